Background: an optimization exercise with open tools, aiming at small area. Do not read the settings as production practice.
Function was checked by simulation only, so behaviour that the tests miss may differ from the original.
Order is by start time. A run may have started before the one above it ended, and the first run may already hold edits.
Not every run is shown, and edits may drop behaviour that the tests do not exercise.
In runs 5 to 10 the design's own scripts or RTL, not TritonCTS, make the clock network.
The clock input has no modelled driver; a real chip could not lean on it and would need a root buffer or a full tree.
Power is estimated from default activity; no workload was simulated.

--- flow/run.sh ---
#!/bin/bash
# synth_recipe.tcl (not shown) runs the flow's synth.tcl, then flattens the netlist and writes it again
# the make line also repeats each setting of config.mk as NAME=value (left out here)
make -C /OpenROAD-flow-scripts/flow DESIGN_CONFIG=/design/flow/config.mk WORK_HOME=/design/flow/orfs CLKGATE_MAP_FILE= SYNTH_SCRIPT=/design/flow/synth_recipe.tcl finish
--- flow/config.mk ---
export PLATFORM = sky130hd
export DESIGN_NAME = space_invaders_vga
export DESIGN_NICKNAME = space_invaders_vga
export VERILOG_FILES = /design/flow/design.v
export SDC_FILE = /design/flow/constraint.sdc
export NUM_CORES = 4
export LEC_CHECK = 0
export CAP_MARGIN = 20
export CORE_MARGIN = 2
export CORE_UTILIZATION = 40
export PLACE_DENSITY = 0.6
export SLEW_MARGIN = 20
--- flow/constraint.sdc ---
create_clock -name core_clock -period 20.0 [get_ports {clk}]
set_input_delay 4.0000 -clock core_clock [delete_from_list [all_inputs] [get_ports {clk}]]
set_output_delay 4.0000 -clock core_clock [all_outputs]
set_load 0.01 [all_outputs]
--- flow/design.v ---
module debounce_switches(
input clk,
input rst,
input [17:0]SW, 
output [17:0]SW_db
);
debounce db0(clk, rst, SW[0], SW_db[0]);
debounce db1(clk, rst, SW[1], SW_db[1]);
debounce db2(clk, rst, SW[2], SW_db[2]);
debounce db3(clk, rst, SW[3], SW_db[3]);
debounce db4(clk, rst, SW[4], SW_db[4]);
debounce db5(clk, rst, SW[5], SW_db[5]);
debounce db6(clk, rst, SW[6], SW_db[6]);
debounce db7(clk, rst, SW[7], SW_db[7]);
debounce db10(clk, rst, SW[8], SW_db[8]);
debounce db11(clk, rst, SW[9], SW_db[9]);
debounce db12(clk, rst, SW[10], SW_db[10]);
debounce db13(clk, rst, SW[11], SW_db[11]);
debounce db14(clk, rst, SW[12], SW_db[12]);
debounce db15(clk, rst, SW[13], SW_db[13]);
debounce db16(clk, rst, SW[14], SW_db[14]);
debounce db17(clk, rst, SW[15], SW_db[15]);
debounce db18(clk, rst, SW[16], SW_db[16]);
debounce db19(clk, rst, SW[17], SW_db[17]);
endmodule
module debounce (
input clk,
input rst,
input SW, 
output reg SW_db
);
reg [7:0]count;
parameter CALMING_WINDOW = 8'd100;
reg [2:0]S;
reg [2:0]NS;
parameter
	START = 3'd0,
	ONE = 3'd1,
	MAYBE_ONE = 3'd2,
	ZERO = 3'd3,
	MAYBE_ZERO = 3'd4,
	ERROR = 3'hF;
always @(posedge clk or negedge rst)
begin
	if (rst == 1'b0)
		S <= START;
	else
		S <= NS;
end
always @(*)
begin
	case (S)
		START: NS = ZERO;  
		ONE: 
			if (SW == 1'b0)
				NS = MAYBE_ZERO;
			else
				NS = ONE;
		MAYBE_ONE:
			if (SW == 1'b1 && count > 8'd100)
				NS = ONE;
			else if (SW == 1'b1)
				NS = MAYBE_ONE;
			else
				NS = ZERO;
		ZERO:
			if (SW == 1'b1)
				NS = MAYBE_ONE;
			else
				NS = ZERO;
		MAYBE_ZERO:
			if (SW == 1'b0 && count > 8'd100)
				NS = ZERO;
			else if (SW == 1'b0)
				NS = MAYBE_ZERO;
			else
				NS = ONE;
		default: NS = ERROR;
	endcase
end
always @(posedge clk or negedge rst)
begin
	if (rst == 1'b0)
	begin
		count <= 8'd0;
		SW_db <= 1'b0;
	end
	else
		case (S)
			START:
			begin
				count <= 8'd0;
			end
			ONE: 
			begin
				count <= 8'd0;
				SW_db <= 1'b1;
			end
			MAYBE_ONE:
			begin
				count <= count + 1'b1;
				SW_db <= 1'b0;
			end
			ZERO:
			begin
				count <= 8'd0;				
				SW_db <= 1'b0;
			end
			MAYBE_ZERO:
			begin
				count <= count + 1'b1;
				SW_db <= 1'b1;
			end
		endcase
end
endmodule
module vga_driver(
input clk,
input rst,
output reg vga_clk,
output reg hsync,  
output reg vsync,  
output reg active_pixels,  
output reg frame_done,  
output reg [9:0]xPixel,  
output reg [9:0]yPixel,  
output reg VGA_BLANK_N,	 
output reg VGA_SYNC_N		 
);
parameter HA_END = 10'd639;            
parameter HS_STA = HA_END + 16;    
parameter HS_END = HS_STA + 96;    
parameter WIDTH   = 10'd799;            
parameter VA_END = 10'd479;            
parameter VS_STA = VA_END + 10;    
parameter VS_END = VS_STA + 2;     
parameter HEIGHT = 10'd524;            
always @(*)
begin 
	hsync = ~((xPixel >= HS_STA) && (xPixel < HS_END));
	vsync = ~((yPixel >= VS_STA) && (yPixel < VS_END));
	active_pixels = (xPixel <= HA_END && yPixel <= VA_END);
	frame_done = (yPixel >= VA_END);
	VGA_BLANK_N = active_pixels;
	VGA_SYNC_N = 1'b1;
end
always @(posedge clk or negedge rst)
begin
	if (rst == 1'b0)
	begin
		vga_clk <= 1'b0;
		xPixel <= 10'd0;
		yPixel <= 10'd0;
	end
	else
	begin
		vga_clk = ~vga_clk;  
		if (vga_clk == 1'b1)
			if(xPixel == WIDTH)
			begin
				xPixel <= 10'd0;
				if(yPixel == HEIGHT)
				begin
					yPixel<=10'd0;
				end
				else
				begin
					yPixel <= yPixel+1'b1;
				end
			end
			else
			begin
				xPixel <= xPixel+1'b1;
			end
		end
end
endmodule
module space_invader(
    input clk,
    input rst,
	 input start,
	 input left,
	 input right,
	 output reg [9:0]player_x_pos,
	 output reg done
	 );
reg [6:0]S;
reg [6:0]NS;
parameter START = 7'd0,
			 START_GAME = 7'd1,
			 PLAYER_WIN = 7'd2,
			 ENEMY_WIN = 7'd3,
			 WIN = 7'd4,
			 GAME_OVER = 7'd5,
			 ERROR = 7'd6;
parameter width = 15,
			 height = 15,
			 i = 0;
wire all_enemy_die = 1'b0;
reg player_die;
reg [9:0] px;  
reg [7:0] score;
reg [9:0] enemy1_x_pos;
reg [9:0] enemy1_y_pos;
reg [9:0] p_bullet_x_pos;
reg [9:0] p_bullet_y_pos;
always @(*)
begin
	case (S)
		START:
		begin
			if (start == 1'b1)
				NS = START_GAME;
			else
				NS = START;
		end
		START_GAME:
		begin
			if (all_enemy_die)
				NS = WIN;
			else if (player_die)
				NS = GAME_OVER;
			else
				NS = START_GAME;
		end
		PLAYER_WIN: 
		if(done == 1'b1)
			NS = WIN;
		else
			NS = PLAYER_WIN;
		ENEMY_WIN: 
		if(done == 1'b1)
			NS = GAME_OVER;
		else
			NS = ENEMY_WIN;
		WIN:
		begin 
			if(start == 1'b1)
				NS = START;
			else
				NS = WIN;
		end
		GAME_OVER: 
		begin
				if(start == 1'b1)
				NS = START;
			else
				NS = WIN;
		end
		default NS = ERROR;
	endcase
end
always @(posedge clk or negedge rst)
begin
	if (rst == 1'b0)
	begin
		done = 1'b0;
		player_die = 1'b0;
		player_x_pos <= 320; 
		enemy1_x_pos = 320; 
		enemy1_y_pos = 240;
		score = 0;
		p_bullet_x_pos = 320;
		p_bullet_y_pos = 15;	
	end
	else
		case (S)
			START_GAME: 
			begin
				if (~done) begin
					px = player_x_pos;
					if ((left == 1) && (px >= 15))
						px = px - 6;
					if ((right == 1) && (px <= 625))
						px = px + 6;
					else if (px >=625)
						px = 625;
					else if (px <=14)
						px = 15;
					player_x_pos <= px;
				end
				if (~done) begin
					enemy1_x_pos = enemy1_x_pos - 1;
					if (enemy1_x_pos <= 14) 
					begin
						enemy1_x_pos = enemy1_x_pos + 1;
						if (enemy1_x_pos >=625)
						begin
							enemy1_y_pos = enemy1_y_pos - 1;
							score = score + 1;
							if (enemy1_y_pos <= 15)
							begin
								player_die = 1'b1;
							end
						end
					end
				end
			end
			PLAYER_WIN: done = 1'b1;
			ENEMY_WIN: done = 1'b1;
		endcase
end
always @(posedge clk or negedge rst)
begin
	if (rst == 1'b0)
	begin
		S <= START;
	end
	else
	begin
		S <= NS;
	end
end
endmodule
module space_invaders_vga (
  input         clk,           
  input         rst_n,         
  input  [3:1]  key,           
  input  [17:0] sw,            
  output        vga_clk,
  output        vga_hs,
  output        vga_vs,
  output        vga_blank_n,
  output        vga_sync_n,
  output reg [7:0] vga_r,
  output reg [7:0] vga_g,
  output reg [7:0] vga_b,
  output        led_done,
  output reg [14:0] fb0_addr,
  output reg [23:0] fb0_wdata,
  output reg        fb0_wren,
  input      [23:0] fb0_rdata,
  output reg [14:0] fb1_addr,
  output reg [23:0] fb1_wdata,
  output reg        fb1_wren,
  input      [23:0] fb1_rdata
);
wire rst;
assign rst = rst_n;
wire left;
wire shoot;
wire right;
assign left = key[3];
assign shoot = key[2];
assign right = key[1];
wire [17:0]SW_db;
debounce_switches db(
.clk(clk),
.rst(rst),
.SW(sw),
.SW_db(SW_db)
);
wire active_pixels;  
wire frame_done;
wire [9:0]posi_x;
wire [9:0]x;  
wire [9:0]y;  
space_invader game(clk ,rst, shoot, left, right, posi_x, led_done);
vga_driver the_vga(
.clk(clk),
.rst(rst),
.vga_clk(vga_clk),
.hsync(vga_hs),
.vsync(vga_vs),
.active_pixels(active_pixels),
.frame_done(frame_done),
.xPixel(x),
.yPixel(y),
.VGA_BLANK_N(vga_blank_n),
.VGA_SYNC_N(vga_sync_n)
);
reg [15:0]i;
reg [7:0]S;
reg [7:0]NS;
parameter
	START 			= 8'd0,
	W2M_INIT 		= 8'd1,
	W2M_COND 		= 8'd2,
	W2M_INC 		= 8'd3,
	W2M_DONE 		= 8'd4,
	RFM_INIT_START 	= 8'd5,
	RFM_INIT_WAIT 	= 8'd6,
	RFM_DRAWING 	= 8'd7,
	ERROR 			= 8'hFF;
parameter MEMORY_SIZE = 16'd19200;  
parameter PIXEL_VIRTUAL_SIZE = 16'd4;  
parameter VGA_WIDTH = 16'd640;
parameter VGA_HEIGHT = 16'd480;
parameter VIRTUAL_PIXEL_WIDTH = VGA_WIDTH/PIXEL_VIRTUAL_SIZE;  
parameter VIRTUAL_PIXEL_HEIGHT = VGA_HEIGHT/PIXEL_VIRTUAL_SIZE;  
reg [1:0]wr_id;
reg [14:0] write_buf_mem_address;
reg [23:0] write_buf_mem_data;
reg write_buf_mem_wren;
reg [23:0]read_buf_mem_q;
reg [14:0] read_buf_mem_address;
parameter MEM_INIT_WRITE = 2'd0,
		  MEM_M0_READ_M1_WRITE = 2'd1,
		  MEM_M0_WRITE_M1_READ = 2'd2,
		  MEM_ERROR = 2'd3;
always @(*)
begin
	if (S == RFM_INIT_WAIT || S == RFM_INIT_START || S == RFM_DRAWING)
	begin
		{vga_r, vga_g, vga_b} = read_buf_mem_q;
	end
	else  
		{vga_r, vga_g, vga_b} = 24'hFFFFFF;
end
always @(*)
	case (S)
		START:
			if (key[1] == 1'b0)  
				NS = W2M_INIT;
			else
				NS = W2M_DONE;
		W2M_INIT: NS = W2M_COND;
		W2M_COND:
			if (i < MEMORY_SIZE)
				NS = W2M_INC;
			else
				NS = W2M_DONE;
		W2M_INC: NS = W2M_COND;
		W2M_DONE:
			if (frame_done == 1'b1)
				NS = RFM_INIT_START;
			else
				NS = W2M_DONE;
		RFM_INIT_START: NS = RFM_INIT_WAIT;
		RFM_INIT_WAIT:
			if (frame_done == 1'b0)
				NS = RFM_DRAWING;
			else
				NS = RFM_INIT_WAIT;
		RFM_DRAWING:
			if (frame_done == 1'b1)
				NS = RFM_INIT_START;
			else
				NS = RFM_DRAWING;
		default:	NS = ERROR;
	endcase
always @(posedge clk or negedge rst)
begin
	if (rst == 1'b0)
	begin
			S <= START;
	end
	else
	begin
			S <= NS;
	end
end
always @(posedge clk or negedge rst)
begin
	if (rst == 1'b0)
	begin
		write_buf_mem_address <= 14'd0;
		write_buf_mem_data <= 24'd0;
		write_buf_mem_wren <= 1'd0;
		i <= 16'd0;
		wr_id <= MEM_INIT_WRITE;
		read_buf_mem_address <= 15'd0;
	end
	else
	begin
		case (S)
			START:
			begin
				write_buf_mem_address <= 14'd0;
				write_buf_mem_data <= 24'd0;
				write_buf_mem_wren <= 1'd0;
				i <= 16'd0;
				wr_id <= MEM_INIT_WRITE;
			end
			W2M_INIT:
			begin
				write_buf_mem_address <= 14'd0;
				write_buf_mem_data <= 24'd0;
				write_buf_mem_wren <= 1'd1;
				i <= 16'd0;
			end
			W2M_COND:
			begin
			end
			W2M_INC:
			begin
				i <= i + 1'b1;
				write_buf_mem_address <= write_buf_mem_address + 1'b1;
				write_buf_mem_data <= 24'hFFFFFF;  
			end
			W2M_DONE: write_buf_mem_wren <= 1'd0;  
			RFM_INIT_START:
			begin
				write_buf_mem_wren <= 1'd0;  
				if (wr_id == MEM_INIT_WRITE)
					wr_id <= MEM_M0_READ_M1_WRITE;
				else if (wr_id == MEM_M0_READ_M1_WRITE)
					wr_id <= MEM_M0_WRITE_M1_READ;
				else
					wr_id <= MEM_M0_READ_M1_WRITE;
				if (y < VGA_HEIGHT-1 && x < VGA_WIDTH-1)  
					read_buf_mem_address <= (x/PIXEL_VIRTUAL_SIZE) * VIRTUAL_PIXEL_HEIGHT + (y/PIXEL_VIRTUAL_SIZE) ;
			end
			RFM_INIT_WAIT:
			begin
				if (y < VGA_HEIGHT-1 && x < VGA_WIDTH-1)  
					read_buf_mem_address <= (x/PIXEL_VIRTUAL_SIZE) * VIRTUAL_PIXEL_HEIGHT + (y/PIXEL_VIRTUAL_SIZE) ;
			end
			RFM_DRAWING:
			begin
				if (y < VGA_HEIGHT-1 && x < VGA_WIDTH-1)
					read_buf_mem_address <= (x/PIXEL_VIRTUAL_SIZE) * VIRTUAL_PIXEL_HEIGHT + (y/PIXEL_VIRTUAL_SIZE) ;
				if (SW_db[17] == 1'b1)  
				begin
					write_buf_mem_address <= posi_x * VIRTUAL_PIXEL_HEIGHT + (SW_db[6:0]);
					write_buf_mem_data <= {SW_db[16]*8'hFF, SW_db[15]*8'hFF, SW_db[14]*8'hFF};
					write_buf_mem_wren <= 1'b1;
				end
				else
					write_buf_mem_wren <= 1'b0;
			end
		endcase
	end
end
always @(*)
begin
	if (wr_id == MEM_INIT_WRITE)  
	begin
		fb0_addr = write_buf_mem_address;
		fb0_wdata = write_buf_mem_data;
		fb0_wren = write_buf_mem_wren;
		fb1_addr = write_buf_mem_address;
		fb1_wdata = write_buf_mem_data;
		fb1_wren = write_buf_mem_wren;
		read_buf_mem_q = fb1_rdata;  
	end
	else if (wr_id == MEM_M0_WRITE_M1_READ)  
	begin
		fb0_addr = write_buf_mem_address;
		fb0_wdata = write_buf_mem_data;
		fb0_wren = write_buf_mem_wren;
		fb1_addr = read_buf_mem_address;
		fb1_wdata = 24'd0;
		fb1_wren = 1'b0;
		read_buf_mem_q = fb1_rdata;
	end
	else  
	begin
		fb0_addr = read_buf_mem_address;
		fb0_wdata = 24'd0;
		fb0_wren = 1'b0;
		read_buf_mem_q = fb0_rdata;
		fb1_addr = write_buf_mem_address;
		fb1_wdata = write_buf_mem_data;
		fb1_wren = write_buf_mem_wren;
	end
end
endmodule
==> flow_metrics.py, run 1 <==
metrics = {
    "status": {
        "outcome": "no timing/DRC/antenna violations",
    },
    "yosys": {
        "synthTopCellsByArea": "sky130_fd_sc_hd__dfrtp_1 35%, sky130_fd_sc_hd__ha_1 7.2%, sky130_fd_sc_hd__o21ai_0 6.4%, sky130_fd_sc_hd__nor2_1 5.0%, sky130_fd_sc_hd__nand2_1 4.9%",
        "synth_flop_cell": "sky130_fd_sc_hd__dfrtp_1",
        "synthesis.instances": 1842,
        "postSynthAreaPerCell_um2": 8.549,
        "synth_largest_type_area_fraction_pct": 35.28,
        "yosys_register_bits": 224,
        "netlist_cell_types": 77,
        "seq_area_frac_synth_pct": 35.61,
        "syn_area_mm2": 0.01575,
        "synth-async-reset-ratio_pct": 100.0,
        "synth_edf_count": 0,
        "synth_largest_area_cell": "sky130_fd_sc_hd__dfrtp_1",
        "yosys_warnings": 5,
    },
    "clock_network": {
        "worst_setup_hold_path_clk_slew_ns": 0.06,
        "cts-resized-gates": 0,
        "holdBufCountCts": 0,
        "post_cts.repair.setup_buffers": 0,
        "cts_tree": "built",
        "insertion_delay_ns": 0.53,
        "cts_sinks": 224,
        "cts-buffers-inserted": 27,
        "ctsHtreeMaxLevel": 1,
        "cts_root_buffer": "sky130_fd_sc_hd__clkbuf_16",
        "max-clock-path-buffers": 3,
    },
    "sta": {
        "hold_viol_final": 0,
        "worst_pin_slew_ns": 1.118,
        "fmax_ghz": 0.1081,
        "finalSetupViolCount": 0,
        "final.period_utilization_pct": 46.23,
        "totalNegativeSetupSlack_ns": 0,
        "final.setup_skew_ns": 0.01268,
        "slew_violations": 0,
        "layout_setup_ws_ns": 10.75,
        "min_period_ns": 9.247,
        "max_slew_margin_pct": 25.37,
        "grt_setup_unrepaired": "no",
    },
    "setup_path": {
        "cp_num_buf_inv": 2,
        "worst_ep_arrival_time_ns": 5.25,
        "cp_top_family": "buffers and inverters",
        "crit_path_top_delay_cell": "sky130_fd_sc_hd__clkdlybuf4s50_1",
        "worst_setup_path_start_kind": "input pin",
        "timing.critical_path.mode_cell": "sky130_fd_sc_hd__clkdlybuf4s50_1",
        "cp_cell_sequence": "clkdlybuf4s50_1 -> mux2i_1 -> nand2_1 -> clkdlybuf4s50_1",
        "crit_path_largest_cell_delay_ns": 0.53,
        "cp_max_fo": 1,
        "endpoint_kind": "output port",
        "critPathRequiredTime_ns": 16.00,
        "worstSetupPathType": "in2out",
        "reg2reg_setup_slack_ns": 15.70,
    },
    "routing": {
        "first_pass_drt_iterations": 5,
        "detail_route.wirelength_um": 35830,
        "drt_drc_violations_left": 0,
        "drt_first_iter_violations": 563,
        "routed-via-count": 12835,
        "avg_vias_per_cell": 5.184,
        "average_wire_length_per_cell_after_detail_routing_um": 14.47,
        "final_antenna_violating_net_count": 0,
    },
    "grt": {
        "first_pass_grt_wire_length_um": 61830,
        "globalRouteTotalUtil_pct": 17.76,
        "initial_antenna_violation_count": 0,
        "pin_count_of_the_biggest_net_entering_global_routing": 95,
        "vias_in_the_first_global_route": 12392,
        "grt_overflow_total": 0,
    },
    "final_layout": {
        "final.fill_count": 3781,
        "antenna_cells": 0,
        "area_growth_syn_to_layout_pct": 17.72,
        "fin_nets": 2133,
        "layout-drive-gt1-share_pct": 6.129,
    },
    "placed_design": {
        "gp_congestion": 0.8052,
        "place_worst_setup_slack_ns": 10.76,
        "place_hpwl_um": 25940,
        "placement.io_buffers": 172,
    },
    "die": {
        "num_rows": 72,
        "starting_density_of_the_core_pct": 40.65,
        "dieHeight_um": 202.4,
        "design.die.area_mm2": 0.04097,
        "core_mm2": 0.03874,
        "top_level_ports": 181,
        "die_width_um": 202.4,
    },
    "pwr": {
        "clock_power_share_pct": 26.0,
        "vdd.ir_drop.worst_uv": 132.8,
        "share_seq_of_total_power_pct": 25.4,
        "sw_share_pct": 39.15,
        "internal-power_w": 0.001203,
        "combinationalPowerShare_pct": 48.7,
        "switchingPower_w": 0.0007739,
        "power_per_cell_area_mw_per_mm2": 106.6,
        "power_leakage_nw": 7.973,
    },
    "min_path": {
        "min_path_type": "reg2reg",
    },
    "flow_run": {
        "max-cap-violations": 0,
    },
}
[kinds of logic (layout without fill, tap and decap cells)]
kind of cell | Yosys count | in the layout | synth area share (%)
XOR/XNOR | 93 | 93 | 5.387
adder cells (fa/ha/maj) | 123 | 123 | 11.30
AND/OR/NAND/NOR | 648 | 648 | 18.98
flip-flops | 224 | 224 | 35.61
multiplexers | 66 | 66 | 4.497
AO/OA/AOI/OAI | 454 | 454 | 17.55
buffers and inverters | 233 | 349 | 6.650
other | 1 | 1 | 0.02381
[flip-flops by register name (all words and copies together) (netlist names), 4 cells and up]
name                   cells
i                         16
read_buf_mem_address      15
write_buf_mem_address     15
game.player_x_pos         10
the_vga.xPixel            10
the_vga.yPixel            10
db.db0.count               8
db.db1.count               8
db.db16.count              8
db.db17.count              8
db.db18.count              8
db.db19.count              8
db.db2.count               8
db.db3.count               8
db.db4.count               8
db.db5.count               8
db.db6.count               8
S                          4
[synthesized netlist by cell type, drive strengths merged, types with 8 or more instances]
master	instances
nor2b	37
xor2	41
clkbuf	66
xnor2	52
inv	122
o31ai	18
nand4	17
nor3	33
o21a	12
a22o	8
nor3b	8
nand3	51
o22ai	8
mux2i	28
a21oi	88
dfrtp	222
a21o	11
ha	91
nand2	204
or3	8
a31oi	35
a41oi	9
o21ai	211
and3	24
nor2	210
fa	32
buf	45
and2	9
nand2b	22
mux2	38
[cells in the final DEF (no fill, tap or decap), types with 49 or more instances in the layout]
| cell type | Yosys | layout |
|---|---|---|
| sky130_fd_sc_hd__nor2_1 | 209 | 208 |
| sky130_fd_sc_hd__nand3_1 | 51 | 51 |
| sky130_fd_sc_hd__dfrtp_1 | 222 | 221 |
| sky130_fd_sc_hd__a21oi_1 | 88 | 87 |
| sky130_fd_sc_hd__nand2_1 | 204 | 204 |
| sky130_fd_sc_hd__inv_1 | 122 | 122 |
| sky130_fd_sc_hd__ha_1 | 91 | 91 |
| sky130_fd_sc_hd__clkdlybuf4s50_1 | 0 | 171 |
| sky130_fd_sc_hd__o21ai_0 | 201 | 201 |
| sky130_fd_sc_hd__xnor2_1 | 49 | 49 |
[worst paths after layout]
check / startpoint / endpoint / cells after the start
min in group asynchronous: rst_n / the_vga.xPixel[5] / 1
min reg2reg: game.player_die / game.player_die / 0
min: game.player_die / game.player_die / 0
max: fb0_rdata[16] / vga_r[0] / 4
max in group asynchronous: rst_n / game.S[1] / 2
max reg2reg: game.player_x_pos[1] / write_buf_mem_address[14] / 13
[power groups by stage]
stage               logic [W]  registers, W  clock network [W]
floorplan            0.000782      0.000498                  0
CTS                  0.000974      0.000501           0.000530
detailed placement   0.000958      0.000509                  0
global placement     0.000953      0.000509                  0
finish               0.000962      0.000501           0.000513
global route          0.00109      0.000505           0.000550
[metal layers]
metal  routed length [µm]  vias up  track usage, %
li1                     -     6478               -
met3                 1058       35           2.290
met4                  474        0           2.946
met5                    0        -               0
met1                17780     6179           25.72
met2                16520      143           28.82
[stage by stage]
step                hold slack, ns  util (%)  area, µm²  instances  power [W]
finish                      0.3799     47.86      18540       2476   0.001977
CTS                         0.3857     47.84      18530       2476   0.002005
floorplan                   0.4293         -      15750       1842   0.001280
global placement            0.3701     45.42      17590       2428   0.001461
global route                0.4080     47.86      18540       2476   0.002149
detailed placement          0.3722     45.44      17600       2428   0.001467
[final cells by class]
cell class	instances	area, µm²	share of cell area (%)
repair buffers	179	1779	9.598
well taps	518	648.1	3.496
clock inverters	12	171.4	0.9247
inverters	122	457.9	2.470
flip-flops and latches	224	5609	30.26
clock buffers	36	759.5	4.097
multi-input cells	1385	9112	49.16
==> run 2, diff against run 1 <==
==> flow/design.v (replaced) <==
module space_invaders_vga (
  input         clk,
  input         rst_n,
  input  [3:1]  key,
  input  [17:0] sw,
  output        vga_clk,
  output        vga_hs,
  output        vga_vs,
  output        vga_blank_n,
  output        vga_sync_n,
  output [7:0]  vga_r,
  output [7:0]  vga_g,
  output [7:0]  vga_b,
  output        led_done,
  output [14:0] fb0_addr,
  output [23:0] fb0_wdata,
  output        fb0_wren,
  input  [23:0] fb0_rdata,
  output [14:0] fb1_addr,
  output [23:0] fb1_wdata,
  output        fb1_wren,
  input  [23:0] fb1_rdata
);
reg       vclk;
reg [9:0] x;    
reg [9:0] y;    
wire x_end = x[9] & x[8] & (&x[4:0]);    
wire y_end = y[9] & y[3] & y[2];          
always @(posedge clk or negedge rst_n)
	if (!rst_n) begin
		vclk <= 1'b0;
		x <= 10'd0;
		y <= 10'd0;
	end else begin
		vclk <= ~vclk;
		if (!vclk) begin
			if (x_end) begin
				x <= 10'd0;
				y <= y_end ? 10'd0 : y + 1'b1;
			end else
				x <= x + 1'b1;
		end
	end
wire x_act = ~(x[9] & (x[8] | x[7]));                 
wire y_act = ~(y[9] | (y[8] & y[7] & y[6] & y[5]));   
assign vga_clk     = vclk;
assign vga_hs      = ~((x >= 10'd655) && (x < 10'd751));
assign vga_vs      = ~(~y[9] & (y[8:4] == 5'b11110) & y[3] & ~y[2] & (y[1] ^ y[0]));  
assign vga_blank_n = x_act & y_act;
assign vga_sync_n  = 1'b1;
assign led_done    = 1'b0;
wire fd = y[9] | (y[8] & y[7] & y[6] & (y[5] | (&y[4:0])));
wire y479 = ~y[9] & (y[8:5] == 4'b1110) & (&y[4:0]);
wire x0 = (x == 10'd0);
wire istart = y479 & x0 & ~vclk;    
reg first;    
wire [10:0] sw_in = {sw[17:14], sw[6:0]};
wire [10:0] db;
genvar gi;
generate for (gi = 0; gi < 11; gi = gi + 1) begin : dbs
	reg       lvl;
	reg       out;
	reg [6:0] c;     
	wire eq = sw_in[gi] ^ lvl;
	wire term = c[6] & c[5] & c[2] & c[1];    
	always @(posedge clk or negedge rst_n)
		if (!rst_n) begin
			lvl <= 1'b0;
			out <= 1'b0;
			c <= 7'd0;
		end else begin
			out <= lvl;
			if (first | ~eq | term)
				c <= 7'd0;
			else
				c <= c + 1'b1;
			if (eq & term)
				lvl <= ~lvl;
		end
	assign db[gi] = out;
end endgenerate
wire        db17 = db[10];
wire [2:0]  dbc  = db[9:7];
wire [6:0]  dby  = db[6:0];
reg       started;
reg [9:0] px;
reg [9:0] p1, p2;
always @(*) begin
	p1 = px;
	if (key[3] && (p1 >= 10'd15))
		p1 = p1 - 10'd6;
	if (key[1] && (p1 <= 10'd625))
		p2 = p1 + 10'd6;
	else if (p1 >= 10'd625)
		p2 = 10'd625;
	else if (p1 <= 10'd14)
		p2 = 10'd15;
	else
		p2 = p1;
end
always @(posedge clk or negedge rst_n)
	if (!rst_n) begin
		started <= 1'b0;
		px <= 10'd320;
	end else begin
		if (!started)
			started <= key[2];
		else
			px <= p2;
	end
reg        w2m_init;
reg        rfm;       
reg        sel;       
reg        fd_d;
reg        wren;
reg [2:0]  wd;
reg [14:0] waddr;
reg [14:0] raddr;
wire rfm_s   = rfm | istart;
wire drawing = rfm & ~fd_d;
wire cnt_end = raddr[14] & raddr[11] & raddr[9] & raddr[8];   
wire inc     = wren & vclk & ~cnt_end;
wire [14:0] pa = px * 15'd120 + dby;
wire [14:0] radd = raddr + (rfm ? 15'd120 : 15'd1);
always @(posedge clk or negedge rst_n)
	if (!rst_n) begin
		first <= 1'b1;
		w2m_init <= 1'b0;
		rfm <= 1'b0;
		sel <= 1'b0;
		fd_d <= 1'b0;
		wren <= 1'b0;
		wd <= 3'd0;
		waddr <= 15'd0;
		raddr <= 15'd0;
	end else begin
		first <= 1'b0;
		w2m_init <= first & ~key[1];
		fd_d <= fd;
		rfm <= rfm_s;
		if (istart & rfm)
			sel <= ~sel;
		if (drawing & db17)
			waddr <= pa;
		else if (istart & ~rfm)
			waddr <= raddr;
		if (rfm_s) begin
			wren <= drawing & db17;
			wd <= dbc;
			if (istart & ~rfm)
				raddr <= 15'd0;
			else if (~fd & x_act) begin
				if (x0)
					raddr <= {8'd0, y[8:2]};
				else if (x[1:0] == 2'b00 && vclk)
					raddr <= radd;
			end
		end else begin
			wren <= w2m_init | (wren & ~(vclk & cnt_end));
			if (inc) begin
				raddr <= radd;
				wd <= 3'b111;
			end
		end
	end
wire rd0 = rfm & ~sel;    
wire rd1 = rfm & sel;     
assign fb0_addr  = rd1 ? waddr : raddr;
assign fb1_addr  = rd0 ? waddr : raddr;
assign fb0_wdata = {{8{wd[2]}}, {8{wd[1]}}, {8{wd[0]}}};
assign fb1_wdata = fb0_wdata;
assign fb0_wren  = wren & ~rd0;
assign fb1_wren  = wren & ~rd1;
wire [23:0] q = rd0 ? fb0_rdata : fb1_rdata;
assign {vga_r, vga_g, vga_b} = rfm_s ? q : 24'hFFFFFF;
endmodule
==> run 2 against run 1 <==
Effect of this change:
- clock-buffer cell count is 18 lower
- sequential cell count is 54 lower
- final cell count decreased by 34%
- non-clock buffer count fell by 4
- largest cell class unchanged
- clock power fell by 35%
==> flow_metrics.py, run 2 <==
metrics = {
    "status": {
        "outcome": "no timing/DRC/antenna violations",
    },
    "grt": {
        "globalRouteTotalUtil_pct": 19.33,
        "first_pass_grt_wire_length_um": 43350,
        "grt_overflow_total": 0,
        "initial_antenna_violation_count": 0,
        "pin_count_of_the_biggest_net_entering_global_routing": 102,
        "vias_in_the_first_global_route": 8220,
    },
    "yosys": {
        "syn_area_mm2": 0.01075,
        "synth-async-reset-ratio_pct": 100.0,
        "synth_edf_count": 0,
        "synthTopCellsByArea": "sky130_fd_sc_hd__dfrtp_1 39%, sky130_fd_sc_hd__nor2_1 6.2%, sky130_fd_sc_hd__ha_1 5.8%, sky130_fd_sc_hd__xnor2_1 5.3%, sky130_fd_sc_hd__mux2_2 4.3%",
        "netlist_cell_types": 74,
        "synthesis.instances": 1175,
        "synth_largest_area_cell": "sky130_fd_sc_hd__dfrtp_1",
        "yosys_register_bits": 170,
        "postSynthAreaPerCell_um2": 9.150,
        "seq_area_frac_synth_pct": 39.60,
        "synth_largest_type_area_fraction_pct": 38.87,
        "yosys_warnings": 1,
        "synth_flop_cell": "sky130_fd_sc_hd__dfrtp_1",
        "ys_top_cells_by_count": "178 x sky130_fd_sc_hd__nor2_1, 167 x sky130_fd_sc_hd__dfrtp_1, 117 x sky130_fd_sc_hd__nand2_1",
        "post-synth-top-count-cell": "sky130_fd_sc_hd__nor2_1",
    },
    "sta": {
        "finalSetupViolCount": 0,
        "grt_setup_unrepaired": "no",
        "hold_ws_ns": 0.4113,
        "max_slew_margin_pct": 36.37,
        "final.period_utilization_pct": 48.72,
        "totalNegativeSetupSlack_ns": 0,
        "hold_viol_final": 0,
        "final.setup_skew_ns": 0.01289,
        "worst_pin_slew_ns": 0.9545,
        "slew_violations": 0,
        "fmax_ghz": 0.1026,
        "min_period_ns": 9.743,
    },
    "placed_design": {
        "placement.io_buffers": 171,
        "place_hpwl_um": 19950,
        "placedCellCount": 1597,
        "gp_congestion": 0.8378,
    },
    "pwr": {
        "sw_share_pct": 39.53,
        "overall_power_of_the_completed_layout_w": 0.001443,
        "internal-power_w": 0.0008723,
        "power_leakage_nw": 5.702,
        "switchingPower_w": 0.0005702,
        "share_seq_of_total_power_pct": 27.3,
        "clock_power_share_pct": 23.3,
        "vdd.ir_drop.worst_uv": 67.92,
        "power_per_cell_area_mw_per_mm2": 111.3,
        "combinationalPowerShare_pct": 49.4,
    },
    "final_layout": {
        "largest-register": "dbs.c",
        "largest_registers": "dbs.c: 77 flops, raddr: 15 flops, waddr: 15 flops",
        "layout-drive-gt1-share_pct": 8.463,
        "largest_register_ffs": 77,
        "final_cell_count_no_fill": 1629,
        "layout.cells.most_common": "sky130_fd_sc_hd__nor2_1",
        "mostFrequentLayoutCells": "177 x sky130_fd_sc_hd__nor2_1, 170 x sky130_fd_sc_hd__clkdlybuf4s50_1, 167 x sky130_fd_sc_hd__dfrtp_1",
        "fin_nets": 1414,
        "area_growth_syn_to_layout_pct": 20.53,
        "antenna_cells": 0,
    },
    "setup_path": {
        "timing.critical_path.mode_cell": "sky130_fd_sc_hd__clkdlybuf4s50_1",
        "cp_max_fo": 1,
        "worst-r2r-cell-count": 13,
        "regToRegEndpoint": "waddr[14]",
        "crit_path_top_delay_cell": "sky130_fd_sc_hd__clkdlybuf4s50_1",
        "cp_top_family": "buffers and inverters",
        "worst_ep_arrival_time_ns": 5.74,
        "worstSetupPathType": "in2out",
        "crit_path_largest_cell_delay_ns": 0.67,
        "cp_num_buf_inv": 2,
        "worst_setup_path_start_kind": "input pin",
        "endpoint_kind": "output port",
        "cp_cell_sequence": "clkdlybuf4s50_1 -> nor2_1 -> o21ai_0 -> clkdlybuf4s50_1",
        "worstReg2RegStart": "px[3]",
        "critical_path_cell_count": 4,
        "reg2reg_setup_slack_ns": 15.77,
        "critPathRequiredTime_ns": 16.00,
    },
    "clock_network": {
        "cts-buffers-inserted": 17,
        "holdBufCountCts": 0,
        "cts_sinks": 170,
        "insertion_delay_ns": 0.43,
        "cts-resized-gates": 0,
        "cts_root_buffer": "sky130_fd_sc_hd__clkbuf_16",
        "cts_tree": "built",
        "post_cts.repair.setup_buffers": 0,
        "ctsHtreeMaxLevel": 4,
        "max-clock-path-buffers": 2,
        "worst_setup_hold_path_clk_slew_ns": 0.06,
    },
    "min_path": {
        "holdPathStages": 0,
        "min_path_type": "reg2reg",
        "worst_hold_startpoint": "dbs[4].lvl",
        "worst_hold_path.endpoint": "dbs[4].out",
    },
    "routing": {
        "first_pass_drt_iterations": 4,
        "avg_vias_per_cell": 5.184,
        "final_antenna_violating_net_count": 0,
        "average_wire_length_per_cell_after_detail_routing_um": 16.45,
        "drt_first_iter_violations": 537,
        "detail_route.wirelength_um": 26790,
        "drt_drc_violations_left": 0,
        "routed-via-count": 8444,
    },
    "die": {
        "num_rows": 60,
        "top_level_ports": 181,
        "design.die.area_mm2": 0.02821,
        "dieHeight_um": 167.9,
        "starting_density_of_the_core_pct": 40.34,
        "die_width_um": 167.9,
        "core_mm2": 0.02665,
    },
    "flow_run": {
        "max-cap-violations": 0,
    },
}
## run 2: cell count changes after synthesis, sizes merged, moves of 41 or more
cell   change
inv       -69
a21oi     -64
o21ai    -141
nand2     -87
ha        -41
dfrtp     -55
## run 2: logic make-up after synthesis
family	synth area share [%]
simple gates	19.81
compound gates	11.23
xor+xnor	8.460
buf+inv	7.273
fa+ha+maj	9.170
flops	39.60
other cells	0.06985
mux	4.387
## run 2: area by class of cell
class / instances / area (µm²)
multi-input cells: 857 / 5729
fillers: 2496 / 13690
clock inverters: 14 / 160.2
inverters: 54 / 202.7
clock buffers: 18 / 439.2
repair buffers: 175 / 1743
well taps: 341 / 426.7
flip-flops and latches: 170 / 4258
## run 2: worst max-delay path by stage
stage / startpoint / endpoint / slack (ns)
final: fb1_rdata[6] / vga_b[6] / 10.26
after global routing: fb1_rdata[6] / vga_b[6] / 10.22
after CTS: fb1_rdata[6] / vga_b[6] / 10.19
after detailed placement: fb1_rdata[6] / vga_b[6] / 10.20
after global placement: fb1_rdata[6] / vga_b[6] / 10.20
after floorplan: fb1_rdata[0] / vga_b[0] / 11.69
## run 2: power groups by stage
stage | clock [W] | sequential [W] | combinational [W]
2_1_floorplan | 0 | 0.000384 | 0.000573
3_3_place_gp | 0 | 0.000399 | 0.000705
3_5_place_dp | 0 | 0.000400 | 0.000716
4_1_cts | 0.000346 | 0.000394 | 0.000718
5_1_grt | 0.000362 | 0.000397 | 0.000818
6_report | 0.000336 | 0.000394 | 0.000713
## run 2: layer usage
| metal | vias to the layer above | track usage (%) | routed length, µm |
|---|---|---|---|
| li1 | 4166 | - | - |
| met1 | 4046 | 24.14 | 11450 |
| met2 | 204 | 33.49 | 13220 |
| met3 | 28 | 3.197 | 1298 |
| met4 | 0 | 7.637 | 822 |
| met5 | - | 0 | 0 |
## run 2: through the flow
step	utilization, %	area (µm²)	worst slack [ns]
after floorplan	-	10760	11.69
after global placement	46.38	12360	10.20
after detailed placement	46.38	12360	10.20
after CTS	48.62	12960	10.19
after global routing	48.62	12960	10.22
final	48.62	12960	10.26
==> run 3, diff against run 2 <==
--- a/flow/design.v
+++ b/flow/design.v
@@ -60,23 +60,17 @@
 generate for (gi = 0; gi < 11; gi = gi + 1) begin : dbs
 	reg       lvl;
-	reg       out;
-	reg [6:0] c;     
-	wire eq = sw_in[gi] ^ lvl;
-	wire term = c[6] & c[5] & c[2] & c[1];    
+	reg [6:0] c;
+	wire eq   = sw_in[gi] ^ lvl;
+	wire term = ~(c[6] | c[4] | c[2] | c[1] | c[0]);    
+	wire jt   = ~(c[6] | c[3] | c[2] | c[1] | c[0]);    
+	wire gate = eq & ~first;
+	always @(posedge clk)
+		c <= gate ? {c[5:2], c[1], c[0] | jt, c[6] ^ c[5]} : 7'd17;
 	always @(posedge clk or negedge rst_n)
-		if (!rst_n) begin
+		if (!rst_n)
 			lvl <= 1'b0;
-			out <= 1'b0;
-			c <= 7'd0;
-		end else begin
-			out <= lvl;
-			if (first | ~eq | term)
-				c <= 7'd0;
-			else
-				c <= c + 1'b1;
-			if (eq & term)
-				lvl <= ~lvl;
-		end
-	assign db[gi] = out;
+		else if (gate & term)
+			lvl <= ~lvl;
+	assign db[gi] = lvl ^ jt;
 end endgenerate
 wire        db17 = db[10];
@@ -85,17 +79,18 @@
 reg       started;
 reg [9:0] px;
-reg [9:0] p1, p2;
+wire hi = px[9] & px[6] & px[5] & px[4] & (px[1] | px[2]);
+wire lo = ~|px[9:5] & (~px[4] | (~px[3] & ~(px[2] & px[0])));
+wire kl = key[3], kr = key[1];
+wire [9:0] psum = px + (kr ? 10'd6 : 10'h3FA);
+reg  [9:0] pn;
 always @(*) begin
-	p1 = px;
-	if (key[3] && (p1 >= 10'd15))
-		p1 = p1 - 10'd6;
-	if (key[1] && (p1 <= 10'd625))
-		p2 = p1 + 10'd6;
-	else if (p1 >= 10'd625)
-		p2 = 10'd625;
-	else if (p1 <= 10'd14)
-		p2 = 10'd15;
+	if (kl & ~kr & lo)
+		pn = 10'd15;
+	else if (~kl & hi)
+		pn = 10'd625;
+	else if (kl ^ kr)
+		pn = psum;
 	else
-		p2 = p1;
+		pn = px;
 end
 always @(posedge clk or negedge rst_n)
@@ -107,5 +102,5 @@
 			started <= key[2];
 		else
-			px <= p2;
+			px <= pn;
 	end
 reg        w2m_init;
@@ -121,6 +116,10 @@
 wire cnt_end = raddr[14] & raddr[11] & raddr[9] & raddr[8];   
 wire inc     = wren & vclk & ~cnt_end;
-wire [14:0] pa = px * 15'd120 + dby;
+wire [11:0] px15 = {px[7:0], 4'b0} - {2'b0, px};
+wire [14:0] pa = {px15 + {8'd0, dby[6:3]}, dby[2:0]};
 wire [14:0] radd = raddr + (rfm ? 15'd120 : 15'd1);
+wire zero = first | (istart & ~rfm);
+wire ld   = rfm & ~fd & x0;
+wire step = rfm ? (~fd & x_act & (x[1:0] == 2'b00) & vclk) : inc;
 always @(posedge clk or negedge rst_n)
 	if (!rst_n) begin
@@ -129,39 +128,34 @@
 		rfm <= 1'b0;
 		sel <= 1'b0;
-		fd_d <= 1'b0;
 		wren <= 1'b0;
 		wd <= 3'd0;
-		waddr <= 15'd0;
-		raddr <= 15'd0;
 	end else begin
 		first <= 1'b0;
 		w2m_init <= first & ~key[1];
-		fd_d <= fd;
 		rfm <= rfm_s;
 		if (istart & rfm)
 			sel <= ~sel;
-		if (drawing & db17)
-			waddr <= pa;
-		else if (istart & ~rfm)
-			waddr <= raddr;
 		if (rfm_s) begin
 			wren <= drawing & db17;
 			wd <= dbc;
-			if (istart & ~rfm)
-				raddr <= 15'd0;
-			else if (~fd & x_act) begin
-				if (x0)
-					raddr <= {8'd0, y[8:2]};
-				else if (x[1:0] == 2'b00 && vclk)
-					raddr <= radd;
-			end
 		end else begin
 			wren <= w2m_init | (wren & ~(vclk & cnt_end));
-			if (inc) begin
-				raddr <= radd;
+			if (inc)
 				wd <= 3'b111;
-			end
 		end
 	end
+always @(posedge clk) begin
+	fd_d <= fd;
+	if (drawing & db17)
+		waddr <= pa;
+	else if (istart & ~rfm)
+		waddr <= raddr;
+	if (zero)
+		raddr <= 15'd0;
+	else if (ld)
+		raddr <= {8'd0, y[8:2]};
+	else if (step)
+		raddr <= radd;
+end
 wire rd0 = rfm & ~sel;    
 wire rd1 = rfm & sel;     
==> run 3 against run 2 <==
Effect of this change:
- sequential cell count down 11
- first-iteration DRC count decreased by 52%
- global-route usage down 2.0 points
- utilization is 2.9 points higher
- non-clock buffer count fell by 1
- cell area is 19% lower
- maximum frequency grew 3.6%
- sequential power increased by 9.1%
- largest power group is now registers
- register-to-register slack gained 0.93 ns
- combinational power down 55%
==> flow_metrics.py, run 3 <==
metrics = {
    "sta": {
        "slew_violations": 0,
        "totalNegativeSetupSlack_ns": 0,
        "min_period_ns": 9.404,
        "finalSetupViolCount": 0,
        "fmax_ghz": 0.1063,
        "hold_viol_final": 0,
        "hold_ws_ns": 0.4468,
        "worst_pin_slew_ns": 0.7771,
        "max_slew_margin_pct": 48.07,
        "final.period_utilization_pct": 47.02,
        "final.setup_skew_ns": 0.007833,
        "grt_setup_unrepaired": "no",
    },
    "grt": {
        "vias_in_the_first_global_route": 6061,
        "globalRouteTotalUtil_pct": 17.37,
        "first_pass_grt_wire_length_um": 30460,
        "grt_overflow_total": 0,
        "pin_count_of_the_biggest_net_entering_global_routing": 52,
        "initial_antenna_violation_count": 0,
    },
    "yosys": {
        "ys_top_cells_by_count": "93 x sky130_fd_sc_hd__dfxtp_1, 93 x sky130_fd_sc_hd__nand2_1, 78 x sky130_fd_sc_hd__o21ai_0",
        "syn_area_mm2": 0.008347,
        "netlist_cell_types": 65,
        "postSynthAreaPerCell_um2": 9.274,
        "yosys_warnings": 1,
        "synthTopCellsByArea": "sky130_fd_sc_hd__dfxtp_1 22%, sky130_fd_sc_hd__dfrtp_1 14%, sky130_fd_sc_hd__mux2_2 5.7%, sky130_fd_sc_hd__edfxtp_1 5.4%, sky130_fd_sc_hd__o21ai_0 4.7%",
        "seq_area_frac_synth_pct": 43.04,
        "synth-async-reset-ratio_pct": 32.08,
        "yosys_register_bits": 159,
        "synth_flop_cell": "sky130_fd_sc_hd__dfxtp_1",
        "synthesis.instances": 900,
        "synth_largest_area_cell": "sky130_fd_sc_hd__dfxtp_1",
        "synth_largest_type_area_fraction_pct": 22.31,
        "synth_edf_count": 15,
    },
    "final_layout": {
        "antenna_cells": 0,
        "post-route-util_pct": 51.55,
        "mostFrequentLayoutCells": "170 x sky130_fd_sc_hd__clkdlybuf4s50_1, 93 x sky130_fd_sc_hd__nand2_1, 93 x sky130_fd_sc_hd__dfxtp_1",
        "layout-drive-gt1-share_pct": 9.293,
        "area_growth_syn_to_layout_pct": 25.77,
        "final_cell_count_no_fill": 1303,
        "largest_register_ffs": 77,
        "largest_registers": "dbs.c: 77 flops, raddr: 15 flops, waddr: 15 flops",
        "layout.cells.most_common": "sky130_fd_sc_hd__clkdlybuf4s50_1",
        "largest-register": "dbs.c",
        "final_area_mm2": 0.01050,
        "fin_nets": 1122,
    },
    "pwr": {
        "combinationalPowerShare_pct": 30.5,
        "sw_share_pct": 33.14,
        "share_seq_of_total_power_pct": 40.6,
        "power_leakage_nw": 4.266,
        "vdd.ir_drop.worst_uv": 65.31,
        "internal-power_w": 0.0007088,
        "switchingPower_w": 0.0003514,
        "clock_power_share_pct": 29.0,
        "power_per_cell_area_mw_per_mm2": 101.0,
    },
    "routing": {
        "avg_vias_per_cell": 5.024,
        "final_antenna_violating_net_count": 0,
        "detail_route.wirelength_um": 18860,
        "drt_first_iter_violations": 260,
        "first_pass_drt_iterations": 5,
        "average_wire_length_per_cell_after_detail_routing_um": 14.47,
        "drt_drc_violations_left": 0,
        "routed-via-count": 6546,
    },
    "clock_network": {
        "post_cts.repair.setup_buffers": 0,
        "cts_tree": "built",
        "cts_sinks": 159,
        "cts-resized-gates": 0,
        "max-clock-path-buffers": 2,
        "worst_setup_hold_path_clk_slew_ns": 0.07,
        "ctsHtreeMaxLevel": 4,
        "holdBufCountCts": 0,
        "insertion_delay_ns": 0.43,
        "cts-buffers-inserted": 17,
        "cts_root_buffer": "sky130_fd_sc_hd__clkbuf_16",
    },
    "die": {
        "core_mm2": 0.02036,
        "num_rows": 52,
        "design.die.area_mm2": 0.02204,
        "top_level_ports": 181,
        "starting_density_of_the_core_pct": 40.99,
        "die_width_um": 148.5,
        "dieHeight_um": 148.5,
    },
    "status": {
        "outcome": "no timing/DRC/antenna violations",
    },
    "placed_design": {
        "gp_congestion": 0.8350,
        "detailed_place.area_mm2": 0.009941,
        "placement.io_buffers": 171,
        "placedCellCount": 1271,
        "place_hpwl_um": 13870,
    },
    "setup_path": {
        "cp_max_fo": 1,
        "endpoint_kind": "output port",
        "critPathRequiredTime_ns": 16.00,
        "worst_ep_arrival_time_ns": 5.40,
        "worst_setup_path_start_kind": "input pin",
        "worstSetupPathType": "in2out",
    },
    "min_path": {
        "min_path_type": "reg2reg",
    },
    "flow_run": {
        "max-cap-violations": 0,
    },
}
-- run 3: cell count changes in the layout (fill, tap and decap cells not counted), moves of 16 or more --
| cell | delta |
|---|---|
| sky130_fd_sc_hd__nand2_1 | -24 |
| sky130_fd_sc_hd__nand3_1 | -27 |
| sky130_fd_sc_hd__and2_1 | +41 |
| sky130_fd_sc_hd__dfxtp_1 | +93 |
| sky130_fd_sc_hd__ha_1 | -21 |
| sky130_fd_sc_hd__inv_1 | -31 |
| sky130_fd_sc_hd__xor2_1 | -16 |
| sky130_fd_sc_hd__xnor2_1 | -21 |
| sky130_fd_sc_hd__fa_1 | -16 |
| sky130_fd_sc_hd__nor2_1 | -106 |
| sky130_fd_sc_hd__dfrtp_1 | -119 |
-- run 3: cell type report --
class	instances	area, µm²
sequential	159	3592
tap	270	337.8
fill	1899	9867
timing repair buffer	174	1729
clock inverter	14	117.6
inverter	24	90.09
multi-input combinational	644	4192
clock buffer	18	439.2
-- run 3: worst max-delay path, cell delays in order --
cell	delay (ns)
sky130_fd_sc_hd__clkdlybuf4s50_1	0.45
sky130_fd_sc_hd__nor2_1	0.04
sky130_fd_sc_hd__o21ai_0	0.31
sky130_fd_sc_hd__clkdlybuf4s50_1	0.61
-- run 3: worst paths after layout --
check | startpoint | to | slack, ns | depth (start not counted)
worst max-delay path | fb1_rdata[22] | vga_r[6] | 10.60 | 4
worst min-delay path | dbs[8].c[1] | dbs[8].c[2] | 0.45 | 1
worst max register to register | dbs[4].c[6] | waddr[12] | 16.70 | 10
worst min register to register | dbs[8].c[1] | dbs[8].c[2] | 0.45 | 1
max in group asynchronous | rst_n | dbs[6].lvl | 15.81 | 2
min in group asynchronous | rst_n | x[2] | 3.71 | 2
-- run 3: layer usage --
metal	global-route usage, %	vias up	part of all wire, %
li1	-	3329	-
met5	0	-	0
met3	4.356	17	5.7
met2	29.84	156	48
met1	21.67	3044	46
met4	5.000	0	1.1
-- run 3: stage by stage --
stage / total power [W] / setup WS (ns)
2_1_floorplan: 0.0006790 / 11.69
3_3_place_gp: 0.0007535 / 10.57
3_5_place_dp: 0.0007604 / 10.57
4_1_cts: 0.001071 / 10.57
5_1_grt: 0.001136 / 10.57
6_report: 0.001060 / 10.60
-- run 3: cell families after synthesis --
| family | count (synthesis) | synth area share [%] |
|---|---|---|
| AOI/OAI and AO/OA | 164 | 12.04 |
| buffers and inverters | 98 | 6.881 |
| adders and majority gates | 31 | 4.827 |
| xor gates and xnor gates | 65 | 6.821 |
| DFF | 159 | 43.04 |
| other | 2 | 0.08998 |
| muxes | 46 | 6.161 |
| and+or+nand+nor | 335 | 20.15 |
-- run 3: power by group through the flow --
stage               Clock, W  Combinational, W  Sequential, W
floorplan                  0          0.000260       0.000419
finish              0.000307          0.000323       0.000430
global route        0.000329          0.000367       0.000439
detailed placement         0          0.000324       0.000436
global placement           0          0.000318       0.000435
CTS                 0.000314          0.000326       0.000431
==> run 4, diff against run 3 <==
==> flow/flow/run.sh (new file) <==
#!/bin/bash
# Layout flow: the standard ORFS flow, with
#  - synthesis mapped by an area-oriented ABC script, without Yosys's
#    full-adder extraction (the registers are those of the standard synthesis);
#  - the smallest buffer (buf_1) on every input and output port;
#  - clock tree synthesis with clkbuf_8 only and without dummy loads.
# Each step's full output goes to a log file in the work folder.
set -euo pipefail
W=$(pwd)
S=$W/scripts
rm -rf "$S"
cp -r "$FLOW_HOME/scripts" "$S"
cp "$W/flow/abc_area.script" "$S/abc_area.script"
export BUFFER_PORTS_ARGS="-buffer_cell sky130_fd_sc_hd__buf_1"
export CTS_ARGS="${CTS_ARGS_OVERRIDE:--sink_clustering_enable -repair_clock_nets -dont_use_dummy_load -buf_list sky130_fd_sc_hd__clkbuf_8}"
V=(SCRIPTS_DIR=$S ABC_AREA=1 ADDER_MAP_FILE=)
bash standard.sh synth "${V[@]}" > "$W/log_1_synth.txt" 2>&1
bash standard.sh floorplan "${V[@]}" > "$W/log_2_floorplan.txt" 2>&1
bash standard.sh place "${V[@]}" > "$W/log_3_place.txt" 2>&1
bash standard.sh cts "${V[@]}" > "$W/log_4_cts.txt" 2>&1
bash standard.sh route "${V[@]}" > "$W/log_5_route.txt" 2>&1
bash standard.sh finish "${V[@]}" > "$W/log_6_finish.txt" 2>&1
==> flow/flow/abc_area.script (new file) <==
strash
&get -n
&st
&dch
&nf -a -R 1000
&put
==> flow/standard.sh (new file) <==
#!/bin/bash
# synth_recipe.tcl (not shown) runs the flow's synth.tcl, then flattens the netlist and writes it again
# the make line also repeats each setting of config.mk as NAME=value (left out here)
make -C /OpenROAD-flow-scripts/flow DESIGN_CONFIG=/design/flow/config.mk WORK_HOME=/design/flow/orfs CLKGATE_MAP_FILE= SYNTH_SCRIPT=/design/flow/synth_recipe.tcl "${@:-finish}"
removed: flow/run.sh
==> run 4 against run 3 <==
Effect of this change:
- sequential share of layout area is 7.1 points higher
- sequential power is 3% higher
- cell area is 17% lower
- via count is 3.3% lower
- hold slack worse by 0.0091 ns
- critical path depth stayed put
- utilization is 5.5 points lower
- combinational power is 11% lower
- synthesized cell count is 3.2% lower
- sequential cell count stayed put
- largest cell class unchanged
- synthesized area is 7.0% lower
==> flow_metrics.py, run 4 <==
metrics = {
    "status": {
        "outcome": "no timing/DRC/antenna violations",
    },
    "final_layout": {
        "layout-drive-gt1-share_pct": 2.944,
        "post-route-util_pct": 46.07,
        "area_growth_syn_to_layout_pct": 12.12,
        "mostFrequentLayoutCells": "170 x sky130_fd_sc_hd__buf_1, 130 x sky130_fd_sc_hd__nor2_1, 93 x sky130_fd_sc_hd__dfxtp_1",
        "largest_register_ffs": 77,
        "fin_nets": 1092,
        "largest_registers": "dbs.c: 77 flops, raddr: 15 flops, waddr: 15 flops",
        "antenna_cells": 0,
        "layout.cells.most_common": "sky130_fd_sc_hd__buf_1",
        "largest-register": "dbs.c",
    },
    "placed_design": {
        "placement.io_buffers": 171,
        "place_worst_setup_slack_ns": 11.50,
        "place_hpwl_um": 12270,
        "gp_congestion": 0.8189,
    },
    "yosys": {
        "postSynthAreaPerCell_um2": 8.912,
        "synth_largest_area_cell": "sky130_fd_sc_hd__dfxtp_1",
        "seq_area_frac_synth_pct": 46.28,
        "yosys_register_bits": 159,
        "synth_largest_type_area_fraction_pct": 23.98,
        "syn_area_mm2": 0.007762,
        "synth_flop_cell": "sky130_fd_sc_hd__dfxtp_1",
        "synth_edf_count": 15,
        "yosys_warnings": 1,
        "synth-async-reset-ratio_pct": 32.08,
        "synthesis.instances": 871,
        "netlist_cell_types": 43,
        "ys_top_cells_by_count": "131 x sky130_fd_sc_hd__nor2_1, 93 x sky130_fd_sc_hd__dfxtp_1, 88 x sky130_fd_sc_hd__nand2_1",
        "synthTopCellsByArea": "sky130_fd_sc_hd__dfxtp_1 24%, sky130_fd_sc_hd__dfrtp_1 15%, sky130_fd_sc_hd__xnor2_1 7.2%, sky130_fd_sc_hd__nor2_1 6.3%, sky130_fd_sc_hd__edfxtp_1 5.8%",
        "post-synth-top-count-cell": "sky130_fd_sc_hd__nor2_1",
    },
    "sta": {
        "worst_pin_slew_ns": 1.023,
        "min_period_ns": 8.503,
        "fmax_ghz": 0.1176,
        "totalNegativeSetupSlack_ns": 0,
        "hold_viol_final": 0,
        "final.period_utilization_pct": 42.51,
        "slew_violations": 0,
        "grt_setup_unrepaired": "no",
        "max_slew_margin_pct": 31.30,
        "final.setup_skew_ns": 0.03621,
        "layout_setup_ws_ns": 11.50,
        "finalSetupViolCount": 0,
    },
    "routing": {
        "first_pass_drt_iterations": 4,
        "drt_first_iter_violations": 318,
        "average_wire_length_per_cell_after_detail_routing_um": 13.44,
        "routed-via-count": 6327,
        "drt_drc_violations_left": 0,
        "detail_route.wirelength_um": 17200,
        "final_antenna_violating_net_count": 0,
        "avg_vias_per_cell": 4.947,
    },
    "clock_network": {
        "worst_setup_hold_path_clk_slew_ns": 0.06,
        "max-clock-path-buffers": 2,
        "cts-resized-gates": 0,
        "insertion_delay_ns": 0.44,
        "ctsHtreeMaxLevel": 4,
        "cts_sinks": 159,
        "cts-buffers-inserted": 17,
        "post_cts.repair.setup_buffers": 0,
        "holdBufCountCts": 0,
        "cts_root_buffer": "sky130_fd_sc_hd__clkbuf_8",
        "cts_tree": "built",
    },
    "pwr": {
        "power_leakage_nw": 3.334,
        "power_per_cell_area_mw_per_mm2": 104.0,
        "switchingPower_w": 0.0003122,
        "internal-power_w": 0.0005928,
        "sw_share_pct": 34.50,
        "share_seq_of_total_power_pct": 48.8,
        "overall_power_of_the_completed_layout_w": 0.0009051,
        "vdd.ir_drop.worst_uv": 55.71,
        "combinationalPowerShare_pct": 31.9,
        "clock_power_share_pct": 19.3,
    },
    "die": {
        "dieHeight_um": 143.3,
        "num_rows": 50,
        "die_width_um": 143.3,
        "design.die.area_mm2": 0.02054,
        "top_level_ports": 181,
        "starting_density_of_the_core_pct": 41.09,
        "core_mm2": 0.01889,
    },
    "setup_path": {
        "worst_setup_path_start_kind": "input pin",
        "crit_path_largest_cell_delay_ns": 0.22,
        "worst_ep_arrival_time_ns": 4.50,
        "critPathRequiredTime_ns": 16.00,
        "timing.critical_path.mode_cell": "sky130_fd_sc_hd__buf_1",
        "crit_path_top_delay_cell": "sky130_fd_sc_hd__a21oi_1",
        "cp_max_fo": 1,
        "worstSetupPathType": "in2out",
        "endpoint_kind": "output port",
        "cp_cell_sequence": "buf_1 -> nor2_1 -> a21oi_1 -> buf_1",
    },
    "flow_run": {
        "max-cap-violations": 0,
    },
    "min_path": {
        "min_path_type": "reg2reg",
    },
    "grt": {
        "grt_overflow_total": 0,
        "vias_in_the_first_global_route": 5669,
        "pin_count_of_the_biggest_net_entering_global_routing": 52,
        "first_pass_grt_wire_length_um": 27790,
        "globalRouteTotalUtil_pct": 16.99,
        "initial_antenna_violation_count": 0,
    },
}
==> run 4: cell count changes in the layout (fill, tap and decap cells not counted), moves of 20 or more <==
| cell | previous run | this run |
|---|---|---|
| sky130_fd_sc_hd__o21ai_0 | 78 | 18 |
| sky130_fd_sc_hd__inv_1 | 21 | 0 |
| sky130_fd_sc_hd__a21oi_1 | 25 | 75 |
| sky130_fd_sc_hd__and2_1 | 46 | 0 |
| sky130_fd_sc_hd__nor2_1 | 71 | 130 |
| sky130_fd_sc_hd__clkdlybuf4s50_1 | 170 | 0 |
| sky130_fd_sc_hd__xnor2_1 | 44 | 64 |
| sky130_fd_sc_hd__buf_1 | 0 | 170 |
| sky130_fd_sc_hd__mux2_2 | 42 | 0 |
| sky130_fd_sc_hd__and2_0 | 0 | 52 |
| sky130_fd_sc_hd__ha_1 | 29 | 0 |
==> run 4: power by group through the flow <==
stage          logic (W)  clock network, W  registers, W
3_5_place_dp    0.000291                 0      0.000448
4_1_cts         0.000292          0.000182      0.000442
2_1_floorplan   0.000241                 0      0.000431
6_report        0.000289          0.000174      0.000441
3_3_place_gp    0.000288                 0      0.000447
5_1_grt         0.000328          0.000195      0.000451
==> run 4: cell families after synthesis <==
kind of cell               after synthesis  synth area share (%)
adders and majority gates                5                0.6448
DFF                                    159                 46.28
and+or+nand+nor                        388                 23.92
buffers and inverters                   66                 5.464
other                                    2               0.09675
AOI/OAI and AO/OA                      144                 10.98
xor gates and xnor gates                90                 10.15
muxes                                   17                 2.466
==> run 4: layer usage <==
metal | GRT usage, % | share of wire, % | vias to the layer above
li1 | - | - | 3220
met1 | 22.66 | 47 | 2970
met2 | 27.45 | 48 | 130
met3 | 4.965 | 4.4 | 7
met4 | 3.818 | 0.79 | 0
met5 | 0 | 0 | -
==> run 4: path summary, 6_finish.rpt <==
check / startpoint / slack [ns] / end / cells past startpoint
worst min-delay path: dbs[3].c[3] / 0.44 / dbs[3].c[4] / 1
min in group asynchronous: rst_n / 3.69 / wd[1] / 2
worst max-delay path: fb1_rdata[2] / 11.50 / vga_b[2] / 4
worst min register to register: dbs[3].c[3] / 0.44 / dbs[3].c[4] / 1
max in group asynchronous: rst_n / 15.80 / px[3] / 2
worst max register to register: rfm / 16.62 / raddr[12] / 11
==> run 4: critical path: cells and delay by family <==
kind            cells  cell delay [ns]
buf+inv             2             0.25
compound gates      1             0.22
simple gates        1             0.04
==> run 4: stage by stage <==
step	std cells	hold slack, ns	area, µm²
3_3_place_gp	1261	0.4202	8442
4_1_cts	1278	0.4421	8676
6_report	1279	0.4377	8703
5_1_grt	1279	0.4706	8703
3_5_place_dp	1261	0.4210	8442
2_1_floorplan	872	0.4068	7766
==> run 4: final cells by class <==
type | count | area (µm²)
clock buffers | 17 | 234.0
fillers | 1892 | 10190
inverters | 19 | 71.32
multi-input cells | 647 | 3772
flip-flops and latches | 159 | 3592
well taps | 260 | 325.3
repair buffers | 177 | 708.2
==> run 5, diff against run 4 <==
--- a/flow/design.v
+++ b/flow/design.v
@@ -61,7 +61,6 @@
 	reg       lvl;
 	reg [6:0] c;
-	wire eq   = sw_in[gi] ^ lvl;
-	wire term = ~(c[6] | c[4] | c[2] | c[1] | c[0]);    
 	wire jt   = ~(c[6] | c[3] | c[2] | c[1] | c[0]);    
+	wire eq   = sw_in[gi] ^ lvl ^ jt;                   
 	wire gate = eq & ~first;
 	always @(posedge clk)
@@ -70,7 +69,7 @@
 		if (!rst_n)
 			lvl <= 1'b0;
-		else if (gate & term)
+		else if (jt & ~first)
 			lvl <= ~lvl;
-	assign db[gi] = lvl ^ jt;
+	assign db[gi] = lvl;
 end endgenerate
 wire        db17 = db[10];
--- a/flow/flow/run.sh
+++ b/flow/flow/run.sh
@@ -4,5 +4,7 @@
 #    full-adder extraction (the registers are those of the standard synthesis);
 #  - the smallest buffer (buf_1) on every input and output port;
-#  - clock tree synthesis with clkbuf_8 only and without dummy loads.
+#  - a clock tree built by hand (flow/cts_tree.tcl): a root and six leaf
+#    clkbuf_16 buffers,
+#    each driving one cluster of flip-flops, in place of clock_tree_synthesis.
 # Each step's full output goes to a log file in the work folder.
 set -euo pipefail
@@ -12,6 +14,7 @@
 cp -r "$FLOW_HOME/scripts" "$S"
 cp "$W/flow/abc_area.script" "$S/abc_area.script"
+sed -i "s|^log_cmd clock_tree_synthesis .*|source $W/flow/cts_tree.tcl|" "$S/cts.tcl"
+grep -q "cts_tree.tcl" "$S/cts.tcl"
 export BUFFER_PORTS_ARGS="-buffer_cell sky130_fd_sc_hd__buf_1"
-export CTS_ARGS="${CTS_ARGS_OVERRIDE:--sink_clustering_enable -repair_clock_nets -dont_use_dummy_load -buf_list sky130_fd_sc_hd__clkbuf_8}"
 V=(SCRIPTS_DIR=$S ABC_AREA=1 ADDER_MAP_FILE=)
 bash standard.sh synth "${V[@]}" > "$W/log_1_synth.txt" 2>&1
==> flow/flow/cts_tree.tcl (new file) <==
# A two-level clock tree built by hand, in place of clock_tree_synthesis:
# the clock port drives a root clkbuf_16, which drives NLEAF (6) clkbuf_16
# buffers, each placed at the centre of
# a cluster of flip-flops (k-means on their placed positions) and driving the
# clock pins of that cluster. Every flip-flop is one buffer away from the port.
set nleaf [expr {[info exists ::env(CTS_NLEAF)] ? $::env(CTS_NLEAF) : 6}]
set block [ord::get_db_block]
set clknet [$block findNet clk]
set sinks {}
foreach it [$clknet getITerms] {
  if {[$it isInputSignal] || [[$it getMTerm] getSigType] eq "CLOCK" || [$it isInput]} {
    set b [[$it getInst] getBBox]
    lappend sinks [list $it [expr {([$b xMin] + [$b xMax]) / 2.0}] [expr {([$b yMin] + [$b yMax]) / 2.0}]]
  }
}
set n [llength $sinks]
puts "manual CTS: $n sinks, $nleaf leaf buffers"
# k-means, seeded by sorting on x then y
set sorted [lsort -real -index 1 $sinks]
set cx {}; set cy {}
for {set k 0} {$k < $nleaf} {incr k} {
  set s [lindex $sorted [expr {int(($k + 0.5) * $n / $nleaf)}]]
  lappend cx [lindex $s 1]; lappend cy [lindex $s 2]
}
for {set iter 0} {$iter < 50} {incr iter} {
  set sx [lrepeat $nleaf 0.0]; set sy [lrepeat $nleaf 0.0]; set cnt [lrepeat $nleaf 0]
  set assign {}
  foreach s $sinks {
    set best 0; set bd 1e30
    for {set k 0} {$k < $nleaf} {incr k} {
      set d [expr {abs([lindex $s 1] - [lindex $cx $k]) + abs([lindex $s 2] - [lindex $cy $k])}]
      if {$d < $bd} { set bd $d; set best $k }
    }
    lappend assign $best
    lset sx $best [expr {[lindex $sx $best] + [lindex $s 1]}]
    lset sy $best [expr {[lindex $sy $best] + [lindex $s 2]}]
    lset cnt $best [expr {[lindex $cnt $best] + 1}]
  }
  for {set k 0} {$k < $nleaf} {incr k} {
    if {[lindex $cnt $k] > 0} {
      lset cx $k [expr {[lindex $sx $k] / [lindex $cnt $k]}]
      lset cy $k [expr {[lindex $sy $k] / [lindex $cnt $k]}]
    }
  }
}
puts "manual CTS: cluster sizes $cnt"
set leafcell [expr {[info exists ::env(CTS_LEAF)] ? $::env(CTS_LEAF) : "sky130_fd_sc_hd__clkbuf_16"}]
set master [[ord::get_db] findMaster $leafcell]
set bufs {}
set leafs {}
for {set k 0} {$k < $nleaf} {incr k} {
  set inst [odb::dbInst_create $block $master "clkbuf_leaf_$k"]
  set w [$master getWidth]; set h [$master getHeight]
  $inst setLocation [expr {int([lindex $cx $k] - $w / 2)}] [expr {int([lindex $cy $k] - $h / 2)}]
  $inst setPlacementStatus PLACED
  set net [odb::dbNet_create $block "clknet_leaf_$k"]
  $net setSigType CLOCK
  [$inst findITerm A] connect $clknet
  [$inst findITerm X] connect $net
  lappend bufs $net
  lappend leafs $inst
}
if {$nleaf > 4} {
  set rmaster [[ord::get_db] findMaster [expr {[info exists ::env(CTS_ROOT)] ? $::env(CTS_ROOT) : "sky130_fd_sc_hd__clkbuf_16"}]]
  set root [odb::dbInst_create $block $rmaster "clkbuf_root"]
  set sx 0.0; set sy 0.0
  for {set k 0} {$k < $nleaf} {incr k} { set sx [expr {$sx + [lindex $cx $k]}]; set sy [expr {$sy + [lindex $cy $k]}] }
  $root setLocation [expr {int($sx / $nleaf)}] [expr {int($sy / $nleaf)}]
  $root setPlacementStatus PLACED
  set rnet [odb::dbNet_create $block "clknet_root"]
  $rnet setSigType CLOCK
  for {set k 0} {$k < $nleaf} {incr k} {
    set it [[lindex $leafs $k] findITerm A]
    $it disconnect
    $it connect $rnet
  }
  [$root findITerm A] connect $clknet
  [$root findITerm X] connect $rnet
}
set i 0
foreach s $sinks {
  set it [lindex $s 0]
  set k [lindex $assign $i]
  $it disconnect
  $it connect [lindex $bufs $k]
  incr i
}
$clknet setSigType CLOCK
--- a/flow/config.mk
+++ b/flow/config.mk
@@ -8,5 +8,5 @@
 export CAP_MARGIN = 20
 export CORE_MARGIN = 2
-export CORE_UTILIZATION = 40
-export PLACE_DENSITY = 0.6
+export CORE_UTILIZATION = 65
+export PLACE_DENSITY = 0.75
 export SLEW_MARGIN = 20
==> run 5 against run 4 <==
Effect of this change:
- cell area fell by 3.4%
- synthesized area decreased by 0.89%
- global-route usage is 8.6 points higher
- critical path depth unchanged
- sequential cell count is the same
- die area fell by 38%
- wire length fell by 4.2%
- maximum frequency down 0.37%
- final cell count decreased by 12%
- setup slack lost 0.032 ns
- combinational power rose by 12%
- highest routed layer unchanged
==> flow_metrics.py, run 5 <==
metrics = {
    "yosys": {
        "syn_area_mm2": 0.007694,
        "yosys_warnings": 1,
        "synth_largest_area_cell": "sky130_fd_sc_hd__dfxtp_1",
        "seq_area_frac_synth_pct": 46.69,
        "synth_largest_type_area_fraction_pct": 24.20,
        "synthesis.instances": 846,
        "synth_flop_cell": "sky130_fd_sc_hd__dfxtp_1",
        "post-synth-top-count-cell": "sky130_fd_sc_hd__nor2_1",
        "yosys_register_bits": 159,
        "ys_top_cells_by_count": "107 x sky130_fd_sc_hd__nor2_1, 99 x sky130_fd_sc_hd__nand2_1, 93 x sky130_fd_sc_hd__dfxtp_1",
        "postSynthAreaPerCell_um2": 9.094,
        "synth_edf_count": 15,
        "netlist_cell_types": 45,
        "synthTopCellsByArea": "sky130_fd_sc_hd__dfxtp_1 24%, sky130_fd_sc_hd__dfrtp_1 16%, sky130_fd_sc_hd__xnor2_1 6.7%, sky130_fd_sc_hd__edfxtp_1 5.9%, sky130_fd_sc_hd__nor2_1 5.2%",
        "synth-async-reset-ratio_pct": 32.08,
    },
    "placed_design": {
        "placedCellCount": 1121,
        "placement.io_buffers": 171,
        "place_worst_setup_slack_ns": 11.46,
        "gp_congestion": 0.8698,
        "detailed_place.area_mm2": 0.008228,
        "place_hpwl_um": 12100,
    },
    "sta": {
        "max_slew_margin_pct": 38.17,
        "min_period_ns": 8.534,
        "final.period_utilization_pct": 42.67,
        "fmax_ghz": 0.1172,
        "layout_setup_ws_ns": 11.47,
        "grt_setup_unrepaired": "no",
        "slew_violations": 0,
        "worst_pin_slew_ns": 0.9252,
        "final.setup_skew_ns": 0.02827,
        "hold_ws_ns": 0.4426,
        "totalNegativeSetupSlack_ns": 0,
        "hold_viol_final": 0,
        "finalSetupViolCount": 0,
    },
    "final_layout": {
        "mostFrequentLayoutCells": "170 x sky130_fd_sc_hd__buf_1, 106 x sky130_fd_sc_hd__nor2_1, 99 x sky130_fd_sc_hd__nand2_1",
        "antenna_cells": 0,
        "fin_nets": 1058,
        "largest_register_ffs": 77,
        "layout-drive-gt1-share_pct": 2.132,
        "final_area_mm2": 0.008408,
        "final_cell_count_no_fill": 1128,
        "layout.cells.most_common": "sky130_fd_sc_hd__buf_1",
        "area_growth_syn_to_layout_pct": 9.286,
        "largest_registers": "dbs.c: 77 flops, raddr: 15 flops, waddr: 15 flops",
        "largest-register": "dbs.c",
    },
    "setup_path": {
        "crit_path_top_delay_cell": "sky130_fd_sc_hd__nor3_1",
        "cp_top_family": "simple AND/OR/NAND/NOR gates",
        "worst_setup_path_start_kind": "input pin",
        "crit_path_largest_cell_delay_ns": 0.24,
        "worst_ep_arrival_time_ns": 4.53,
        "worstSetupPathType": "in2out",
        "cp_cell_sequence": "buf_1 -> nor3_1 -> nor2_1 -> buf_1",
        "endpoint_kind": "output port",
        "timing.critical_path.mode_cell": "sky130_fd_sc_hd__buf_1",
        "cp_num_buf_inv": 2,
        "cp_max_fo": 1,
        "critPathRequiredTime_ns": 16.00,
    },
    "grt": {
        "most_crowded_layer_after_global_routing": "met2",
        "grt_overflow_total": 0,
        "use_met2_pct": 46.35,
        "pin_count_of_the_biggest_net_entering_global_routing": 52,
        "grtUsageMet1_pct": 33.39,
        "initial_antenna_violation_count": 0,
        "first_pass_grt_wire_length_um": 27650,
        "globalRouteTotalUtil_pct": 25.64,
        "vias_in_the_first_global_route": 5901,
        "grtUsageMet3_pct": 3.964,
    },
    "clock_network": {
        "insertion_delay_ns": 0.36,
        "cts-resized-gates": 0,
        "post_cts.repair.setup_buffers": 0,
        "worst_setup_hold_path_clk_slew_ns": 0.10,
        "holdBufCountCts": 0,
    },
    "pwr": {
        "power_leakage_nw": 3.214,
        "power_per_cell_area_mw_per_mm2": 112.4,
        "vdd.ir_drop.worst_uv": 138.2,
    },
    "routing": {
        "avg_vias_per_cell": 5.496,
        "drt_first_iter_violations": 315,
        "final_antenna_violating_net_count": 0,
        "drt_drc_violations_left": 0,
        "average_wire_length_per_cell_after_detail_routing_um": 14.61,
        "first_pass_drt_iterations": 4,
        "routed-via-count": 6199,
        "detail_route.wirelength_um": 16480,
    },
    "flow_run": {
        "max-cap-violations": 0,
    },
    "status": {
        "outcome": "no timing/DRC/antenna violations",
    },
    "die": {
        "num_rows": 39,
        "design.die.area_mm2": 0.01272,
        "die_width_um": 112.8,
        "starting_density_of_the_core_pct": 67.09,
        "core_mm2": 0.01147,
        "dieHeight_um": 112.8,
        "top_level_ports": 181,
    },
    "min_path": {
        "min_path_type": "reg2reg",
    },
}
-- run 5: worst paths after layout --
check	startpoint	end	slack, ns	depth (start not counted)
min in group asynchronous	rst_n	dbs[0].lvl	3.74	2
max	fb1_rdata[9]	vga_g[1]	11.47	4
max in group asynchronous	rst_n	px[7]	15.77	2
max reg2reg	y[0]	raddr[6]	17.00	12
min reg2reg	dbs[4].c[4]	dbs[4].c[5]	0.44	1
min	dbs[4].c[4]	dbs[4].c[5]	0.44	1
-- run 5: layout make-up --
type | count | area [µm²]
repair buffers | 178 | 695.7
well taps | 143 | 178.9
fillers | 876 | 3059
flip-flops and latches | 159 | 3592
multi-input cells | 629 | 3721
inverters | 12 | 45.04
plain buffers | 7 | 175.2
-- run 5: worst register-to-register path: stages (launching register included) --
cell and delay [ns]:
sky130_fd_sc_hd__dfrtp_1 0.45, sky130_fd_sc_hd__and3_1 0.21, sky130_fd_sc_hd__and3_1 0.24, sky130_fd_sc_hd__nor2_1 0.10
sky130_fd_sc_hd__nor2_1 0.05, sky130_fd_sc_hd__or2_0 0.24, sky130_fd_sc_hd__nor4_1 0.27, sky130_fd_sc_hd__nand3_1 0.11
sky130_fd_sc_hd__o21ai_0 0.36, sky130_fd_sc_hd__clkinv_1 0.21, sky130_fd_sc_hd__nor2_1 0.38, sky130_fd_sc_hd__a22oi_1 0.11
sky130_fd_sc_hd__a21oi_1 0.18
-- run 5: kinds of logic after synthesis --
kind of cell	count (synthesis)	share of synthesized area (%)
xor+xnor	99	11.27
buf+inv	59	5.172
compound gates	111	8.782
simple gates	395	24.95
fa+ha+maj	2	0.2602
mux	19	2.781
other cells	2	0.09761
flops	159	46.69
-- run 5: layer usage --
| metal | vias up | part of all wire [%] |
|---|---|---|
| met5 | - | 0 |
| met4 | 0 | 1.7 |
| met3 | 22 | 6.9 |
| met2 | 187 | 49 |
| met1 | 2880 | 43 |
| li1 | 3110 | - |
-- run 5: report_power, final --
group | switching [W] | leakage [nW] | internal [W] | total, W
clock | 0.0000894 | 0.0863 | 0.0000635 | 0.000153
sequential | 0.0000689 | 1.50 | 0.000400 | 0.000469
combinational | 0.000167 | 1.63 | 0.000156 | 0.000323
-- run 5: through the flow --
| step | power [W] | utilization [%] |
|---|---|---|
| after CTS | 0.0009207 | 73.28 |
| after global routing | 0.001018 | 73.32 |
| after detailed placement | 0.0007970 | 71.75 |
| after floorplan | 0.0007241 | - |
| after global placement | 0.0007811 | 71.75 |
| final | 0.0009449 | 73.32 |
==> run 6, diff against run 5 <==
--- a/flow/design.v
+++ b/flow/design.v
@@ -165,5 +165,6 @@
 assign fb0_wren  = wren & ~rd0;
 assign fb1_wren  = wren & ~rd1;
-wire [23:0] q = rd0 ? fb0_rdata : fb1_rdata;
-assign {vga_r, vga_g, vga_b} = rfm_s ? q : 24'hFFFFFF;
+wire show0 = rfm_s & rd0;
+wire show1 = rfm_s & ~rd0;
+assign {vga_r, vga_g, vga_b} = (fb0_rdata | {24{~show0}}) & (fb1_rdata | {24{~show1}});
 endmodule
--- a/flow/flow/run.sh
+++ b/flow/flow/run.sh
@@ -1,5 +1,5 @@
 #!/bin/bash
 # Layout flow: the standard ORFS flow, with
-#  - synthesis mapped by an area-oriented ABC script, without Yosys's
+#  - synthesis mapped by an area-oriented ABC script (with deepsyn), without Yosys's
 #    full-adder extraction (the registers are those of the standard synthesis);
 #  - the smallest buffer (buf_1) on every input and output port;
==> flow/flow/abc_area.script (replaced) <==
strash
&get -n
&st
&deepsyn -T 120
&dch
&nf -a -R 1000
&put
--- a/flow/flow/cts_tree.tcl
+++ b/flow/flow/cts_tree.tcl
@@ -3,5 +3,5 @@
 # buffers, each placed at the centre of
 # a cluster of flip-flops (k-means on their placed positions) and driving the
-# clock pins of that cluster. Every flip-flop is one buffer away from the port.
+# clock pins of that cluster. Every flip-flop is two buffers away from the port.
 set nleaf [expr {[info exists ::env(CTS_NLEAF)] ? $::env(CTS_NLEAF) : 6}]
 set block [ord::get_db_block]
==> run 6 against run 5 <==
Effect of this change:
- utilization shrank 0.67 points
- combinational power shrank 39%
- sequential cell count is the same
- critical path type unchanged
==> flow_metrics.py, run 6 <==
metrics = {
    "status": {
        "outcome": "no timing/DRC/antenna violations",
    },
    "placed_design": {
        "detailed_place.area_mm2": 0.007666,
        "place_hpwl_um": 10490,
        "placement.io_buffers": 171,
        "gp_congestion": 0.8933,
    },
    "routing": {
        "detail_route.wirelength_um": 14260,
        "final_antenna_violating_net_count": 0,
        "routed-via-count": 5531,
        "avg_vias_per_cell": 5.455,
        "drt_drc_violations_left": 0,
        "average_wire_length_per_cell_after_detail_routing_um": 14.06,
        "drt_first_iter_violations": 296,
        "first_pass_drt_iterations": 4,
    },
    "final_layout": {
        "layout-drive-gt1-share_pct": 1.716,
        "final_area_mm2": 0.007841,
        "area_growth_syn_to_layout_pct": 9.334,
        "largest_registers": "dbs.c: 77 flops, raddr: 15 flops, waddr: 15 flops",
        "antenna_cells": 0,
        "layout.cells.most_common": "sky130_fd_sc_hd__buf_1",
        "largest_register_ffs": 77,
        "register_area_mm2": 0.003592,
        "fin_nets": 947,
        "multi_input_gate_area_in_the_final_layout_mm2": 0.003181,
        "mostFrequentLayoutCells": "170 x sky130_fd_sc_hd__buf_1, 93 x sky130_fd_sc_hd__dfxtp_1, 64 x sky130_fd_sc_hd__nand2_1",
        "post-route-util_pct": 72.65,
        "largest-register": "dbs.c",
        "final.fill_count": 808,
    },
    "setup_path": {
        "worst_ep_arrival_time_ns": 4.43,
        "cp_cell_sequence": "buf_1 -> o22a_1 -> buf_1",
        "worstSetupPathType": "in2out",
        "crit_path_largest_cell_delay_ns": 0.22,
        "critPathRequiredTime_ns": 16.00,
        "timing.critical_path.mode_cell": "sky130_fd_sc_hd__buf_1",
        "endpoint_kind": "output port",
        "cp_top_family": "buffers and inverters",
        "crit_path_top_delay_cell": "sky130_fd_sc_hd__o22a_1",
        "cp_max_fo": 1,
        "cp_num_buf_inv": 2,
        "worst_setup_path_start_kind": "input pin",
    },
    "yosys": {
        "synth_edf_count": 15,
        "seq_area_frac_synth_pct": 50.09,
        "yosys_register_bits": 159,
        "synth_largest_area_cell": "sky130_fd_sc_hd__dfxtp_1",
        "synthTopCellsByArea": "sky130_fd_sc_hd__dfxtp_1 26%, sky130_fd_sc_hd__dfrtp_1 17%, sky130_fd_sc_hd__edfxtp_1 6.3%, sky130_fd_sc_hd__xnor2_1 6.0%, sky130_fd_sc_hd__buf_4 4.9%",
        "yosys_warnings": 1,
        "post-synth-top-count-cell": "sky130_fd_sc_hd__dfxtp_1",
        "synth_flop_cell": "sky130_fd_sc_hd__dfxtp_1",
        "synth-async-reset-ratio_pct": 32.08,
        "ys_top_cells_by_count": "93 x sky130_fd_sc_hd__dfxtp_1, 64 x sky130_fd_sc_hd__nand2_1, 61 x sky130_fd_sc_hd__nor2_1",
        "synth_largest_type_area_fraction_pct": 25.96,
        "syn_area_mm2": 0.007172,
        "synthesis.instances": 739,
        "netlist_cell_types": 45,
        "postSynthAreaPerCell_um2": 9.705,
    },
    "die": {
        "top_level_ports": 181,
        "design.die.area_mm2": 0.01189,
        "core_mm2": 0.01079,
        "starting_density_of_the_core_pct": 66.45,
        "dieHeight_um": 109.0,
        "die_width_um": 109.0,
        "num_rows": 38,
    },
    "clock_network": {
        "post_cts.repair.setup_buffers": 0,
        "holdBufCountCts": 0,
        "worst_setup_hold_path_clk_slew_ns": 0.11,
        "cts-resized-gates": 0,
        "insertion_delay_ns": 0.36,
    },
    "grt": {
        "pin_count_of_the_biggest_net_entering_global_routing": 52,
        "vias_in_the_first_global_route": 5022,
        "first_pass_grt_wire_length_um": 22910,
        "globalRouteTotalUtil_pct": 23.40,
        "initial_antenna_violation_count": 0,
        "grt_overflow_total": 0,
    },
    "sta": {
        "worst_pin_slew_ns": 0.9924,
        "grt_setup_unrepaired": "no",
        "totalNegativeSetupSlack_ns": 0,
        "max_slew_margin_pct": 33.84,
        "fmax_ghz": 0.1186,
        "finalSetupViolCount": 0,
        "hold_viol_final": 0,
        "slew_violations": 0,
        "final.period_utilization_pct": 42.17,
        "min_period_ns": 8.433,
        "final.setup_skew_ns": 0.02897,
    },
    "pwr": {
        "power_per_cell_area_mw_per_mm2": 103.5,
        "vdd.ir_drop.worst_uv": 88.90,
        "power_leakage_nw": 2.941,
    },
    "flow_run": {
        "max-cap-violations": 0,
    },
    "min_path": {
        "min_path_type": "reg2reg",
    },
}
[run 6: worst register-to-register path: stages, from the launching register on]
cell and delay, ns:
sky130_fd_sc_hd__dfrtp_1 0.44, sky130_fd_sc_hd__and3_1 0.19, sky130_fd_sc_hd__a21oi_1 0.25, sky130_fd_sc_hd__and2_0 0.22
sky130_fd_sc_hd__nand3b_1 0.10, sky130_fd_sc_hd__nor3_1 0.36, sky130_fd_sc_hd__o221ai_1 0.24, sky130_fd_sc_hd__mux2_1 0.39
sky130_fd_sc_hd__and3_1 0.23, sky130_fd_sc_hd__and3_1 0.24, sky130_fd_sc_hd__and3_1 0.25, sky130_fd_sc_hd__a311oi_1 0.26
[run 6: worst paths after layout]
check                         startpoint          end  slack, ns  cells past startpoint
hold reg to reg              dbs[9].c[2]  dbs[9].c[3]       0.44                      2
max in group asynchronous          rst_n        px[3]      15.77                      2
setup / recovery           fb0_rdata[21]     vga_r[5]      11.57                      3
min in group asynchronous          rst_n         x[5]       3.73                      2
hold / removal               dbs[9].c[2]  dbs[9].c[3]       0.44                      2
setup reg to reg                    y[6]    raddr[14]      16.74                     11
[run 6: cell families after synthesis]
group           count (synthesis)  synth area share [%]
other cells                     2                0.1047
compound gates                150                 13.24
xor+xnor                       58                 7.083
simple gates                  285                 20.08
flops                         159                 50.09
buf+inv                        61                 5.652
mux                            24                 3.751
[run 6: layer usage]
metal	vias to the layer above	share of wire (%)	global-route usage, %
met5	-	0	0
met4	0	1.9	4.579
met3	21	4.7	2.271
met2	138	49	42.77
met1	2572	44	30.21
li1	2800	-	-
[run 6: layout make-up]
| class | count | share of cell area, % |
|---|---|---|
| timing repair buffer | 174 | 8.489 |
| inverter | 14 | 0.6702 |
| tap | 140 | 2.234 |
| sequential | 159 | 45.81 |
| buffer | 7 | 2.234 |
| multi-input combinational | 520 | 40.56 |
[run 6: metrics by stage]
step | total power [W] | std cells | hold slack (ns) | worst slack (ns)
after floorplan | 0.0006145 | 740 | 0.4030 | 11.78
final | 0.0008113 | 1014 | 0.4372 | 11.57
after global routing | 0.0008703 | 1014 | 0.4586 | 11.55
after detailed placement | 0.0006656 | 1007 | 0.4182 | 11.57
after global placement | 0.0006522 | 1007 | 0.4109 | 11.59
after CTS | 0.0007875 | 1014 | 0.4206 | 11.57
[run 6: power breakdown]
group | total (W) | switching [W] | leakage [nW] | internal (W)
clock | 0.000152 | 0.0000887 | 0.0863 | 0.0000634
combinational | 0.000197 | 0.0000956 | 1.35 | 0.000102
sequential | 0.000462 | 0.0000666 | 1.51 | 0.000395
==> run 7, diff against run 6 <==
--- a/flow/design.v
+++ b/flow/design.v
@@ -66,9 +66,6 @@
 	always @(posedge clk)
 		c <= gate ? {c[5:2], c[1], c[0] | jt, c[6] ^ c[5]} : 7'd17;
-	always @(posedge clk or negedge rst_n)
-		if (!rst_n)
-			lvl <= 1'b0;
-		else if (jt & ~first)
-			lvl <= ~lvl;
+	always @(posedge clk)
+		lvl <= (lvl ^ jt) & ~first;
 	assign db[gi] = lvl;
 end endgenerate
@@ -94,13 +91,13 @@
 end
 always @(posedge clk or negedge rst_n)
-	if (!rst_n) begin
+	if (!rst_n)
 		started <= 1'b0;
+	else if (!started)
+		started <= key[2];
+always @(posedge clk)
+	if (first)
 		px <= 10'd320;
-	end else begin
-		if (!started)
-			started <= key[2];
-		else
-			px <= pn;
-	end
+	else if (started)
+		px <= pn;
 reg        w2m_init;
 reg        rfm;       
@@ -126,23 +123,20 @@
 		w2m_init <= 1'b0;
 		rfm <= 1'b0;
-		sel <= 1'b0;
 		wren <= 1'b0;
-		wd <= 3'd0;
 	end else begin
 		first <= 1'b0;
 		w2m_init <= first & ~key[1];
 		rfm <= rfm_s;
-		if (istart & rfm)
-			sel <= ~sel;
-		if (rfm_s) begin
+		if (rfm_s)
 			wren <= drawing & db17;
-			wd <= dbc;
-		end else begin
+		else
 			wren <= w2m_init | (wren & ~(vclk & cnt_end));
-			if (inc)
-				wd <= 3'b111;
-		end
 	end
 always @(posedge clk) begin
+	sel <= (sel ^ (istart & rfm)) & ~first;
+	if (rfm_s)
+		wd <= dbc;
+	else
+		wd <= {3{inc}} | (wd & {3{~first}});
 	fd_d <= fd;
 	if (drawing & db17)
--- a/flow/flow/cts_tree.tcl
+++ b/flow/flow/cts_tree.tcl
@@ -2,5 +2,6 @@
 # the clock port drives a root clkbuf_16, which drives NLEAF (6) clkbuf_16
 # buffers, each placed at the centre of
-# a cluster of flip-flops (k-means on their placed positions) and driving the
+# a cluster of flip-flops (k-means with equal-sized clusters, on their placed
+# positions) and driving the
 # clock pins of that cluster. Every flip-flop is two buffers away from the port.
 set nleaf [expr {[info exists ::env(CTS_NLEAF)] ? $::env(CTS_NLEAF) : 6}]
@@ -23,17 +24,41 @@
   lappend cx [lindex $s 1]; lappend cy [lindex $s 2]
 }
+# k-means with a capacity: no cluster gets more than cap sinks. Each round
+# assigns the sinks in order of how much they lose by not getting their
+# nearest centre, each to the nearest centre that still has room.
+set cap [expr {int(ceil(double($n) / $nleaf)) + 1}]
 for {set iter 0} {$iter < 50} {incr iter} {
-  set sx [lrepeat $nleaf 0.0]; set sy [lrepeat $nleaf 0.0]; set cnt [lrepeat $nleaf 0]
-  set assign {}
+  set order {}
+  set i 0
   foreach s $sinks {
-    set best 0; set bd 1e30
+    set ds {}
     for {set k 0} {$k < $nleaf} {incr k} {
-      set d [expr {abs([lindex $s 1] - [lindex $cx $k]) + abs([lindex $s 2] - [lindex $cy $k])}]
-      if {$d < $bd} { set bd $d; set best $k }
+      lappend ds [list $k [expr {abs([lindex $s 1] - [lindex $cx $k]) + abs([lindex $s 2] - [lindex $cy $k])}]]
     }
-    lappend assign $best
-    lset sx $best [expr {[lindex $sx $best] + [lindex $s 1]}]
-    lset sy $best [expr {[lindex $sy $best] + [lindex $s 2]}]
-    lset cnt $best [expr {[lindex $cnt $best] + 1}]
+    set ds [lsort -real -index 1 $ds]
+    set regret [expr {[lindex $ds 1 1] - [lindex $ds 0 1]}]
+    lappend order [list $i $regret $ds]
+    incr i
+  }
+  set order [lsort -real -decreasing -index 1 $order]
+  set cnt [lrepeat $nleaf 0]
+  set assign [lrepeat $n 0]
+  foreach o $order {
+    foreach kd [lindex $o 2] {
+      set k [lindex $kd 0]
+      if {[lindex $cnt $k] < $cap} {
+        lset assign [lindex $o 0] $k
+        lset cnt $k [expr {[lindex $cnt $k] + 1}]
+        break
+      }
+    }
+  }
+  set sx [lrepeat $nleaf 0.0]; set sy [lrepeat $nleaf 0.0]
+  set i 0
+  foreach s $sinks {
+    set k [lindex $assign $i]
+    lset sx $k [expr {[lindex $sx $k] + [lindex $s 1]}]
+    lset sy $k [expr {[lindex $sy $k] + [lindex $s 2]}]
+    incr i
   }
   for {set k 0} {$k < $nleaf} {incr k} {
==> run 7 against run 6 <==
Effect of this change:
- wire length grew 3.5%
- die area shrank 2.0%
- critical path depth is the same
- clock skew shrank 0.011 ns
- sequential share of layout area shrank 0.77 points
- synthesized cell count shrank 1.1%
- highest routed layer unchanged
==> flow_metrics.py, run 7 <==
metrics = {
    "yosys": {
        "ys_top_cells_by_count": "118 x sky130_fd_sc_hd__dfxtp_1, 79 x sky130_fd_sc_hd__nor2_1, 54 x sky130_fd_sc_hd__and2_0",
        "syn_area_mm2": 0.007022,
        "post-synth-top-count-cell": "sky130_fd_sc_hd__dfxtp_1",
        "synthTopCellsByArea": "sky130_fd_sc_hd__dfxtp_1 34%, sky130_fd_sc_hd__dfrtp_1 8.9%, sky130_fd_sc_hd__edfxtp_1 6.4%, sky130_fd_sc_hd__buf_4 5.0%, sky130_fd_sc_hd__and2_0 4.8%",
        "yosys_register_bits": 159,
        "yosys_warnings": 1,
        "synthesis.instances": 731,
        "seq_area_frac_synth_pct": 49.34,
        "synth_largest_type_area_fraction_pct": 33.64,
        "netlist_cell_types": 43,
        "synth_flop_cell": "sky130_fd_sc_hd__dfxtp_1",
        "synth_edf_count": 15,
        "synth-async-reset-ratio_pct": 16.35,
        "synth_largest_area_cell": "sky130_fd_sc_hd__dfxtp_1",
        "postSynthAreaPerCell_um2": 9.606,
    },
    "final_layout": {
        "largest-register": "dbs.c",
        "largest_register_ffs": 77,
        "mostFrequentLayoutCells": "171 x sky130_fd_sc_hd__buf_1, 118 x sky130_fd_sc_hd__dfxtp_1, 79 x sky130_fd_sc_hd__nor2_1",
        "layout-drive-gt1-share_pct": 1.499,
        "largest_registers": "dbs.c: 77 flops, raddr: 15 flops, waddr: 15 flops",
        "area_growth_syn_to_layout_pct": 9.551,
        "antenna_cells": 0,
        "layout.cells.most_common": "sky130_fd_sc_hd__buf_1",
        "multi_input_gate_area_in_the_final_layout_mm2": 0.003124,
        "final.fill_count": 778,
        "register_area_mm2": 0.003465,
        "final_area_mm2": 0.007692,
        "fin_nets": 940,
    },
    "routing": {
        "final_antenna_violating_net_count": 0,
        "detail_route.wirelength_um": 14760,
        "drt_drc_violations_left": 0,
        "first_pass_drt_iterations": 4,
        "routed-via-count": 5566,
        "avg_vias_per_cell": 5.549,
        "drt_first_iter_violations": 268,
        "average_wire_length_per_cell_after_detail_routing_um": 14.72,
    },
    "sta": {
        "totalNegativeSetupSlack_ns": 0,
        "min_period_ns": 8.450,
        "final.period_utilization_pct": 42.25,
        "finalSetupViolCount": 0,
        "grt_setup_unrepaired": "no",
        "final.setup_skew_ns": 0.01821,
        "hold_viol_final": 0,
        "max_slew_margin_pct": 35.47,
        "fmax_ghz": 0.1183,
        "slew_violations": 0,
        "worst_pin_slew_ns": 0.9680,
    },
    "setup_path": {
        "worstSetupPathType": "in2out",
        "critPathRequiredTime_ns": 16.00,
        "cp_num_buf_inv": 2,
        "cp_cell_sequence": "buf_1 -> o22a_1 -> buf_1",
        "worstReg2RegStart": "y[6]",
        "cp_top_family": "compound AO/OA/AOI/OAI gates",
        "crit_path_largest_cell_delay_ns": 0.23,
        "worst_ep_arrival_time_ns": 4.45,
        "setup.worst_path.start": "fb0_rdata[13]",
        "crit_path_top_delay_cell": "sky130_fd_sc_hd__o22a_1",
        "reg2reg_setup_slack_ns": 16.01,
        "worst_setup_path_start_kind": "input pin",
        "timing.critical_path.mode_cell": "sky130_fd_sc_hd__buf_1",
        "cp_max_fo": 1,
        "endpoint_kind": "output port",
    },
    "min_path": {
        "min_path_type": "reg2reg",
        "worst_hold_startpoint": "dbs[8].c[4]",
    },
    "die": {
        "core_mm2": 0.01042,
        "top_level_ports": 181,
        "die_width_um": 107.9,
        "dieHeight_um": 107.9,
        "design.die.area_mm2": 0.01165,
        "num_rows": 37,
        "starting_density_of_the_core_pct": 67.41,
    },
    "pwr": {
        "power_per_cell_area_mw_per_mm2": 97.93,
        "vdd.ir_drop.worst_uv": 86.49,
        "power_leakage_nw": 2.895,
    },
    "grt": {
        "initial_antenna_violation_count": 0,
        "globalRouteTotalUtil_pct": 25.08,
        "first_pass_grt_wire_length_um": 24250,
        "vias_in_the_first_global_route": 5205,
        "pin_count_of_the_biggest_net_entering_global_routing": 47,
        "grt_overflow_total": 0,
    },
    "placed_design": {
        "detailed_place.area_mm2": 0.007517,
        "place_hpwl_um": 11130,
        "placement.io_buffers": 171,
        "gp_congestion": 0.8580,
    },
    "clock_network": {
        "cts-resized-gates": 0,
        "holdBufCountCts": 0,
        "insertion_delay_ns": 0.36,
        "worst_setup_hold_path_clk_slew_ns": 0.10,
        "post_cts.repair.setup_buffers": 0,
    },
    "flow_run": {
        "max-cap-violations": 0,
    },
    "status": {
        "outcome": "no timing/DRC/antenna violations",
    },
}
run 7: cell count changes after synthesis, sizes merged, moves of 7 or more:
cell and delta:
xnor2 -11, nand2 -16, nand2b -14, or3 +8, or4 +12, dfxtp +25
a211oi +12, clkinv +9, o21ai -15, nor4 -10, xor2 +8, nor2 +18
o21a -7, dfrtp -23
run 7: area by class of cell:
| cell class | count | share of cell area, % |
|---|---|---|
| plain buffers | 7 | 2.277 |
| inverters | 23 | 1.122 |
| multi-input cells | 503 | 40.61 |
| flip-flops and latches | 159 | 45.04 |
| well taps | 136 | 2.212 |
| repair buffers | 175 | 8.735 |
run 7: worst paths after layout:
check | end | depth (start not counted)
setup / recovery | vga_g[5] | 3
hold / removal | dbs[8].c[5] | 1
setup reg to reg | raddr[14] | 15
hold reg to reg | dbs[8].c[5] | 1
max in group asynchronous | first | 2
min in group asynchronous | y[3] | 2
run 7: metrics by stage:
stage | hold slack (ns) | worst slack, ns | power (W) | std cells | util (%)
detailed placement | 0.4201 | 11.55 | 0.0006079 | 996 | 72.17
global placement | 0.4105 | 11.55 | 0.0005954 | 996 | 72.17
finish | 0.4364 | 11.55 | 0.0007533 | 1003 | 73.85
floorplan | 0.4058 | 11.78 | 0.0005672 | 732 | -
CTS | 0.4134 | 11.55 | 0.0007301 | 1003 | 73.85
global route | 0.4551 | 11.53 | 0.0008018 | 1003 | 73.85
run 7: cells by family (layout without fill, tap and decap cells):
kind of cell,Yosys count,count (layout),synth area share [%]
AND/OR/NAND/NOR,286,286,20.76
flip-flops,159,159,49.34
AO/OA/AOI/OAI,131,131,12.22
buffers and inverters,70,205,6.254
XOR/XNOR,55,55,6.860
multiplexers,27,27,4.312
other,2,3,0.1070
adder cells (fa/ha/maj),1,1,0.1426
run 7: where the power goes:
| part | internal, W | switching (W) | leakage [nW] |
|---|---|---|---|
| clock network | 0.0000635 | 0.0000890 | 0.0863 |
| logic | 0.0000811 | 0.0000931 | 1.39 |
| registers | 0.000387 | 0.0000397 | 1.42 |
run 7: routing by layer:
layer  up-vias  wire length [µm]  track usage (%)
li1       2764                 -                -
met1      2617              6202            31.99
met2       157              7473            46.41
met3        28               648            1.808
met4         0               439            5.952
met5         -                 0                0
==> run 8, diff against run 7 <==
--- a/flow/flow/run.sh
+++ b/flow/flow/run.sh
@@ -1,5 +1,6 @@
 #!/bin/bash
 # Layout flow: the standard ORFS flow, with
-#  - synthesis mapped by an area-oriented ABC script (with deepsyn), without Yosys's
+#  - synthesis mapped by an area-oriented ABC script (deepsyn, then amap),
+#    without Yosys's
 #    full-adder extraction (the registers are those of the standard synthesis);
 #  - the smallest buffer (buf_1) on every input and output port;
==> flow/flow/abc_area.script (replaced) <==
strash
&get -n
&st
&deepsyn -T 120
&put
dch
amap
==> run 8 against run 7 <==
Effect of this change:
- still clean on timing, DRC and antenna
- die area shrank 1.7%
- utilization down 0.55 points
- final cell count increased by 7.6%
- maximum frequency fell by 0.13%
- cell area down 1.6%
- sequential share of layout area up 0.74 points
- sequential cell count stayed put
- hold slack improved by 0.0066 ns
- setup slack got worse by 0.011 ns
- global-route usage rose by 2.0 points
- register-to-register slack lost 0.03 ns
- first-iteration DRC count is 70% higher
- critical path type unchanged
- largest power group unchanged
==> flow_metrics.py, run 8 <==
metrics = {
    "final_layout": {
        "mostFrequentLayoutCells": "171 x sky130_fd_sc_hd__buf_1, 136 x sky130_fd_sc_hd__nor2_1, 118 x sky130_fd_sc_hd__dfxtp_1",
        "final_area_mm2": 0.007567,
        "layout.cells.most_common": "sky130_fd_sc_hd__buf_1",
        "layout-drive-gt1-share_pct": 1.273,
        "largest-register": "dbs.c",
        "register_area_mm2": 0.003465,
        "fin_nets": 1016,
        "final.fill_count": 817,
        "multi_input_gate_area_in_the_final_layout_mm2": 0.002733,
        "largest_register_ffs": 77,
        "area_growth_syn_to_layout_pct": 9.684,
        "largest_registers": "dbs.c: 77 flops, raddr: 15 flops, waddr: 15 flops",
        "antenna_cells": 0,
    },
    "die": {
        "starting_density_of_the_core_pct": 66.83,
        "core_mm2": 0.01032,
        "num_rows": 37,
        "dieHeight_um": 107.0,
        "design.die.area_mm2": 0.01145,
        "die_width_um": 107.0,
        "top_level_ports": 181,
    },
    "sta": {
        "grt_setup_unrepaired": "no",
        "totalNegativeSetupSlack_ns": 0,
        "final.setup_skew_ns": 0.01475,
        "hold_viol_final": 0,
        "hold_ws_ns": 0.4431,
        "slew_violations": 0,
        "final.period_utilization_pct": 42.30,
        "finalSetupViolCount": 0,
        "fmax_ghz": 0.1182,
        "min_period_ns": 8.461,
        "worst_pin_slew_ns": 1.073,
        "layout_setup_ws_ns": 11.54,
        "max_slew_margin_pct": 27.79,
    },
    "setup_path": {
        "worst-r2r-cell-count": 23,
        "worstSetupPathType": "in2out",
        "worstReg2RegStart": "vclk",
        "regToRegEndpoint": "raddr[14]",
        "reg2reg_setup_slack_ns": 15.98,
        "worst_setup_path_start_kind": "input pin",
        "worst_ep_arrival_time_ns": 4.46,
        "cp_max_fo": 1,
        "critPathRequiredTime_ns": 16.00,
        "endpoint_kind": "output port",
    },
    "min_path": {
        "min_path_type": "reg2reg",
        "holdPathStages": 1,
        "worst_hold_startpoint": "dbs[7].c[4]",
        "worst_hold_path.endpoint": "dbs[7].c[5]",
    },
    "clock_network": {
        "cts-resized-gates": 0,
        "insertion_delay_ns": 0.36,
        "holdBufCountCts": 0,
        "post_cts.repair.setup_buffers": 0,
        "worst_setup_hold_path_clk_slew_ns": 0.10,
    },
    "pwr": {
        "power_leakage_nw": 2.701,
        "internal-power_w": 0.0004512,
        "combinationalPowerShare_pct": 14.8,
        "clock_power_share_pct": 25.2,
        "share_seq_of_total_power_pct": 60.1,
        "sw_share_pct": 26.26,
        "switchingPower_w": 0.0001606,
        "power_per_cell_area_mw_per_mm2": 80.85,
        "overall_power_of_the_completed_layout_w": 0.0006118,
        "vdd.ir_drop.worst_uv": 99.11,
    },
    "placed_design": {
        "place_worst_setup_slack_ns": 11.53,
        "placement.io_buffers": 171,
        "place_hpwl_um": 11950,
        "detailed_place.area_mm2": 0.007392,
        "gp_congestion": 0.8946,
    },
    "yosys": {
        "synthTopCellsByArea": "sky130_fd_sc_hd__dfxtp_1 34%, sky130_fd_sc_hd__dfrtp_1 9.1%, sky130_fd_sc_hd__nor2_1 7.4%, sky130_fd_sc_hd__edfxtp_1 6.5%, sky130_fd_sc_hd__nor2b_1 5.2%",
        "synth_xor_xnor_area_share_pct": 0,
        "simple_gate_share_of_the_synthesized_area_pct": 19.88,
        "ys_top_cells_by_count": "136 x sky130_fd_sc_hd__nor2_1, 118 x sky130_fd_sc_hd__dfxtp_1, 94 x sky130_fd_sc_hd__clkinv_1",
        "synth_compound_gate_area_share_pct": 19.57,
        "syn_area_mm2": 0.006899,
        "synth_largest_type_area_fraction_pct": 34.24,
        "seq_area_frac_synth_pct": 50.22,
        "post-synth-top-count-cell": "sky130_fd_sc_hd__nor2_1",
        "synth-async-reset-ratio_pct": 16.35,
        "multiplexer_area_fraction_after_synthesis_pct": 0,
        "synth_edf_count": 15,
        "netlist_cell_types": 34,
        "synthesis.instances": 807,
        "yosys_register_bits": 159,
        "synth_largest_area_cell": "sky130_fd_sc_hd__dfxtp_1",
        "synth_flop_cell": "sky130_fd_sc_hd__dfxtp_1",
        "main_combinational_cell_family_by_area_after_synthesis": "simple AND/OR/NAND/NOR gates",
        "yosys_warnings": 1,
        "postSynthAreaPerCell_um2": 8.549,
        "synth-adder-area-share_pct": 0,
    },
    "routing": {
        "routed-via-count": 6048,
        "first_pass_drt_iterations": 5,
        "detail_route.wirelength_um": 16000,
        "final_antenna_violating_net_count": 0,
        "average_wire_length_per_cell_after_detail_routing_um": 14.83,
        "avg_vias_per_cell": 5.605,
        "drt_first_iter_violations": 455,
        "drt_drc_violations_left": 0,
    },
    "flow_run": {
        "max-cap-violations": 0,
    },
    "grt": {
        "vias_in_the_first_global_route": 5716,
        "first_pass_grt_wire_length_um": 25630,
        "grt_overflow_total": 0,
        "initial_antenna_violation_count": 0,
        "globalRouteTotalUtil_pct": 27.08,
        "pin_count_of_the_biggest_net_entering_global_routing": 40,
    },
    "status": {
        "outcome": "no timing/DRC/antenna violations",
    },
}
[run 8: logic make-up (layout without fill, tap and decap cells)]
kind of cell    count (synthesis)  count (layout)
compound gates                212             212
buf+inv                       141             276
flops                         159             159
other cells                     2               3
simple gates                  293             293
[run 8: metrics by stage]
stage | util (%) | cells
detailed placement | 71.60 | 1072
global route | 73.30 | 1079
global placement | 71.60 | 1072
CTS | 73.30 | 1079
floorplan | - | 808
finish | 73.30 | 1079
[run 8: cell type report]
cell class | instances | area share, %
sequential | 159 | 45.78
multi-input combinational | 508 | 36.11
tap | 136 | 2.249
timing repair buffer | 175 | 8.879
inverter | 94 | 4.663
buffer | 7 | 2.315
[run 8: how the worst max path moves through the flow]
stage | from | end
detailed placement | fb1_rdata[18] | vga_r[2]
finish | fb0_rdata[15] | vga_g[7]
CTS | fb1_rdata[18] | vga_r[2]
floorplan | fb0_rdata[0] | vga_b[0]
global placement | fb1_rdata[18] | vga_r[2]
global route | fb0_rdata[4] | vga_b[4]
[run 8: metal layers]
metal / wire length (µm) / GRT usage, % / vias to the layer above
li1: - / - / 3016
met1: 6422 / 31.91 / 2751
met2: 8112 / 50.63 / 245
met3: 977 / 2.492 / 36
met4: 485 / 10.20 / 0
met5: 0 / 0 / -
[run 8: worst max-delay path: stages]
cell                     delay (ns)
sky130_fd_sc_hd__buf_1         0.08
sky130_fd_sc_hd__o22a_1        0.14
sky130_fd_sc_hd__buf_1         0.24
[run 8: power groups by stage]
stage	clock network, W	registers, W	logic, W
after floorplan	0	0.000369	0.0000740
after global placement	0	0.000373	0.0000858
after detailed placement	0	0.000374	0.0000893
after CTS	0.000119	0.000375	0.0000904
after global routing	0.000168	0.000371	0.000104
final	0.000154	0.000368	0.0000903
==> run 9, diff against run 8 <==
--- a/flow/design.v
+++ b/flow/design.v
@@ -61,9 +61,9 @@
 	reg       lvl;
 	reg [6:0] c;
-	wire jt   = ~(c[6] | c[3] | c[2] | c[1] | c[0]);    
+	wire jt   = c[0] & c[1] & c[3] & c[5] & c[6];        
 	wire eq   = sw_in[gi] ^ lvl ^ jt;                   
 	wire gate = eq & ~first;
 	always @(posedge clk)
-		c <= gate ? {c[5:2], c[1], c[0] | jt, c[6] ^ c[5]} : 7'd17;
+		c <= gate ? {c[5] & ~jt, c[4:0], ~(c[6] ^ c[5])} : 7'd27;
 	always @(posedge clk)
 		lvl <= (lvl ^ jt) & ~first;
--- a/flow/flow/run.sh
+++ b/flow/flow/run.sh
@@ -5,6 +5,6 @@
 #    full-adder extraction (the registers are those of the standard synthesis);
 #  - the smallest buffer (buf_1) on every input and output port;
-#  - a clock tree built by hand (flow/cts_tree.tcl): a root and six leaf
-#    clkbuf_16 buffers,
+#  - a clock tree built by hand (flow/cts_tree.tcl): a root clkbuf_16 and
+#    eight leaf clkbuf_8 buffers,
 #    each driving one cluster of flip-flops, in place of clock_tree_synthesis.
 # Each step's full output goes to a log file in the work folder.
--- a/flow/flow/cts_tree.tcl
+++ b/flow/flow/cts_tree.tcl
@@ -1,9 +1,9 @@
 # A two-level clock tree built by hand, in place of clock_tree_synthesis:
-# the clock port drives a root clkbuf_16, which drives NLEAF (6) clkbuf_16
+# the clock port drives a root clkbuf_16, which drives NLEAF (8) clkbuf_8
 # buffers, each placed at the centre of
 # a cluster of flip-flops (k-means with equal-sized clusters, on their placed
 # positions) and driving the
 # clock pins of that cluster. Every flip-flop is two buffers away from the port.
-set nleaf [expr {[info exists ::env(CTS_NLEAF)] ? $::env(CTS_NLEAF) : 6}]
+set nleaf [expr {[info exists ::env(CTS_NLEAF)] ? $::env(CTS_NLEAF) : 8}]
 set block [ord::get_db_block]
 set clknet [$block findNet clk]
@@ -70,5 +70,5 @@
 }
 puts "manual CTS: cluster sizes $cnt"
-set leafcell [expr {[info exists ::env(CTS_LEAF)] ? $::env(CTS_LEAF) : "sky130_fd_sc_hd__clkbuf_16"}]
+set leafcell [expr {[info exists ::env(CTS_LEAF)] ? $::env(CTS_LEAF) : "sky130_fd_sc_hd__clkbuf_8"}]
 set master [[ord::get_db] findMaster $leafcell]
 set bufs {}
==> run 9 against run 8 <==
Effect of this change:
- final cell count shrank 0.74%
- via count about the same
- maximum frequency hardly changed
- synthesized area is essentially flat
- clock skew up 0.0045 ns
- critical path depth did not move
- sequential cell count unchanged
- register-to-register slack better by 0.12 ns
- hold slack got worse by 0.013 ns
- first-iteration DRC count decreased by 9.9%
- combinational power shrank 44%
- critical path type unchanged
==> flow_metrics.py, run 9 <==
metrics = {
    "setup_path": {
        "worst-r2r-cell-count": 21,
        "cp_top_family": "buffers and inverters",
        "crit_path_largest_cell_delay_ns": 0.24,
        "cp_cell_sequence": "buf_1 -> o22a_1 -> buf_1",
        "crit_path_top_delay_cell": "sky130_fd_sc_hd__buf_1",
        "worstSetupPathType": "in2out",
        "critical_path_cell_count": 3,
        "endpoint_kind": "output port",
        "cp_num_buf_inv": 2,
        "timing.critical_path.mode_cell": "sky130_fd_sc_hd__buf_1",
        "worst_ep_arrival_time_ns": 4.45,
        "worst_setup_path_start_kind": "input pin",
        "cp_max_fo": 1,
        "critPathRequiredTime_ns": 16.00,
    },
    "sta": {
        "totalNegativeSetupSlack_ns": 0,
        "slew_violations": 0,
        "final.period_utilization_pct": 42.26,
        "min_period_ns": 8.453,
        "grt_setup_unrepaired": "no",
        "final.setup_skew_ns": 0.01922,
        "hold_viol_final": 0,
        "worst_pin_slew_ns": 1.058,
        "fmax_ghz": 0.1183,
        "hold_ws_ns": 0.4297,
        "max_slew_margin_pct": 28.91,
        "finalSetupViolCount": 0,
    },
    "clock_network": {
        "holdBufCountCts": 0,
        "worst_setup_hold_path_clk_slew_ns": 0.12,
        "post_cts.repair.setup_buffers": 0,
        "cts-resized-gates": 0,
        "insertion_delay_ns": 0.36,
    },
    "placed_design": {
        "gp_congestion": 0.9212,
        "place_hpwl_um": 11970,
        "placement.io_buffers": 171,
        "placedCellCount": 1062,
    },
    "final_layout": {
        "register_area_mm2": 0.003465,
        "final_cell_count_no_fill": 1071,
        "area_growth_syn_to_layout_pct": 9.284,
        "layout-drive-gt1-share_pct": 1.711,
        "multi_input_gate_area_in_the_final_layout_mm2": 0.002765,
        "post-route-util_pct": 73.05,
        "antenna_cells": 0,
        "final.fill_count": 842,
        "largest_register_ffs": 77,
        "fin_nets": 1008,
        "mostFrequentLayoutCells": "171 x sky130_fd_sc_hd__buf_1, 118 x sky130_fd_sc_hd__dfxtp_1, 99 x sky130_fd_sc_hd__nor2_1",
        "largest_registers": "dbs.c: 77 flops, raddr: 15 flops, waddr: 15 flops",
        "layout.cells.most_common": "sky130_fd_sc_hd__buf_1",
        "largest-register": "dbs.c",
    },
    "flow_run": {
        "max-cap-violations": 0,
    },
    "pwr": {
        "power_leakage_nw": 2.549,
        "power_per_cell_area_mw_per_mm2": 69.96,
        "vdd.ir_drop.worst_uv": 78.76,
    },
    "yosys": {
        "netlist_cell_types": 37,
        "synth-async-reset-ratio_pct": 16.35,
        "syn_area_mm2": 0.006900,
        "synth_largest_type_area_fraction_pct": 34.23,
        "yosys_warnings": 1,
        "synth_edf_count": 15,
        "seq_area_frac_synth_pct": 50.21,
        "yosys_register_bits": 159,
        "ys_top_cells_by_count": "118 x sky130_fd_sc_hd__dfxtp_1, 99 x sky130_fd_sc_hd__nor2_1, 87 x sky130_fd_sc_hd__clkinv_1",
        "synthesis.instances": 796,
        "postSynthAreaPerCell_um2": 8.669,
        "post-synth-top-count-cell": "sky130_fd_sc_hd__dfxtp_1",
        "synth_largest_area_cell": "sky130_fd_sc_hd__dfxtp_1",
        "synthTopCellsByArea": "sky130_fd_sc_hd__dfxtp_1 34%, sky130_fd_sc_hd__dfrtp_1 9.1%, sky130_fd_sc_hd__edfxtp_1 6.5%, sky130_fd_sc_hd__nor2_1 5.4%, sky130_fd_sc_hd__buf_4 5.1%",
        "synth_flop_cell": "sky130_fd_sc_hd__dfxtp_1",
    },
    "die": {
        "design.die.area_mm2": 0.01146,
        "dieHeight_um": 107.0,
        "num_rows": 37,
        "core_mm2": 0.01032,
        "die_width_um": 107.0,
        "top_level_ports": 181,
        "starting_density_of_the_core_pct": 66.84,
    },
    "routing": {
        "avg_vias_per_cell": 5.642,
        "first_pass_drt_iterations": 6,
        "final_antenna_violating_net_count": 0,
        "drt_first_iter_violations": 410,
        "drt_drc_violations_left": 0,
        "routed-via-count": 6043,
        "average_wire_length_per_cell_after_detail_routing_um": 14.91,
        "detail_route.wirelength_um": 15970,
    },
    "grt": {
        "grtUsageMet1_pct": 33.11,
        "grt_overflow_total": 0,
        "first_pass_grt_wire_length_um": 25640,
        "grtUsageMet3_pct": 2.553,
        "globalRouteTotalUtil_pct": 26.98,
        "most_crowded_layer_after_global_routing": "met2",
        "pin_count_of_the_biggest_net_entering_global_routing": 40,
        "use_met2_pct": 49.32,
        "initial_antenna_violation_count": 0,
        "vias_in_the_first_global_route": 5621,
    },
    "status": {
        "outcome": "no timing/DRC/antenna violations",
    },
    "min_path": {
        "min_path_type": "reg2reg",
        "holdPathStages": 1,
    },
}
[run 9: layout make-up]
cell class                      count  share of cell area, %
Multi-Input combinational cell    504                  36.67
Sequential cell                   159                  45.94
Buffer                              9                  1.792
Timing Repair Buffer              176                  9.009
Tap cell                          136                  2.257
Inverter                           87                  4.331
[run 9: kinds of logic (layout without fill, tap and decap cells)]
group	Yosys count	in the layout	share of synthesized area, %
flops	159	159	50.21
buf+inv	134	272	9.846
other cells	2	3	0.1088
simple gates	304	304	21.69
compound gates	197	197	18.15
[run 9: power breakdown]
part           internal [W]  switching, W  total (W)
combinational     0.0000203     0.0000304  0.0000507
clock             0.0000459     0.0000889   0.000135
sequential         0.000332     0.0000102   0.000342
total              0.000398      0.000129   0.000528
[run 9: final timing paths]
| kind | start | endpoint | slack (ns) |
|---|---|---|---|
| hold reg to reg | dbs[0].c[2] | dbs[0].c[3] | 0.43 |
| hold / removal | dbs[0].c[2] | dbs[0].c[3] | 0.43 |
| max in group asynchronous | rst_n | first | 16.06 |
| setup / recovery | fb0_rdata[0] | vga_b[0] | 11.55 |
| min in group asynchronous | rst_n | y[0] | 3.62 |
| setup reg to reg | vclk | raddr[14] | 16.10 |
[run 9: through the flow]
step                setup slack [ns]   power, W  area, µm²
floorplan                      11.78  0.0003869       6904
global route                   11.51  0.0005471       7541
finish                         11.55  0.0005275       7541
CTS                            11.57  0.0004990       7541
global placement               11.57  0.0003971       7406
detailed placement             11.57  0.0003993       7406
[run 9: metal layers]
metal	vias to the layer above	part of all wire, %
met1	2778	41
met4	0	3.5
li1	2988	-
met3	47	6.0
met2	230	50
met5	-	0
==> run 10, diff against run 9 <==
--- a/flow/design.v
+++ b/flow/design.v
@@ -60,10 +60,11 @@
 generate for (gi = 0; gi < 11; gi = gi + 1) begin : dbs
 	reg       lvl;
-	reg [6:0] c;
+	reg [6:0] r;
+	wire [6:0] c = r ^ 7'b1010101;
 	wire jt   = c[0] & c[1] & c[3] & c[5] & c[6];        
 	wire eq   = sw_in[gi] ^ lvl ^ jt;                   
 	wire gate = eq & ~first;
 	always @(posedge clk)
-		c <= gate ? {c[5] & ~jt, c[4:0], ~(c[6] ^ c[5])} : 7'd27;
+		r <= (gate ? {c[5] & ~jt, c[4:0], ~(c[6] ^ c[5])} : 7'd27) ^ 7'b1010101;
 	always @(posedge clk)
 		lvl <= (lvl ^ jt) & ~first;
--- a/flow/flow/run.sh
+++ b/flow/flow/run.sh
@@ -5,6 +5,6 @@
 #    full-adder extraction (the registers are those of the standard synthesis);
 #  - the smallest buffer (buf_1) on every input and output port;
-#  - a clock tree built by hand (flow/cts_tree.tcl): a root clkbuf_16 and
-#    eight leaf clkbuf_8 buffers,
+#  - a clock tree built by hand (flow/cts_tree.tcl): a root and six leaf
+#    clkbuf_16 buffers,
 #    each driving one cluster of flip-flops, in place of clock_tree_synthesis.
 # Each step's full output goes to a log file in the work folder.
--- a/flow/flow/cts_tree.tcl
+++ b/flow/flow/cts_tree.tcl
@@ -1,9 +1,9 @@
 # A two-level clock tree built by hand, in place of clock_tree_synthesis:
-# the clock port drives a root clkbuf_16, which drives NLEAF (8) clkbuf_8
+# the clock port drives a root clkbuf_16, which drives NLEAF (6) clkbuf_16
 # buffers, each placed at the centre of
 # a cluster of flip-flops (k-means with equal-sized clusters, on their placed
 # positions) and driving the
 # clock pins of that cluster. Every flip-flop is two buffers away from the port.
-set nleaf [expr {[info exists ::env(CTS_NLEAF)] ? $::env(CTS_NLEAF) : 8}]
+set nleaf [expr {[info exists ::env(CTS_NLEAF)] ? $::env(CTS_NLEAF) : 6}]
 set block [ord::get_db_block]
 set clknet [$block findNet clk]
@@ -70,5 +70,5 @@
 }
 puts "manual CTS: cluster sizes $cnt"
-set leafcell [expr {[info exists ::env(CTS_LEAF)] ? $::env(CTS_LEAF) : "sky130_fd_sc_hd__clkbuf_8"}]
+set leafcell [expr {[info exists ::env(CTS_LEAF)] ? $::env(CTS_LEAF) : "sky130_fd_sc_hd__clkbuf_16"}]
 set master [[ord::get_db] findMaster $leafcell]
 set bufs {}
==> run 10 against run 9 <==
Effect of this change:
- still clean on timing, DRC and antenna
- wire length increased by 0.74%
- critical path depth unchanged
- clock power increased by 12%
- clock skew decreased by 0.0066 ns
- register-to-register slack improved by 0.24 ns
- via count decreased by 1.9%
- critical path type unchanged
==> flow_metrics.py, run 10 <==
metrics = {
    "pwr": {
        "internal-power_w": 0.0004127,
        "power_leakage_nw": 2.601,
        "combinationalPowerShare_pct": 9.0,
        "switchingPower_w": 0.0001263,
        "power_per_cell_area_mw_per_mm2": 71.71,
        "clock_power_share_pct": 28.0,
        "share_seq_of_total_power_pct": 63.0,
        "vdd.ir_drop.worst_uv": 90.45,
        "sw_share_pct": 23.43,
    },
    "placed_design": {
        "place_hpwl_um": 11960,
        "detailed_place.area_mm2": 0.007342,
        "placedCellCount": 1053,
        "gp_congestion": 0.9384,
        "placement.io_buffers": 171,
    },
    "grt": {
        "initial_antenna_violation_count": 0,
        "globalRouteTotalUtil_pct": 27.38,
        "first_pass_grt_wire_length_um": 25590,
        "vias_in_the_first_global_route": 5337,
        "grt_overflow_total": 0,
        "pin_count_of_the_biggest_net_entering_global_routing": 41,
    },
    "sta": {
        "worst_pin_slew_ns": 1.007,
        "min_period_ns": 8.436,
        "grt_setup_unrepaired": "no",
        "totalNegativeSetupSlack_ns": 0,
        "fmax_ghz": 0.1185,
        "hold_ws_ns": 0.3849,
        "hold_viol_final": 0,
        "slew_violations": 0,
        "final.period_utilization_pct": 42.18,
        "final.setup_skew_ns": 0.01258,
        "max_slew_margin_pct": 32.71,
        "finalSetupViolCount": 0,
    },
    "setup_path": {
        "worst_setup_path_start_kind": "input pin",
        "worst_ep_arrival_time_ns": 4.44,
        "crit_path_top_delay_cell": "sky130_fd_sc_hd__o22a_1",
        "worst-r2r-cell-count": 19,
        "reg2reg_setup_slack_ns": 16.34,
        "cp_cell_sequence": "buf_1 -> o22a_1 -> buf_1",
        "timing.critical_path.mode_cell": "sky130_fd_sc_hd__buf_1",
        "worstSetupPathType": "in2out",
        "cp_top_family": "buffers and inverters",
        "critPathRequiredTime_ns": 16.00,
        "crit_path_largest_cell_delay_ns": 0.21,
        "endpoint_kind": "output port",
        "critical_path_cell_count": 3,
        "cp_num_buf_inv": 2,
        "cp_max_fo": 1,
    },
    "yosys": {
        "syn_area_mm2": 0.006842,
        "synthTopCellsByArea": "sky130_fd_sc_hd__dfxtp_1 35%, sky130_fd_sc_hd__dfrtp_1 9.1%, sky130_fd_sc_hd__edfxtp_1 6.6%, sky130_fd_sc_hd__nor2_1 6.2%, sky130_fd_sc_hd__clkinv_1 6.1%",
        "post-synth-top-count-cell": "sky130_fd_sc_hd__dfxtp_1",
        "postSynthAreaPerCell_um2": 8.693,
        "synth_largest_area_cell": "sky130_fd_sc_hd__dfxtp_1",
        "synthesis.instances": 787,
        "synth_edf_count": 15,
        "netlist_cell_types": 38,
        "synth_flop_cell": "sky130_fd_sc_hd__dfxtp_1",
        "synth-async-reset-ratio_pct": 16.35,
        "synth_largest_type_area_fraction_pct": 34.53,
        "ys_top_cells_by_count": "118 x sky130_fd_sc_hd__dfxtp_1, 113 x sky130_fd_sc_hd__nor2_1, 112 x sky130_fd_sc_hd__clkinv_1",
        "seq_area_frac_synth_pct": 50.64,
        "yosys_warnings": 1,
        "yosys_register_bits": 159,
    },
    "final_layout": {
        "area_growth_syn_to_layout_pct": 9.876,
        "largest-register": "dbs.r",
        "layout.cells.most_common": "sky130_fd_sc_hd__buf_1",
        "fin_nets": 997,
        "largest_registers": "dbs.r: 77 flops, raddr: 15 flops, waddr: 15 flops",
        "largest_register_ffs": 77,
        "antenna_cells": 0,
        "post-route-util_pct": 73.14,
        "final.fill_count": 815,
        "final_area_mm2": 0.007517,
        "final_cell_count_no_fill": 1060,
        "layout-drive-gt1-share_pct": 1.515,
        "mostFrequentLayoutCells": "171 x sky130_fd_sc_hd__buf_1, 118 x sky130_fd_sc_hd__dfxtp_1, 113 x sky130_fd_sc_hd__nor2_1",
    },
    "clock_network": {
        "cts-resized-gates": 0,
        "post_cts.repair.setup_buffers": 0,
        "insertion_delay_ns": 0.35,
        "holdBufCountCts": 0,
        "worst_setup_hold_path_clk_slew_ns": 0.10,
    },
    "routing": {
        "drt_drc_violations_left": 0,
        "average_wire_length_per_cell_after_detail_routing_um": 15.17,
        "drt_first_iter_violations": 448,
        "final_antenna_violating_net_count": 0,
        "detail_route.wirelength_um": 16080,
        "first_pass_drt_iterations": 7,
        "avg_vias_per_cell": 5.592,
        "routed-via-count": 5927,
    },
    "die": {
        "top_level_ports": 181,
        "num_rows": 37,
        "dieHeight_um": 106.6,
        "design.die.area_mm2": 0.01136,
        "starting_density_of_the_core_pct": 66.57,
        "core_mm2": 0.01028,
        "die_width_um": 106.6,
    },
    "min_path": {
        "min_path_type": "reg2reg",
        "holdPathStages": 1,
    },
    "flow_run": {
        "max-cap-violations": 0,
    },
    "status": {
        "outcome": "no timing/DRC/antenna violations",
    },
}
-- run 10: changes by cell type after synthesis, sizes merged, moves of 13 or more --
cell	change
nor2b	-27
o21ai	-16
nor2	+14
and2	-13
nand2b	+22
clkinv	+25
nand2	-17
or2	-22
-- run 10: layout make-up --
cell class	count	area, µm²	share of cell area (%)
Buffer	7	175.2	2.330
Multi-Input combinational cell	470	2608	34.69
Tap cell	136	170.2	2.264
Inverter	112	420.4	5.593
Sequential cell	159	3465	46.09
Timing Repair Buffer	176	679.4	9.038
-- run 10: path summary, 6_finish.rpt --
check                             start           to
min in group asynchronous         rst_n         y[3]
hold / removal              dbs[0].r[4]  dbs[0].r[5]
setup reg to reg                   vclk    raddr[14]
setup / recovery           fb0_rdata[8]     vga_g[0]
max in group asynchronous         rst_n        first
hold reg to reg             dbs[0].r[4]  dbs[0].r[5]
-- run 10: logic make-up (layout without fill, tap and decap cells) --
group	Yosys count	after routing	share of synthesized area, %
buf+inv	159	295	11.30
flops	159	159	50.64
compound gates	204	204	19.53
other cells	2	3	0.1098
simple gates	263	263	18.42
-- run 10: stage by stage --
step	power, W	setup WS (ns)
2_1_floorplan	0.0003818	11.78
3_3_place_gp	0.0003925	11.54
3_5_place_dp	0.0003944	11.55
4_1_cts	0.0005137	11.55
5_1_grt	0.0005613	11.54
6_report	0.0005390	11.56
-- run 10: power by group through the flow --
stage / Clock [W] / Combinational, W / Sequential (W)
3_3_place_gp: 0 / 0.0000464 / 0.000346
4_1_cts: 0.000119 / 0.0000482 / 0.000347
2_1_floorplan: 0 / 0.0000376 / 0.000344
6_report: 0.000151 / 0.0000485 / 0.000339
5_1_grt: 0.000166 / 0.0000547 / 0.000341
3_5_place_dp: 0 / 0.0000478 / 0.000347
-- run 10: layer usage --
| metal | vias up | wire [µm] | global-route usage (%) |
|---|---|---|---|
| li1 | 2987 | - | - |
| met1 | 2710 | 7137 | 37.19 |
| met2 | 198 | 7556 | 48.13 |
| met3 | 32 | 994 | 2.310 |
| met4 | 0 | 395 | 6.030 |
| met5 | - | 0 | 0 |
-- run 10: worst reg2reg max path, stage by stage (launching register included) --
cell	delay, ns
sky130_fd_sc_hd__dfrtp_1	0.46
sky130_fd_sc_hd__clkinv_1	0.11
sky130_fd_sc_hd__nor3_1	0.05
sky130_fd_sc_hd__a31oi_1	0.22
sky130_fd_sc_hd__nand3_1	0.24
sky130_fd_sc_hd__nor2_1	0.23
sky130_fd_sc_hd__nand2_1	0.14
sky130_fd_sc_hd__nor3_1	0.32
sky130_fd_sc_hd__nand2_1	0.14
sky130_fd_sc_hd__nor2_1	0.15
sky130_fd_sc_hd__o22ai_1	0.12
sky130_fd_sc_hd__nor2_1	0.22
sky130_fd_sc_hd__nand2_1	0.12
sky130_fd_sc_hd__nor2_1	0.18
sky130_fd_sc_hd__nand2_1	0.11
sky130_fd_sc_hd__nor2_1	0.17
sky130_fd_sc_hd__nand2_1	0.11
sky130_fd_sc_hd__nor2_1	0.18
sky130_fd_sc_hd__nor2_1	0.06
sky130_fd_sc_hd__a211oi_1	0.23

port drivers added, routing unchanged:
In the flow no input, the clock included, has a driving cell. The finished layouts below were timed again as built, in two steps. Step 1, drivers: a clkbuf_16 drives clk and a buf_2 each remaining input, both assumed. Step 2, shift: input delay + t, output delay - t, t = (earliest + latest rising clock arrival at the registers) / 2. This alone moves slack from input paths to output paths. a / b / c = no drivers / after step 1 / after step 2; a / b = the first two.
run	shift t [ns]	setup slack, ns	worst hold slack (ns)	slew at the worst register clock pin (ns)	worst slew at a driven data input, ns
run 1	0.577	10.754 / 10.722 / 10.722	0.380 / 0.380 / 0.380	0.06 / 0.06	0.05
run 2	0.461	10.257 / 10.231 / 10.231	0.411 / 0.411 / 0.411	0.08 / 0.08	0.05
run 3	0.465	10.596 / 10.568 / 10.568	0.447 / 0.447 / 0.447	0.07 / 0.07	0.04
run 4	0.464	11.497 / 11.474 / 11.474	0.438 / 0.438 / 0.438	0.09 / 0.09	0.05
run 5	0.388	11.466 / 11.443 / 11.443	0.443 / 0.443 / 0.443	0.11 / 0.11	0.06
run 6	0.389	11.567 / 11.537 / 11.537	0.437 / 0.437 / 0.437	0.11 / 0.11	0.04
run 7	0.383	11.550 / 11.524 / 11.524	0.436 / 0.436 / 0.436	0.10 / 0.10	0.05
run 8	0.391	11.539 / 11.504 / 11.504	0.443 / 0.443 / 0.443	0.11 / 0.11	0.06
run 9	0.388	11.547 / 11.523 / 11.523	0.430 / 0.430 / 0.430	0.12 / 0.12	0.04
run 10	0.384	11.564 / 11.540 / 11.540	0.385 / 0.385 / 0.385	0.10 / 0.10	0.04
After both steps setup and hold are still met in every run listed. For run 8, which loses most, drivers alone change the setup slack by -0.035 ns; drivers and shift together by -0.035 ns.
